This design comes from an exercise in tuning for a short achievable clock period and few clock cycles on the open sky130 flow, not from production work. Where RTL was checked, it was by simulation tests only, not by an equivalence proof against the original. The runs stand in the order in which they began. Some may have run side by side, so a run need not build on the results above it, and the first need not be the original design. Not every run is shown, and edits may drop behaviour that the tests do not exercise. Function not checked in run 4: the RTL went through the layout flow alone. Power is estimated from default activity; no workload was simulated.

[config.mk]
export PLATFORM = sky130hd
export DESIGN_NAME = pipelineProcessor
export DESIGN_NICKNAME = pipelineProcessor
export VERILOG_FILES = /design/flow/design.v
export SDC_FILE = /design/flow/constraint.sdc
export NUM_CORES = 4
export LEC_CHECK = 0
export CAP_MARGIN = 20
export CORE_MARGIN = 2
export CORE_UTILIZATION = 40
export PLACE_DENSITY = 0.6
export SLEW_MARGIN = 20
[constraint.sdc]
create_clock -name core_clock -period 9.0 [get_ports {clk}]
set_input_delay 1.8000 -clock core_clock [delete_from_list [all_inputs] [get_ports {clk}]]
set_output_delay 1.8000 -clock core_clock [all_outputs]
set_load 0.01 [all_outputs]
[design.v]
module pc_counter(
		input clk,
		input reset,
		input [31:0] next_addr,
		output reg [31:0] current,
		input hazardStall);
	always @(posedge clk) begin
		if (reset == 1)
			current <= 32'h00003000;
		else if (hazardStall == 0)
			current <= next_addr;
	end
endmodule
module alu( output reg[31:0] aluresult, output zero,
            input[3:0] operation, input[31:0] data_a, input [31:0] data_b );
  assign zero = (aluresult == 32'b0);
  always @(*) begin
    case (operation)
      4'b0000: begin  
        aluresult = data_a & data_b;
      end
      4'b0001: begin  
        aluresult = data_a | data_b;
      end
      4'b0010: begin  
        aluresult = data_a + data_b;
      end
      4'b0110: begin  
        aluresult = data_a - data_b;
      end
      4'b0111: begin  
        if  
          ((data_a[31] == 1) && (data_b [31] == 0))
          begin
          aluresult = 1;
        end
       else if  
          ((data_b[31] == 1) && (data_a [31] == 0))
          begin
          aluresult = 0;
        end
        else  
        begin
          aluresult =  data_a < data_b ? 1 : 0;
      end
      end
      4'b1100: begin  
        aluresult = ~( data_a  | data_b );
      end
      default: begin
        aluresult = data_a + data_b;
      end
    endcase
  end
endmodule
module mux32_2_1(
	input s,
	input [31:0] in0,
	input [31:0] in1,
	output reg [31:0] out
	);
	always @(*)
		if (s==1) begin
			out = in1;
		end
		else begin
			out = in0;
		end
endmodule
module InstructionFetch(
    input clk,
		input reset,
		output [31:0] inst_addr,
		input [31:0] aluAddresult,
		output [31:0] instr_add_4,
		input pcSrc,
		input hazardStall,  
		input jump,
		input [31:0] jumpMux1
		);
	wire [31:0] next_addr;
	pc_counter pc_counter(
	    .clk (clk),
			.reset    (reset   ), 	 
			.next_addr    (next_addr), 	 
			.current  (inst_addr),	 
			.hazardStall(hazardStall));
	wire [31:0] mux2mux;
	mux32_2_1 mux32_2_1_b (
			.s    (pcSrc   ),  
			.in0  (instr_add_4 ),   
			.in1  (aluAddresult ),  
			.out  (mux2mux ));  
	alu aluPLus4 (
			.aluresult  (instr_add_4),  
			.zero       (      ), 		
			.operation  (4'b0010 ), 	 
			.data_a     (inst_addr), 	 
			.data_b     (32'd4    ));		 
  mux32_2_1 mux32_2_1_j (
			.s    (jump   ),  
			.in0  (mux2mux ),   
			.in1  (jumpMux1),  
			.out  (next_addr ));  
endmodule
module IFIDPipeReg(
		input reset,
		input[31:0] instr_add_4,
		output reg [31:0] IFIDinstr_add_4,
		input[31:0] instr,
		output reg [31:0] IFIDinstr,
		input ifFlush,  
		input stall,
		input clk);  
	always @(posedge clk)
	begin
		if (reset == 1) begin
			IFIDinstr <= 32'h0000;
		end
		else if (stall == 1) begin
			IFIDinstr <= IFIDinstr;
		end
		else if (ifFlush == 1) begin
			IFIDinstr <= 32'h0000;
		end
		else begin
			IFIDinstr_add_4 <= instr_add_4;
			IFIDinstr <= instr;
		end
	end
endmodule
module controlunit ( output reg regdest, output reg jump, output reg branch, output reg memread,
                     output reg memtoreg, output reg memwrite, output reg alusrc, output reg regwrite,
                     output reg[1:0] aluop, input [5:0] opcode );
  always @(*) begin
    {regdest, alusrc, memtoreg, regwrite, memread, memwrite, branch, jump, aluop}=10'b0000000000;
    case (opcode)
      6'b000000: begin  
        regdest = 1;
        regwrite = 1;
        aluop = 2'b10;
      end
      6'b100011: begin  
        alusrc = 1;
        memtoreg = 1;
        regwrite = 1;
        memread = 1;
      end
      6'b101011: begin  
        alusrc = 1;
	   memwrite = 1;
      end
      6'b000100: begin  
        branch = 1;
        aluop = 2'b01;
      end
      6'b001000: begin  
        regwrite = 1;
	alusrc = 1;
      end
      6'b001001: begin  
        regwrite = 1;
	   alusrc = 1;
      end
      6'b000010: begin  
        jump = 1;
      end
    endcase
  end
endmodule
module sign_extend(
	input [15:0] extendMe,
	output reg [31:0] extended);
	always @(*)
		begin if
				(extendMe[15] == 0)
			extended =  {16'b0000000000000000, extendMe};
		else
			extended =  {16'b1111111111111111, extendMe};
		end
endmodule
module shiftleft2(
	input [29:0] shiftMe,
	output reg [31:0] shifted);
	always @(*) begin
		shifted = {shiftMe[29:0], 2'b00};
	end
endmodule
module combineSLPC4(
	input [3:0] aluPlus4,
	input [25:0] instr,
	output reg [31:0] out
	);
	always @(*) begin
		out = {aluPlus4, instr, 2'b00};
	end
endmodule
module reg_file(
input [4:0] readReg1, readReg2, writeReg,
input [31:0] writeData,
input regWrite, clk,
output reg [31:0] readData1, readData2
);
reg [31:0] regFile [31:0];
always @(*) begin
	if (readReg1 == 0)
		readData1 = 0;
	else if (regWrite && writeReg == readReg1)
		readData1 = writeData;
	else
		readData1 = regFile[readReg1];
	if (readReg2 == 0)
		readData2 = 0;
	else if (regWrite && writeReg == readReg2)
		readData2 = writeData;
	else
		readData2 = regFile[readReg2];
end
always @(posedge clk) begin
	if (regWrite && writeReg != 0)
		regFile[writeReg] <= writeData;
end
endmodule
module comparator(
		input [31:0] readData1,
		input [31:0] readData2,
		output reg IFFlush,
		input [5:0] IFIDinstr,
		output reg PCSrc,
		output reg jump,
		output zero
		);
	alu alu (
			.aluresult  (  ),
			.zero       (zero      ),
			.operation  (4'b0110 ),
			.data_a     (readData1    ),
			.data_b     (readData2    ));
	always @(*) begin
    case (IFIDinstr)
      6'b000010: begin
		IFFlush = 1;
		PCSrc = 0;
		jump = 1;
      end
      6'b000100: begin  
		IFFlush = zero;
		PCSrc = zero;
		jump = 0;
      end
      default: begin
        IFFlush = 0;
		PCSrc = 0;
		jump = 0;
      end
    endcase
  end
endmodule
module andGate(input in0, input in1, output reg out);
	always @(*) begin
		if ((in0 == 1 ) && (in1 == 1))
				out = 1;
		else
			out = 0;
		end
endmodule
module InstructionDecode(
		input [31:0] IFIDinstr,
		input [31:0] IFIDinstr_add_4,
		output [31:0] aluAddresult,
		input [4:0] writeReg,
		input [31:0] writeData,
		input regWrite,
		input clk,
		input stall,
		output [31:0] readData1,
		output [31:0] data_out,
		output ifflush,
		output pcSrc,
		output [31:0] signExtended,
		output jump,
		output [31:0] aluAddB
		);
	wire [31:0] branchOffset;
	sign_extend sign_extend (
			.extendMe  (IFIDinstr[15:0]),  
			.extended  (signExtended));  
	shiftleft2 shiftleft2 (
			.shiftMe  (signExtended[29:0]),   
			.shifted  (branchOffset ));		 
	alu aluAdd (
			.aluresult  (aluAddresult ),  
			.zero       (      ),  
			.operation  (4'b0010),  
			.data_a     (IFIDinstr_add_4  ),   
			.data_b     (branchOffset    ));  
	combineSLPC4 combineSLPC4 (
		.aluPlus4  (IFIDinstr_add_4[31:28]),  
		.instr  (IFIDinstr[25:0] ),  
		.out  (aluAddB ));	 
	reg_file reg_file (
			.readReg1   (IFIDinstr[25:21]),  
			.readReg2   (IFIDinstr[20:16]),  
			.writeReg   (writeReg  ),    
			.writeData  (writeData ),    
			.regWrite   (regWrite  ),    
			.clk        (clk       ),    
			.readData1  (readData1 ),    
			.readData2  (data_out ));   
	wire ifflushInternal, pcSrcAnd, jumpInternal, zero;
	comparator c1(
			.readData1 (readData1),
			.readData2 (data_out),
			.IFFlush (ifflushInternal),
			.IFIDinstr (IFIDinstr[31:26]),
			.PCSrc (pcSrcAnd),
			.jump (jumpInternal),
			.zero (zero));
	wire go = ~stall;
	andGate andGate (
		.in0  (ifflushInternal ),
		.in1  (go ),
		.out  (ifflush ));
	andGate andGate2 (
		.in0  (pcSrcAnd ),
		.in1  (go ),
		.out  (pcSrc ));
	andGate andGate3 (
		.in0  (jumpInternal ),
		.in1  (go ),
		.out  (jump ));
endmodule
module IDEXPipeReg(
	input reset,
	input bubble,
	input regdestID,
	input mem_readID,
	input memtoregID,
	input MemWriteSafe,
	input alusrcID,
	input RegWriteHazardSafe,
	input [1:0] aluopID,
	output reg regdest,
	output reg mem_readEX,
	output reg memtoregEX,
	output reg MemWriteSafeEX,
	output reg alusrc,
	output reg RegWriteHazardSafeEX,
	output reg [1:0] aluop,
	input  [31:0] readData1ID,
	input  [31:0] readData2ID,
	output reg [31:0] readData1EX,
	output reg  [31:0] readData2EX,
	input [31:0] extendedID,
	output reg [31:0] extendedEX,
	input [31:0] IFIDinstr,
	output reg [31:0] IDEXinstr,
	input clk);
	always @(posedge clk)
	begin
		if (reset == 1 || bubble == 1) begin
			mem_readEX <= 0;
			MemWriteSafeEX <= 0;
			RegWriteHazardSafeEX <= 0;
		end
		else begin
			mem_readEX <= mem_readID;
			MemWriteSafeEX <= MemWriteSafe;
			RegWriteHazardSafeEX <= RegWriteHazardSafe;
		end
		regdest <= regdestID;
		memtoregEX <= memtoregID;
		alusrc <= alusrcID;
		aluop <= aluopID;
		readData1EX <= readData1ID;
		readData2EX <= readData2ID;
		extendedEX <= extendedID;
		IDEXinstr <= IFIDinstr;
	end
endmodule
module alu_control(input[1:0] aluop, input[5:0] funct, output reg[3:0] operation );
  always @(*) begin
    if (aluop == 2'b00)
      operation = 4'b0010;       
    else if (aluop == 2'b01)
      operation = 4'b0110;       
    else if (aluop == 2'b10 && funct == 6'b100000)
      operation = 4'b0010;       
    else if (aluop[1] == 1 && funct == 6'b100010)
      operation = 4'b0110;        
    else if (aluop == 2'b10 && funct == 6'b100100)
      operation = 4'b0000;       
    else if (aluop == 2'b10 && funct== 6'b100101)
      operation = 4'b0001;       
    else if (aluop == 2'b10 && funct == 6'b101010)
      operation = 4'b0111;       
    else
      operation = 4'b0010;       
  end
endmodule
module mux4_4_1(
		input [31:0] IDEX,
		input [31:0] EXMEM,
		input [31:0] MEMWB,
		input [1:0] s,
		output reg [31:0] aluInput);
	always @(*)
	    case (s)
     2'b10 : begin 
        aluInput = EXMEM;
      end
     2'b01 : begin 
        aluInput = MEMWB;
      end
     default : begin 
        aluInput = IDEX;
      end
	    endcase
endmodule
module mux4_2_1(
		input [4:0] in0,
		input [4:0] in1,
		input s,
		output reg [4:0] out);
	always @(*)
		if (s==1) begin
			out = in1;
	 end
	 else begin
			out = in0;
	 end
endmodule
module execute(
		input [1:0] alu_op,
		output [31:0] data_addrEXMEM,
		input [31:0] IDEXreadData1,
		input [31:0] IDEXreadData2,
		input [31:0] EXMEMresult,
		input [31:0] MEMWBresult,
		input [31:0] IDEXsignExtended,
		input [31:0] IDEXinstr,
		input alu_src,
		input [1:0] fwdA,
		input [1:0] fwdB,
		input regdest,
		output [4:0] writeReg,
		output [31:0] fwdBMux
		);
	wire [3:0] operation;
	alu_control alu_control (
			.aluop      (alu_op),   
			.funct      (IDEXinstr[5:0]     ),  
			.operation  (operation ));  
	wire [31:0] readData1;
	wire [31:0] readData2;
	mux4_4_1 fwdmuxa (
			.IDEX      (IDEXreadData1     ),
			.EXMEM     (EXMEMresult       ),
			.MEMWB     (MEMWBresult       ),
			.s         (fwdA        ),
			.aluInput  (readData1 ));
	mux4_4_1 fwdmuxb (
			.IDEX      (IDEXreadData2     ),
			.EXMEM     (EXMEMresult       ),
			.MEMWB     (MEMWBresult       ),
			.s         (fwdB        ),
			.aluInput  (fwdBMux ));
	mux32_2_1 mux32_2_1 (
			.s    (alu_src   ),
			.in0  (fwdBMux ),
			.in1  (IDEXsignExtended ),
			.out  (readData2 ));
	alu aluMain (
			.aluresult  (data_addrEXMEM),
			.zero       (      ),
			.operation  (operation ),
			.data_a     (readData1    ),
			.data_b     (readData2    ));
	mux4_2_1 mux4_2_1 (
			.in0  (IDEXinstr[20:16]),
			.in1  (IDEXinstr[15:11]),
			.s    (regdest),
			.out  (writeReg));
endmodule
module EXMEMPipeReg(
		input reset,
		input [4:0] writeRegEX,
		input [31:0] data_addrEX,
		input [31:0] writeDataEX,
		input mem_readEX, memwrite,
		input RegWriteEx, memtoregEX,
		output reg [4:0] writeRegMEM,
		output reg [31:0] data_addr,
		output reg [31:0] writeData,
		output reg mem_read, mem_write,
		output reg RegWriteMem, memtoregMEM,
		input clk);
	always @(posedge clk) begin
		if (reset == 1) begin
			mem_read <= 0;
			mem_write <= 0;
			RegWriteMem <= 0;
		end
		else begin
			mem_read <= mem_readEX;
			mem_write <= memwrite;
			RegWriteMem <= RegWriteEx;
		end
		writeRegMEM <= writeRegEX;
		data_addr <= data_addrEX;
		writeData <= writeDataEX;
		memtoregMEM <= memtoregEX;
	end
endmodule
module MEMWBPipeReg(
	input reset,
	input [31:0] read_data,
	input [31:0] data_addr,
	input [4:0] writeRegMem,
	input regWriteMem,
	input memtoregMem,
	output reg [31:0] read_dataIF,
	output reg [31:0] data_addrIF,
	output reg [4:0] writeRegMemIF,
	output reg regWrite,
	output reg memtoreg,
	input clk);
	always @(posedge clk) begin
		if (reset == 1)
			regWrite <= 0;
		else
			regWrite <= regWriteMem;
		data_addrIF <= data_addr;
		memtoreg <= memtoregMem;
		writeRegMemIF <= writeRegMem;
		read_dataIF <= read_data;
	end
endmodule
module HazardDetector(
		input [4:0] IDEXinstrRt2016,
		input [4:0] IFIDinstrRs2521,
		input [4:0] IFIDinstrRt2016,
		input IDEXMemRead,
		input IDbranch,
		input IDEXRegWrite,
		input [4:0] IDEXWriteReg,
		input EXMEMRegWrite,
		input [4:0] EXMEMWriteReg,
		output reg stall,
		input RegWrite,
		input MemWrite,
		output reg RegWriteSafe,
		output reg MemWriteSafe);
	reg loadUse, branchWait;
	always @(*) begin
		loadUse = (IDEXMemRead == 1) &&
			((IDEXinstrRt2016 == IFIDinstrRs2521) || (IDEXinstrRt2016 == IFIDinstrRt2016));
		branchWait = (IDbranch == 1) && (
			((IDEXRegWrite == 1) && (IDEXWriteReg != 0) &&
			 ((IDEXWriteReg == IFIDinstrRs2521) || (IDEXWriteReg == IFIDinstrRt2016))) ||
			((EXMEMRegWrite == 1) && (EXMEMWriteReg != 0) &&
			 ((EXMEMWriteReg == IFIDinstrRs2521) || (EXMEMWriteReg == IFIDinstrRt2016))));
		stall = loadUse || branchWait;
		if (stall) begin
			RegWriteSafe = 0;
			MemWriteSafe = 0;
		end
		else begin
			RegWriteSafe = RegWrite;
			MemWriteSafe = MemWrite;
		end
	end
endmodule
module ForwardingUnit(
		input [4:0] IDEXinstrRt2016,
		input [4:0] IDEXinstrRs2521,
		input EXMEMRegWrite,
		input [4:0] EXMEMRegRd1511,
		input MEMWBRegWrite,
		input [4:0] MEMWBRegRd1511,
		output reg [1:0] fwdA,
		output reg [1:0] fwdB
		);
	always @(*)
	begin
		fwdA = 2'b00;
		fwdB = 2'b00;
		if ((EXMEMRegWrite == 1) && (EXMEMRegRd1511 != 0)) begin
			if (EXMEMRegRd1511 == IDEXinstrRs2521) begin
				fwdA = 2'b10;
			end
			if (EXMEMRegRd1511 == IDEXinstrRt2016) begin
				fwdB = 2'b10;
			end
		end
		if ((EXMEMRegWrite == 0) || (EXMEMRegRd1511 == 0 || EXMEMRegRd1511 != IDEXinstrRs2521)) begin
			if ((MEMWBRegWrite == 1) && (MEMWBRegRd1511 != 0)) begin
				if (MEMWBRegRd1511 == IDEXinstrRs2521) begin
					fwdA = 2'b01;
				end
			end
		end
		if ((EXMEMRegWrite == 0) || (EXMEMRegRd1511 == 0 || EXMEMRegRd1511 != IDEXinstrRt2016)) begin
			if ((MEMWBRegWrite == 1) && (MEMWBRegRd1511 != 0)) begin
				if (MEMWBRegRd1511 == IDEXinstrRt2016) begin
					fwdB = 2'b01;
				end
			end
		end
	end
endmodule
module pipelineProcessor(
	input clk,
	input reset,
	output [31:0]  inst_addr,
	input  [31:0]  instr,
	output [31:0]  data_addr,
	output  [31:0]  data_out,
	output        mem_read,
	output          mem_write,
	input  [31:0]  data_in
	);
	wire [31:0] instr_add_4;
	wire [31:0] aluAddresult;
	wire [31:0] IFIDinstr;
	wire [31:0] jumpMux1;
	wire pcSrc, jump, stall, ifFlush;
	InstructionFetch InstructionFetch (
	  .clk   (clk),
		.reset         (reset        ),
		.inst_addr     (inst_addr    ),
		.aluAddresult  (aluAddresult ),
		.instr_add_4   (instr_add_4  ),
		.pcSrc         (pcSrc        ),
		.hazardStall	(stall ),
		.jump         (jump),
		.jumpMux1     (jumpMux1));
	wire [31:0] IFIDinstr_add_4;
	IFIDPipeReg IFIDPipeReg (
		.reset            (reset           ),
		.instr_add_4      (instr_add_4     ),
		.IFIDinstr_add_4  (IFIDinstr_add_4 ),
		.instr            (instr           ),
		.IFIDinstr        (IFIDinstr       ),
		.ifFlush          (ifFlush         ),
		.stall            (stall           ),
		.clk              (clk             ));
	wire [1:0] aluopID;
	wire regdestID, jumpID, branchID, mem_readID, memtoregID, MemWriteHazard;
	wire alusrcID, RegWriteHazard;
	controlunit controlunit (
		.regdest   (regdestID  ),
		.jump      (jumpID     ),
		.branch    (branchID   ),
		.memread   (mem_readID  ),
		.memtoreg  (memtoregID ),
		.memwrite  (MemWriteHazard ),
		.alusrc    (alusrcID   ),
		.regwrite  (RegWriteHazard ),
		.aluop     (aluopID    ),
		.opcode    (IFIDinstr[31:26]   ));
	wire [31:0] readData1ID;
	wire [31:0] readData2ID;
	wire [31:0] signExtended;
	wire [4:0] writeReg;
	wire [31:0] writeData;
	wire regWrite;
	InstructionDecode InstructionDecode (
		.IFIDinstr        (IFIDinstr       ),
		.IFIDinstr_add_4  (IFIDinstr_add_4 ),
		.aluAddresult     (aluAddresult    ),
		.writeReg         (writeReg        ),
		.writeData        (writeData       ),
		.regWrite         (regWrite        ),
		.clk              (clk             ),
		.stall            (stall           ),
		.readData1        (readData1ID       ),
		.data_out         (readData2ID        ),
		.ifflush          (ifFlush         ),
		.pcSrc            (pcSrc           ),
		.signExtended     (signExtended    ),
		.jump 			  (jump)			,
		.aluAddB		  (jumpMux1));
	wire [31:0] extendedEX;
	wire [31:0] IDEXreadData1, IDEXreadData2, IDEXinstr2;
	wire [1:0] alu_op;
	wire regdest, mem_readEX, memtoregEX, mem_writeEX, alusrc, RegWriteEx;
	wire RegWriteSafe, MemWriteSafe;
	IDEXPipeReg IDEXPipeReg (
		.reset                 (reset                ),
		.bubble                (stall                ),
		.regdestID             (regdestID            ),
		.mem_readID            (mem_readID           ),
		.memtoregID            (memtoregID           ),
		.MemWriteSafe          (MemWriteSafe         ),
		.alusrcID              (alusrcID             ),
		.RegWriteHazardSafe    (RegWriteSafe  		 ),
		.aluopID               (aluopID              ),
		.regdest               (regdest              ),
		.mem_readEX            (mem_readEX           ),
		.memtoregEX            (memtoregEX           ),
		.MemWriteSafeEX        (mem_writeEX       ),
		.alusrc                (alusrc               ),
		.RegWriteHazardSafeEX  (RegWriteEx		 ),
		.aluop                 (alu_op                ),
		.readData1ID           (readData1ID          ),
		.readData2ID           (readData2ID          ),
		.readData1EX           (IDEXreadData1          ),
		.readData2EX           (IDEXreadData2          ),
		.extendedID            (signExtended           ),
		.extendedEX            (extendedEX           ),
		.IFIDinstr			   (IFIDinstr			  ),
		.IDEXinstr				(IDEXinstr2			  ),
		.clk                   (clk                  ));
	wire [31:0] data_addrEX;
	wire [1:0] fwdA, fwdB;
	wire [4:0] writeRegEX;
	wire [31:0] writeDataEX;
	execute execute (
		.alu_op            (alu_op           ),
		.data_addrEXMEM    (data_addrEX   ),
		.IDEXreadData1     (IDEXreadData1    ),
		.IDEXreadData2     (IDEXreadData2    ),
		.EXMEMresult       (data_addr      ),
		.MEMWBresult       (writeData      ),
		.IDEXsignExtended  (extendedEX  ),
		.IDEXinstr         (IDEXinstr2        ),
		.alu_src           (alusrc          ),
		.fwdA              (fwdA             ),
		.fwdB              (fwdB             ),
		.regdest           (regdest          ),
		.writeReg          (writeRegEX       ),
		.fwdBMux		   (writeDataEX		));
	wire [4:0] writeRegMEM;
	wire RegWriteMem, memtoregMEM;
	EXMEMPipeReg EXMEMPipeReg (
		.reset        (reset       ),
		.writeRegEX   (writeRegEX  ),
		.data_addrEX  (data_addrEX ),
		.writeDataEX  (writeDataEX ),
		.mem_readEX   (mem_readEX  ),
		.memwrite     (mem_writeEX    ),
		.RegWriteEx   (RegWriteEx  ),
		.memtoregEX   (memtoregEX  ),
		.writeRegMEM  (writeRegMEM ),
		.data_addr    (data_addr   ),
		.writeData    (data_out   ),
		.mem_read     (mem_read    ),
		.mem_write    (mem_write   ),
		.RegWriteMem  (RegWriteMem ),
		.memtoregMEM  (memtoregMEM ),
		.clk          (clk         ));
	wire [31:0] read_dataIF, data_addrIF;
	wire memtoreg;
	MEMWBPipeReg MEMWBPipeReg (
		.reset          (reset         ),
		.read_data      (data_in     ),
		.data_addr      (data_addr     ),
		.writeRegMem    (writeRegMEM   ),
		.regWriteMem    (RegWriteMem  ),
		.memtoregMem    (memtoregMEM   ),
		.read_dataIF    (read_dataIF   ),
		.data_addrIF    (data_addrIF   ),
		.writeRegMemIF  (writeReg ),
		.regWrite       (regWrite      ),
		.memtoreg       (memtoreg      ),
		.clk            (clk           ));
	mux32_2_1 mux32_2_1data (
		.s    (memtoreg   ),
		.in0  (data_addrIF ),
		.in1  (read_dataIF ),
		.out  (writeData ));
	HazardDetector HazardDetector (
		.IDEXinstrRt2016  (IDEXinstr2[20:16] ),
		.IFIDinstrRs2521  (IFIDinstr[25:21] ),
		.IFIDinstrRt2016  (IFIDinstr[20:16] ),
		.IDEXMemRead      (mem_readEX     ),
		.IDbranch         (branchID        ),
		.IDEXRegWrite     (RegWriteEx      ),
		.IDEXWriteReg     (writeRegEX      ),
		.EXMEMRegWrite    (RegWriteMem     ),
		.EXMEMWriteReg    (writeRegMEM     ),
		.stall            (stall           ),
		.RegWrite         (RegWriteHazard        ),
		.MemWrite         (MemWriteHazard        ),
		.RegWriteSafe     (RegWriteSafe    ),
		.MemWriteSafe     (MemWriteSafe    ));
	ForwardingUnit ForwardingUnit (
		.IDEXinstrRt2016  (IDEXinstr2[20:16] ),
		.IDEXinstrRs2521  (IDEXinstr2[25:21] ),
		.EXMEMRegWrite    (RegWriteMem   ),
		.EXMEMRegRd1511   (writeRegMEM  ),
		.MEMWBRegWrite    (regWrite   ),
		.MEMWBRegRd1511   (writeReg  ),
		.fwdA             (fwdA            ),
		.fwdB             (fwdB            ));
endmodule
[run.sh]
#!/bin/bash
# synth_recipe.tcl (not shown) runs the flow's synth.tcl, then flattens the netlist and writes it again
# the make line also repeats each setting of config.mk as NAME=value (left out here)
make -C /OpenROAD-flow-scripts/flow DESIGN_CONFIG=/design/flow/config.mk WORK_HOME=/design/flow/orfs CLKGATE_MAP_FILE= SYNTH_SCRIPT=/design/flow/synth_recipe.tcl finish
==> impl_metrics.py, run 1 <==
metrics = {
    "routing": {
        "first_iter_violations": 5016,
        "viasPerCell": 6.258,
        "wire_per_inst_um": 29.77,
        "wl_mm": 209.1,
        "firstDrtPassIters": 6,
        "drt_drc_violations_left": 0,
        "ant_nets": 0,
        "num_vias": 43960,
    },
    "sta": {
        "period_minus_slack_ps": 7601,
        "fin_crit_sh_pct": 84.46,
        "fmax_ghz": 0.1316,
        "fin_skew_ps": 36.56,
        "rsz0062_at_grt": "no",
        "setup_viol": 0,
        "hold_violations": 0,
        "slew_viol_final": 0,
        "hold_ws_ps": 327.5,
        "slew-limit-headroom_pct": 23.95,
        "tns_ps": 0,
        "tightest_slew_ps": 1136,
    },
    "clock_tree": {
        "cts_hold_buf": 0,
        "clock_path_buffers": 3,
        "clock-sinks": 1372,
        "clock_latency_ps": 820,
        "ctsResizeCount": 0,
        "clk_pin_slew_worst_paths_ps": 60,
        "cts-htree-levels": 4,
        "cts_tree": "yes",
        "root_buffer": "clkbuf_16",
        "cts_post_setup_buffers_inserted": 0,
        "cts-buffers-inserted": 150,
    },
    "logic_synthesis": {
        "synth_edf_count": 1056,
        "ys_seq_elements": 1372,
        "ys.flop_type": "edfxtp_1",
        "seq_area_frac_synth_pct": 55.98,
        "yosys_warnings": 19,
        "synthDistinctLibCells": 91,
        "synth.avg_cell_area_um2": 14.95,
        "syn-cell-area_um2": 67950,
        "syn_inst": 4544,
        "async_reset_ff_share_pct": 0,
    },
    "global_routing": {
        "grt_usage_pct": 23.96,
        "overflow": 0,
        "antenna_found_initial": 11,
        "grt_pass1_vias": 43150,
        "grt_pass1_wl_mm": 303.1,
        "grt_start_max_net_pins": 71,
    },
    "status": {
        "status": "complete, no violations",
    },
    "critical_path": {
        "slowest_stage": "mux2i_1",
        "crit_chain": "buf_4 -> mux4_2 -> mux4_2 -> mux2i_1 -> nand2_1 -> o21ai_0 -> or2_2 -> ha_1 -> o21a_1 -> a21boi_2 -> o2111ai_1 -> a2111oi_0 -> o211ai_1 -> and3_1 -> o2111ai_1 -> nor4b_4 -> and2_1 -> buf_4 -> nor2_1 -> a22oi_1 -> a211oi_1",
        "worstPathMaxFanout": 27,
        "reg2reg_slack_ps": 1400,
        "critPathArrivalTime_ps": 8300,
        "critPathBufInv": 2,
        "start_kind": "register",
        "path_delay_family": "compound AO/OA/AOI/OAI gates",
        "cp_slowest_stage_delay_ps": 810,
        "setup.worst_path.end_class": "register",
        "crit_type": "register to register",
        "required_ps": 9700,
    },
    "floorplan": {
        "die_h_um": 416.2,
        "fp-row-count": 151,
        "pin_count": 164,
        "dieArea_um2": 173200,
        "initial_utilization_pct": 40.18,
        "core_um2": 169100,
        "die_w_um": 416.2,
    },
    "layout": {
        "fin_util_pct": 45.91,
        "final_cells": 7024,
        "area_growth_syn_to_layout_pct": 14.25,
        "drive_gt1_share_pct": 23.49,
        "nNetsFinal": 4912,
    },
    "place": {
        "dp.cells": 6747,
        "port_buffers": 163,
        "hpwl_mm": 130.5,
        "gp_congestion": 0.9124,
    },
    "power": {
        "worst_ir_drop_vdd_mv": 0.2041,
        "power_density_nw_per_um2": 246.2,
        "p_leak_uw": 0.02595,
    },
    "run": {
        "maxCapViolations": 0,
    },
    "min_path": {
        "holdCritPathClass": "register to register",
    },
}
[placed cells by master (no fill, tap or decap), types with 69 or more instances in the layout]
master,n
a21oi_1,182
a22oi_1,102
buf_4,86
clkbuf_16,155
clkdlybuf4s50_1,162
dfxtp_1,304
edfxtp_1,1056
ha_1,160
inv_1,198
mux2i_1,78
mux4_2,637
nand2_1,205
nor2_1,232
o21ai_0,197
xnor2_1,69
[metrics by stage]
| stage | worst slack (ps) | total power [uW] | instance area [um2] |
|---|---|---|---|
| floorplan | 758.0 | 11000 | 68060 |
| global placement | 1496 | 12760 | 72530 |
| detailed placement | 1445 | 12800 | 72550 |
| CTS | 1423 | 19150 | 77620 |
| global route | 890.1 | 19840 | 77620 |
| finish | 1399 | 19110 | 77630 |
[synth_stat cells, types with 13 or more instances]
cell type	count	area (um2)
edfxtp_1	1056	31710
mux4_2	637	14350
dfxtp_1	316	6326
nor2_1	265	994.7
clkbuf_1	222	833.3
nand2_1	205	769.5
inv_1	198	743.2
o21ai_0	197	986.0
a21oi_1	182	910.9
ha_1	162	2027
a22oi_1	102	765.7
mux2i_1	78	780.8
xnor2_1	69	604.3
buf_1	60	225.2
nand3_1	59	295.3
xor2_1	54	473.0
a211oi_1	53	397.9
nor3_1	45	225.2
a21o_1	37	277.8
or2_2	37	231.5
mux2_2	34	382.9
o22ai_1	33	206.5
o21bai_1	29	217.7
or3_1	28	175.2
a221oi_1	24	210.2
nand4_1	24	150.1
a31oi_1	23	143.9
and3_1	23	143.9
buf_2	21	105.1
nand2b_1	20	125.1
nor2b_1	18	112.6
o211ai_1	15	112.6
nor4_1	13	81.33
o221a_2	13	146.4
o221ai_1	13	113.9
[power breakdown]
part,internal (uW),switching (uW)
Sequential,7900,345
Combinational,1590,2900
Clock,3720,2660
[path summary, 6_finish.rpt]
path                                              from                                 endpoint  depth (start not counted)
worst max register to register                register  InstructionFetch.pc_counter.current[16]                         21
worst min register to register  IDEXPipeReg.memtoregEX                 EXMEMPipeReg.memtoregMEM                          0
worst max-delay path                          register  InstructionFetch.pc_counter.current[16]                         21
worst min-delay path            IDEXPipeReg.memtoregEX                 EXMEMPipeReg.memtoregMEM                          0
[cell type report]
class	instances	area (um2)
Sequential cell	1372	38070
Fill cell	14550	91470
Antenna cell	3	7.507
Clock inverter	81	953.4
Multi-Input combinational cell	2690	28310
Inverter	199	747.0
Tap cell	2218	2775
Timing Repair Buffer	268	2644
Clock buffer	193	4121
[sequential cells by signal (all words and copies together), names as in the netlist, 2 cells and up, named ones only]
name,count
EXMEMPipeReg.data_addr,32
EXMEMPipeReg.writeData,32
EXMEMPipeReg.writeRegMEM,5
IDEXPipeReg.IDEXinstr,26
IDEXPipeReg.aluop,2
IDEXPipeReg.readData1EX,32
IDEXPipeReg.readData2EX,32
IFIDPipeReg.IFIDinstr,32
IFIDPipeReg.IFIDinstr_add_4,32
InstructionDecode.reg_file.regFile,1024
InstructionFetch.pc_counter.current,32
MEMWBPipeReg.data_addrIF,32
MEMWBPipeReg.read_dataIF,32
MEMWBPipeReg.writeRegMemIF,5
[cell families after synthesis]
logic type / Yosys count / synth area share, %
flops: 1372 / 55.98
compound gates: 823 / 7.916
simple gates: 795 / 5.557
mux: 750 / 22.84
buf+inv: 513 / 2.976
fa+ha+maj: 165 / 3.071
xor+xnor: 125 / 1.652
other cells: 1 / 0.005519
[layer usage]
metal  up-vias  part of all wire (%)  GRT usage (%)
met2      2184                    48          38.90
met3       364                   8.6          3.806
met5         -                 0.017              0
met1     23010                    40          33.24
li1      18400                     -              -
met4         6                   2.9          7.260
Testbench counts, summed over its fixed seeds: cycles 82,488.
==> run 2, diff against run 1 <==
==> design.v (replaced) <==
module pipelineProcessor(
	input clk,
	input reset,
	output [31:0]  inst_addr,
	input  [31:0]  instr,
	output [31:0]  data_addr,
	output  [31:0]  data_out,
	output        mem_read,
	output          mem_write,
	input  [31:0]  data_in
	);
	reg [31:2] pc;
	reg        ifid_v;
	reg [31:0] ifid_ir;
	reg [31:2] ifid_pc4;
	reg        idex_we, idex_mr, idex_mw, idex_br;
	reg [4:0]  idex_rd;
	reg [31:0] idex_a, idex_b, idex_sd;
	reg        idex_fa_em, idex_fa_mw, idex_fb_em, idex_fb_mw, idex_fs_em, idex_fs_mw;
	reg        idex_sub, idex_and, idex_or, idex_slt;
	reg [31:2] idex_tgt;
	reg        exmem_we, exmem_mr, exmem_mw;
	reg [4:0]  exmem_rd;
	reg [31:0] exmem_res, exmem_sd;
	reg        memwb_we;
	reg [4:0]  memwb_rd;
	reg [31:0] memwb_res;
	reg [31:0] rf [1:31];
	wire [31:2] pc4 = pc + 30'd1;
	wire if_j = (instr[31:26] == 6'b000010);
	wire [31:2] if_jt = {pc4[31:28], instr[25:0]};
	wire [5:0] op = ifid_ir[31:26];
	wire [4:0] rs = ifid_ir[25:21];
	wire [4:0] rt = ifid_ir[20:16];
	wire [4:0] rdf = ifid_ir[15:11];
	wire [15:0] imm = ifid_ir[15:0];
	wire d_rtype = (op == 6'b000000);
	wire d_addi  = (op == 6'b001000) | (op == 6'b001001);
	wire d_lw    = (op == 6'b100011);
	wire d_sw    = (op == 6'b101011);
	wire d_beq   = (op == 6'b000100) & (imm != 16'd0);
	wire d_same  = (rs == rt);
	wire d_bsame = d_beq & d_same;     
	wire d_bex   = d_beq & ~d_same;    
	wire use_rs = d_rtype | d_addi | d_lw | d_sw | d_bex;
	wire use_rt = d_rtype | d_sw | d_bex;
	wire d_we   = d_rtype | d_addi | d_lw;
	wire [4:0] d_rd = d_rtype ? rdf : rt;
	wire wb_hit_s = memwb_we & (memwb_rd == rs);
	wire wb_hit_t = memwb_we & (memwb_rd == rt);
	wire [31:0] rf_s = (rs == 5'd0) ? 32'd0 : (wb_hit_s ? memwb_res : rf[rs]);
	wire [31:0] rf_t = (rt == 5'd0) ? 32'd0 : (wb_hit_t ? memwb_res : rf[rt]);
	wire [31:0] sext = {{16{imm[15]}}, imm};
	wire [31:2] d_tgt = ifid_pc4 + {{14{imm[15]}}, imm};
	wire em_s = idex_we & (idex_rd == rs);
	wire em_t = idex_we & (idex_rd == rt);
	wire mw_s = exmem_we & (exmem_rd == rs);
	wire mw_t = exmem_we & (exmem_rd == rt);
	wire stall = ifid_v & idex_mr & ((use_rs & em_s) | (use_rt & em_t));
	wire [31:0] ex_a  = idex_fa_em ? exmem_res : (idex_fa_mw ? memwb_res : idex_a);
	wire [31:0] ex_b  = idex_fb_em ? exmem_res : (idex_fb_mw ? memwb_res : idex_b);
	wire [31:0] ex_sd = idex_fs_em ? exmem_res : (idex_fs_mw ? memwb_res : idex_sd);
	wire [31:0] ex_sum = ex_a + (ex_b ^ {32{idex_sub}}) + {31'd0, idex_sub};
	wire ex_lt = (ex_a[31] ^ ex_b[31]) ? ex_a[31] : ex_sum[31];
	wire [31:0] ex_res = idex_slt ? {31'd0, ex_lt} :
	                     idex_and ? (ex_a & ex_b) :
	                     idex_or  ? (ex_a | ex_b) : ex_sum;
	wire ex_taken = idex_br & (ex_a == ex_b);
	wire id_taken = ifid_v & d_bsame;
	always @(posedge clk) begin
		if (reset)
			pc <= 30'h00000C00;
		else if (ex_taken)
			pc <= idex_tgt;
		else if (id_taken)
			pc <= d_tgt;
		else if (stall)
			pc <= pc;
		else if (if_j)
			pc <= if_jt;
		else
			pc <= pc4;
	end
	always @(posedge clk) begin
		if (reset | ex_taken | id_taken)
			ifid_v <= 1'b0;
		else if (!stall)
			ifid_v <= ~if_j;
		if (!stall) begin
			ifid_ir  <= instr;
			ifid_pc4 <= pc4;
		end
	end
	wire id_go = ifid_v & ~stall & ~ex_taken;
	always @(posedge clk) begin
		if (reset) begin
			idex_we <= 1'b0;
			idex_mr <= 1'b0;
			idex_mw <= 1'b0;
			idex_br <= 1'b0;
		end
		else begin
			idex_we <= id_go & d_we & (d_rd != 5'd0);
			idex_mr <= id_go & d_lw;
			idex_mw <= id_go & d_sw;
			idex_br <= id_go & d_bex;
		end
		idex_rd  <= d_rd;
		idex_a   <= rf_s;
		idex_b   <= (d_addi | d_lw | d_sw) ? sext : rf_t;
		idex_sd  <= rf_t;
		idex_fa_em <= em_s;
		idex_fa_mw <= mw_s & ~em_s;
		idex_fb_em <= em_t & ~(d_addi | d_lw | d_sw);
		idex_fb_mw <= mw_t & ~em_t & ~(d_addi | d_lw | d_sw);
		idex_fs_em <= em_t;
		idex_fs_mw <= mw_t & ~em_t;
		idex_sub <= d_bex | (d_rtype & ifid_ir[1]) | (d_rtype & ifid_ir[3]);
		idex_slt <= d_rtype & ifid_ir[3];
		idex_and <= d_rtype & ~ifid_ir[3] & ifid_ir[2] & ~ifid_ir[0];
		idex_or  <= d_rtype & ~ifid_ir[3] & ifid_ir[2] & ifid_ir[0];
		idex_tgt <= d_tgt;
	end
	always @(posedge clk) begin
		if (reset) begin
			exmem_we <= 1'b0;
			exmem_mr <= 1'b0;
			exmem_mw <= 1'b0;
		end
		else begin
			exmem_we <= idex_we;
			exmem_mr <= idex_mr;
			exmem_mw <= idex_mw;
		end
		exmem_rd  <= idex_rd;
		exmem_res <= ex_res;
		exmem_sd  <= ex_sd;
	end
	assign data_addr = exmem_res;
	assign data_out  = exmem_sd;
	assign mem_read  = exmem_mr;
	assign mem_write = exmem_mw;
	always @(posedge clk) begin
		if (reset)
			memwb_we <= 1'b0;
		else
			memwb_we <= exmem_we;
		memwb_rd  <= exmem_rd;
		memwb_res <= exmem_mr ? data_in : exmem_res;
	end
	always @(posedge clk) begin
		if (memwb_we)
			rf[memwb_rd] <= memwb_res;
	end
	assign inst_addr = {pc, 2'b00};
endmodule
--- a/config.mk
+++ b/config.mk
@@ -5,8 +5,11 @@
 export SDC_FILE = /design/flow/constraint.sdc
 export NUM_CORES = 4
 export LEC_CHECK = 0
+export ABC_CLOCK_PERIOD_IN_PS = 3000
 export CAP_MARGIN = 20
 export CORE_MARGIN = 2
 export CORE_UTILIZATION = 40
 export PLACE_DENSITY = 0.6
+export SETUP_SLACK_MARGIN = 5
 export SLEW_MARGIN = 20
+export TNS_END_PERCENT = 100
==> impl_metrics.py, run 2 <==
metrics = {
    "status": {
        "status": "complete, no violations",
    },
    "logic_synthesis": {
        "synth.avg_cell_area_um2": 14.86,
        "synthTopCellsByArea": "edfxtp_1 49%, mux4_2 17%, dfxtp_1 9.0%",
        "ys_seq_elements": 1345,
        "synth_xor_area_share_pct": 1.994,
        "synth_edf_count": 1054,
        "syn-cell-area_um2": 64940,
        "synth_most_common_cell": "edfxtp_1",
        "yosys-mux-area-fraction_pct": 23.15,
        "synthDistinctLibCells": 79,
        "seq_area_frac_synth_pct": 57.71,
        "ys.flop_type": "edfxtp_1",
        "yosys.area.top_type_share_pct": 48.74,
        "syn_inst": 4369,
        "synth-compound-area-share_pct": 7.297,
        "yosys_warnings": 1,
        "synth_top_family_by_area": "multiplexers",
        "async_reset_ff_share_pct": 0,
        "synthAdderAreaFrac_pct": 2.412,
        "synth_common_cells": "1054 x edfxtp_1, 493 x mux4_2, 291 x dfxtp_1",
        "synthSimpleGateAreaFrac_pct": 4.954,
        "yosysTopAreaCell": "edfxtp_1",
    },
    "global_routing": {
        "grt_pass1_wl_mm": 293.1,
        "grt_start_max_net_pins": 113,
        "grt_usage_pct": 24.65,
        "overflow": 0,
        "antenna_found_initial": 2,
        "grt_pass1_vias": 41380,
    },
    "clock_tree": {
        "clock_path_buffers": 3,
        "cts-htree-levels": 4,
        "cts_hold_buf": 0,
        "cts_tree": "yes",
        "root_buffer": "clkbuf_16",
        "clock-sinks": 1345,
        "cts-buffers-inserted": 141,
        "clk_pin_slew_worst_paths_ps": 60,
        "clock_latency_ps": 790,
    },
    "layout": {
        "mostFrequentLayoutCells": "1054 x edfxtp_1, 493 x mux4_2, 270 x mux2i_1, 265 x dfxtp_1",
        "final_common_cell": "edfxtp_1",
        "antenna_cells": 0,
        "drive_gt1_share_pct": 24.05,
        "largest_register_ffs": 992,
        "nNetsFinal": 4726,
        "regMostFlops": "rf",
        "area_growth_syn_to_layout_pct": 15.40,
    },
    "routing": {
        "wire_per_inst_um": 30.29,
        "viasPerCell": 6.159,
        "first_iter_violations": 4668,
        "firstDrtPassIters": 5,
        "wl_mm": 206.2,
        "drt_drc_violations_left": 0,
        "num_vias": 41940,
        "ant_nets": 0,
    },
    "min_path": {
        "holdPathEnd": "exmem_rd[2]",
        "worstHoldStart": "idex_rd[2]",
        "holdCritPathClass": "register to register",
        "hold_depth": 0,
    },
    "critical_path": {
        "setup.worst_path.end_class": "register",
        "required_ps": 9700,
        "crit_type": "register to register",
        "critPathArrivalTime_ps": 4670,
        "start_kind": "register",
        "r2r_end": "exmem_res[28]",
        "reg2reg_depth": 16,
        "worstPathMaxFanout": 6,
        "reg2reg_slack_ps": 5020,
        "r2r_start": "exmem_res[0]",
    },
    "power": {
        "power_density_nw_per_um2": 219.2,
        "p_leak_uw": 0.02551,
        "p_total_uw": 16430,
        "worst_ir_drop_vdd_mv": 0.2224,
    },
    "floorplan": {
        "initial_utilization_pct": 40.35,
        "fp-row-count": 147,
        "die_w_um": 406.9,
        "dieArea_um2": 165600,
        "pin_count": 164,
        "core_um2": 160900,
        "die_h_um": 406.9,
    },
    "place": {
        "gp_congestion": 0.8816,
        "port_buffers": 161,
        "hpwl_mm": 119.0,
    },
    "sta": {
        "fin_skew_ps": 25.94,
        "hold_violations": 0,
        "tightest_slew_ps": 1081,
        "fmax_ghz": 0.2514,
        "fin_crit_sh_pct": 44.19,
        "slew-limit-headroom_pct": 27.97,
        "slew_viol_final": 0,
        "setup_viol": 0,
        "period_minus_slack_ps": 3978,
        "tns_ps": 0,
        "rsz0062_at_grt": "yes",
    },
    "run": {
        "maxCapViolations": 0,
    },
}
## run 2: changes by cell type in the layout (fill, tap and decap cells not counted), sizes merged, moves of 31 or more
cell	previous run	this run
a211oi	55	92
a21oi	184	263
a22oi	102	1
buf	106	173
ha	162	122
inv	206	108
mux2	35	97
mux2i	78	281
mux4	637	493
o21ai	203	145
o22ai	33	2
or2	38	6
## run 2: how the worst max path moves through the flow
stage                              from            end  slack [ps]  cells past startpoint
after global placement       idex_fb_em          pc[5]        3840                     10
after detailed placement     idex_fb_em          pc[8]        3760                     10
after CTS                  memwb_res[4]  exmem_res[21]        4960                     18
final                      exmem_res[0]  exmem_res[28]        5020                     16
after floorplan              idex_fa_em  exmem_res[28]        4910                     18
after global routing      memwb_res[31]         pc[20]        4880                     13
## run 2: logic make-up after synthesis
family,after synthesis
AO/OA/AOI/OAI,748
buffers and inverters,416
other,1
flip-flops,1345
adder cells (fa/ha/maj),124
XOR/XNOR,147
AND/OR/NAND/NOR,717
multiplexers,871
## run 2: critical path, stage by stage (launching register included)
cell	delay [ps]
dfxtp_1	590
nand2b_1	260
o21ai_4	80
buf_4	140
a21oi_2	160
fa_2	230
nor2b_2	50
o311a_4	320
a211oi_2	260
o211a_1	270
nor4_4	80
o31a_1	350
a21bo_2	260
a221oi_2	290
xor2_1	100
mux2_4	280
a211oi_2	160
## run 2: where the power goes
part           switching, uW  internal [uW]  total [uW]
sequential               518           7620        8140
combinational           1540           1030        2570
clock                   2500           3210        5710
## run 2: layer usage
layer | global-route usage, % | share of wire (%) | up-vias
li1 | - | - | 17620
met1 | 34.68 | 41 | 21730
met2 | 38.52 | 46 | 2220
met3 | 4.035 | 9.0 | 376
met4 | 9.123 | 3.9 | 0
met5 | 0 | 0 | -
## run 2: timing repair
item / 4_1_cts / 5_1_grt
gates resized for setup: 81 / 51
gates cloned: 3 / 1
setup endpoints to repair: 96 / 55
endpoints found under the hold margin: 0 / 0
setup buffers: 31 / 28
pin swaps: 16 / 25
## run 2: through the flow
stage	hold WS, ps	setup WS [ps]	utilization (%)	instance area, um2	instances
4_1_cts	393.4	4962	46.27	74460	6780
2_1_floorplan	373.0	4906	-	64980	4370
3_5_place_dp	385.3	3760	43.06	69300	6490
5_1_grt	399.6	4880	46.56	74930	6809
3_3_place_gp	387.1	3837	43.06	69290	6490
6_report	391.1	5022	46.56	74930	6809
## run 2: cell type report
| cell class | instances | area (um2) |
|---|---|---|
| repair buffers | 337 | 3378 |
| well taps | 2160 | 2703 |
| flip-flops and latches | 1345 | 37550 |
| multi-input cells | 2609 | 26450 |
| inverters | 102 | 385.4 |
| fillers | 13870 | 86000 |
| clock buffers | 198 | 3970 |
| clock inverters | 58 | 495.5 |
Testbench counts for the RTL of run 2, summed over its fixed seeds: cycles 64,940.
==> run 3, diff against run 2 <==
==> config.mk (replaced) <==
export PLATFORM = sky130hd
export DESIGN_NAME = pipelineProcessor
export DESIGN_NICKNAME = pipelineProcessor
export VERILOG_FILES = /design/flow/design.v
export SDC_FILE = /design/flow/constraint.sdc
export NUM_CORES = 4
export LEC_CHECK = 0
export CAP_MARGIN = 20
export CORE_MARGIN = 2
export CORE_UTILIZATION = 40
export PLACE_DENSITY = 0.6
export SLEW_MARGIN = 20
==> impl_metrics.py, run 3 <==
metrics = {
    "sta": {
        "tns_ps": 0,
        "hold_violations": 0,
        "slew_viol_final": 0,
        "fin_crit_sh_pct": 54.32,
        "period_minus_slack_ps": 4889,
        "fin_skew_ps": 25.12,
        "slew-limit-headroom_pct": 25.00,
        "setup_viol": 0,
        "rsz0062_at_grt": "no",
        "tightest_slew_ps": 1118,
        "fmax_ghz": 0.2046,
    },
    "logic_synthesis": {
        "yosys_warnings": 1,
        "syn_inst": 4369,
        "async_reset_ff_share_pct": 0,
        "synth.avg_cell_area_um2": 14.86,
        "synthTopCellsByArea": "edfxtp_1 49%, mux4_2 17%, dfxtp_1 9.0%",
        "seq_area_frac_synth_pct": 57.71,
        "syn-cell-area_um2": 64940,
        "synth_common_cells": "1054 x edfxtp_1, 493 x mux4_2, 291 x dfxtp_1",
        "synthDistinctLibCells": 79,
        "yosysTopAreaCell": "edfxtp_1",
        "synth_edf_count": 1054,
        "yosys.area.top_type_share_pct": 48.74,
        "synth_most_common_cell": "edfxtp_1",
        "ys.flop_type": "edfxtp_1",
        "ys_seq_elements": 1345,
    },
    "routing": {
        "drt_drc_violations_left": 0,
        "wl_mm": 201.4,
        "firstDrtPassIters": 5,
        "wl_met2_mm": 95.78,
        "wire_per_inst_um": 29.86,
        "ant_nets": 0,
        "viasPerCell": 6.115,
        "wl_met3_mm": 16.59,
        "first_iter_violations": 4966,
        "drt-met1-wl_mm": 82.11,
        "num_vias": 41250,
        "top_layer": "met4",
    },
    "floorplan": {
        "dieArea_um2": 165600,
        "pin_count": 164,
        "die_w_um": 406.9,
        "die_h_um": 406.9,
        "initial_utilization_pct": 40.35,
        "fp-row-count": 147,
        "core_um2": 160900,
    },
    "status": {
        "status": "complete, no violations",
    },
    "power": {
        "pwr-share-seq_pct": 48.6,
        "pwr-share-comb_pct": 15.3,
        "p_leak_uw": 0.02512,
        "p_sw_uw": 4469,
        "sw_frac_of_total_pct": 26.97,
        "clock_power_share_pct": 36.1,
        "worst_ir_drop_vdd_mv": 0.2032,
        "p_total_uw": 16570,
        "power_density_nw_per_um2": 223.9,
        "internal-power_uw": 12100,
    },
    "place": {
        "place_area_um2": 69280,
        "port_buffers": 161,
        "dp.cells": 6489,
        "hpwl_mm": 118.0,
        "gp_congestion": 0.8950,
    },
    "layout": {
        "largest_register_ffs": 992,
        "post-route-cell-area_um2": 74010,
        "nNetsFinal": 4662,
        "final_common_cell": "edfxtp_1",
        "nFillCells": 13910,
        "drive_gt1_share_pct": 21.65,
        "final_cells": 6746,
        "antenna_cells": 0,
        "fin_util_pct": 45.99,
        "area_growth_syn_to_layout_pct": 13.97,
        "mostFrequentLayoutCells": "1054 x edfxtp_1, 493 x mux4_2, 279 x mux2i_1, 270 x dfxtp_1, 263 x a21oi_1",
        "regMostFlops": "rf",
    },
    "critical_path": {
        "cp_slowest_stage_delay_ps": 930,
        "start_kind": "register",
        "worstPathMaxFanout": 33,
        "critPathBufInv": 1,
        "critPathArrivalTime_ps": 5580,
        "crit_chain": "buf_4 -> mux2i_1 -> nor2_1 -> a21oi_1 -> ha_1 -> nor4_1 -> nand4_1 -> nor4_1 -> or3_1 -> o211ai_1 -> a21oi_1",
        "r2r_start": "idex_fb_mw",
        "slowest_stage": "nor4_1",
        "required_ps": 9690,
        "reg2reg_slack_ps": 4110,
        "setup.worst_path.end_class": "register",
        "reg2reg_depth": 11,
        "path_delay_family": "simple AND/OR/NAND/NOR gates",
        "crit_type": "register to register",
        "r2r_end": "pc[7]",
    },
    "min_path": {
        "worstHoldStart": "idex_rd[4]",
        "hold_depth": 0,
        "holdPathEnd": "exmem_rd[4]",
        "holdCritPathClass": "register to register",
    },
    "clock_tree": {
        "clock-sinks": 1345,
        "ctsResizeCount": 0,
        "cts_hold_buf": 0,
        "cts-buffers-inserted": 140,
        "cts-htree-levels": 4,
        "clock_path_buffers": 3,
        "cts_tree": "yes",
        "root_buffer": "clkbuf_16",
        "cts_post_setup_buffers_inserted": 0,
        "clk_pin_slew_worst_paths_ps": 60,
        "clock_latency_ps": 770,
    },
    "global_routing": {
        "grt_start_max_net_pins": 132,
        "overflow": 0,
        "grt_pass1_wl_mm": 288.5,
        "grt_usage_pct": 24.18,
        "grt_pass1_vias": 41030,
        "antenna_found_initial": 3,
    },
    "run": {
        "maxCapViolations": 0,
    },
}
==> run 3: power by group through the flow <==
| stage | Sequential, uW | Combinational (uW) | Clock (uW) |
|---|---|---|---|
| after global placement | 8180 | 2510 | 0 |
| after detailed placement | 8180 | 2530 | 0 |
| after CTS | 8050 | 2540 | 6060 |
| final | 8050 | 2540 | 5980 |
| after floorplan | 8300 | 1180 | 0 |
| after global routing | 8090 | 2740 | 6310 |
==> run 3: per-stage QoR <==
| step | hold slack (ps) | worst slack (ps) |
|---|---|---|
| after floorplan | 373.0 | 4459 |
| after global placement | 392.8 | 4227 |
| after detailed placement | 391.1 | 4108 |
| after CTS | 382.1 | 4079 |
| after global routing | 402.7 | 3775 |
| final | 383.8 | 4111 |
==> run 3: routing by layer <==
| layer | track usage, % | vias to the layer above |
|---|---|---|
| li1 | - | 17500 |
| met1 | 33.19 | 21480 |
| met2 | 38.84 | 1956 |
| met3 | 4.035 | 311 |
| met4 | 8.551 | 0 |
| met5 | 0 | - |
==> run 3: how the worst max path moves through the flow <==
stage | to | cells after the start | from | slack [ps]
after floorplan | exmem_res[28] | 19 | idex_fb_mw | 4460
after global placement | exmem_res[30] | 16 | memwb_res[0] | 4230
after detailed placement | exmem_res[28] | 16 | memwb_res[2] | 4110
after CTS | exmem_res[28] | 16 | memwb_res[2] | 4080
after global routing | exmem_res[26] | 16 | idex_fb_mw | 3770
final | pc[7] | 11 | idex_fb_mw | 4110
==> run 3: area by class of cell <==
cell class | count | area (um2) | share of cell area (%)
Clock buffer | 203 | 4074 | 5.504
Inverter | 102 | 382.9 | 0.5173
Multi-Input combinational cell | 2609 | 26130 | 35.31
Timing Repair Buffer | 274 | 2567 | 3.469
Clock inverter | 53 | 635.6 | 0.8588
Tap cell | 2160 | 2703 | 3.652
Sequential cell | 1345 | 37510 | 50.69
==> run 3: cell families after synthesis <==
family / count (synthesis) / synth area share [%]
DFF: 1345 / 57.71
muxes: 871 / 23.15
AOI/OAI and AO/OA: 748 / 7.297
and+or+nand+nor: 717 / 4.954
buffers and inverters: 416 / 2.476
xor gates and xnor gates: 147 / 1.994
adders and majority gates: 124 / 2.412
other: 1 / 0.005775
==> run 4, diff against run 3 <==
==> design.v (replaced) <==
module ks_add #(parameter W = 32) (
	input  [W-1:0] a,
	input  [W-1:0] b,
	input          cin,
	output [W-1:0] s,
	output         cout);
	reg [W:0] g, p, gn, pn;
	integer l, i;
	always @(*) begin
		g = {a & b, cin};
		p = {a ^ b, 1'b0};
		for (l = 0; (1 << l) <= W; l = l + 1) begin
			for (i = 0; i <= W; i = i + 1) begin
				if (i >= (1 << l)) begin
					gn[i] = g[i] | (p[i] & g[i - (1 << l)]);
					pn[i] = p[i] & p[i - (1 << l)];
				end
				else begin
					gn[i] = g[i];
					pn[i] = p[i];
				end
			end
			g = gn;
			p = pn;
		end
	end
	assign s = a ^ b ^ g[W-1:0];
	assign cout = g[W];
endmodule
module pipelineProcessor(
	input clk,
	input reset,
	output [31:0]  inst_addr,
	input  [31:0]  instr,
	output [31:0]  data_addr,
	output  [31:0]  data_out,
	output        mem_read,
	output          mem_write,
	input  [31:0]  data_in
	);
	reg [31:2] pc;
	reg        ifid_v;
	reg [31:0] ifid_ir;
	reg [31:2] ifid_pc4;
	reg        idex_we, idex_mr, idex_mw, idex_br;
	reg [4:0]  idex_rd;
	reg [31:0] idex_a, idex_b, idex_bx, idex_sd;
	reg        idex_fa_em, idex_fb_em, idex_fs_em;
	reg        idex_sub, idex_and, idex_or, idex_slt;
	reg [31:2] idex_tgt;
	reg        exmem_we, exmem_mr, exmem_mw;
	reg [4:0]  exmem_rd;
	reg [31:0] exmem_res, exmem_sd;
	reg        memwb_we;
	reg [4:0]  memwb_rd;
	reg [31:0] memwb_res;
	reg        ifid_imm, ifid_lw, ifid_sw, ifid_bex, ifid_bsame;
	reg        ifid_use_rs, ifid_use_rt, ifid_we, ifid_sub, ifid_slt, ifid_and, ifid_or;
	reg [4:0]  ifid_rd;
	reg [31:0] ifid_rs_oh, ifid_rt_oh;
	wire [31:2] pc4;
	ks_add #(30) pc_inc (.a(pc), .b(30'd0), .cin(1'b1), .s(pc4), .cout());
	wire if_j = (instr[31:26] == 6'b000010);
	wire [31:2] if_jt = {pc4[31:28], instr[25:0]};
	wire [5:0] f_op = instr[31:26];
	wire f_rtype = (f_op == 6'b000000);
	wire f_addi  = (f_op == 6'b001000) | (f_op == 6'b001001);
	wire f_lw    = (f_op == 6'b100011);
	wire f_sw    = (f_op == 6'b101011);
	wire f_beq   = (f_op == 6'b000100) & (instr[15:0] != 16'd0);
	wire f_same  = (instr[25:21] == instr[20:16]);
	wire f_bex   = f_beq & ~f_same;    
	wire f_short = (instr[15:3] == 13'h0000) | (instr[15:3] == 13'h1fff);
	wire if_bs   = f_beq & f_same & f_short;
	wire [16*30-1:0] if_bts;
	genvar gk;
	generate
		for (gk = 0; gk < 16; gk = gk + 1) begin : bts
			wire [29:0] off = {{26{gk[3]}}, gk[3:0]} + 30'd1;
			ks_add #(30) add (.a(pc), .b(off), .cin(1'b0), .s(if_bts[gk*30 +: 30]), .cout());
		end
	endgenerate
	wire [31:2] if_bt = if_bts[instr[3:0]*30 +: 30];
	wire [4:0] f_rd = f_rtype ? instr[15:11] : instr[20:16];
	wire [31:0] f_rs_oh = 32'd1 << instr[25:21];
	wire [31:0] f_rt_oh = 32'd1 << instr[20:16];
	wire [4:0] rs = ifid_ir[25:21];
	wire [4:0] rt = ifid_ir[20:16];
	wire [15:0] imm = ifid_ir[15:0];
	wire [32*32-1:0] rfq;
	assign rfq[31:0] = 32'd0;
	genvar gi;
	generate
		for (gi = 1; gi < 32; gi = gi + 1) begin : regs
			reg [31:0] q;
			always @(posedge clk)
				if (memwb_we && memwb_rd == gi)
					q <= memwb_res;
			assign rfq[gi*32 +: 32] = q;
		end
	endgenerate
	reg [31:0] rd_s, rd_t;
	integer ri;
	always @(*) begin
		rd_s = 32'd0;
		rd_t = 32'd0;
		for (ri = 1; ri < 32; ri = ri + 1) begin
			rd_s = rd_s | ({32{ifid_rs_oh[ri]}} & rfq[ri*32 +: 32]);
			rd_t = rd_t | ({32{ifid_rt_oh[ri]}} & rfq[ri*32 +: 32]);
		end
	end
	wire wb_hit_s = memwb_we & (memwb_rd == rs);
	wire wb_hit_t = memwb_we & (memwb_rd == rt);
	wire [31:0] rf_s = wb_hit_s ? memwb_res : rd_s;
	wire [31:0] rf_t = wb_hit_t ? memwb_res : rd_t;
	wire [31:0] sext = {{16{imm[15]}}, imm};
	wire [31:2] d_tgt;
	ks_add #(30) id_badd (.a(ifid_pc4), .b({{14{imm[15]}}, imm}), .cin(1'b0), .s(d_tgt), .cout());
	wire em_s = idex_we & (idex_rd == rs);
	wire em_t = idex_we & (idex_rd == rt);
	wire mw_s = exmem_we & (exmem_rd == rs);
	wire mw_t = exmem_we & (exmem_rd == rt);
	wire [31:0] mem_val = exmem_mr ? data_in : exmem_res;
	wire stall = ifid_v & idex_mr & ((ifid_use_rs & em_s) | (ifid_use_rt & em_t));
	wire [31:0] ex_a  = idex_fa_em ? exmem_res : idex_a;
	wire [31:0] ex_b  = idex_fb_em ? exmem_res : idex_b;
	wire [31:0] ex_sd = idex_fs_em ? exmem_res : idex_sd;
	wire [31:0] ex_fbx = exmem_res ^ {32{idex_sub}};
	wire [31:0] sum00, sum01, sum10, sum11;
	wire        c00, c01, c10, c11;
	ks_add #(32) ex_add00 (.a(idex_a),    .b(idex_bx), .cin(idex_sub), .s(sum00), .cout(c00));
	ks_add #(32) ex_add01 (.a(idex_a),    .b(ex_fbx),  .cin(idex_sub), .s(sum01), .cout(c01));
	ks_add #(32) ex_add10 (.a(exmem_res), .b(idex_bx), .cin(idex_sub), .s(sum10), .cout(c10));
	ks_add #(32) ex_add11 (.a(exmem_res), .b(ex_fbx),  .cin(idex_sub), .s(sum11), .cout(c11));
	wire [31:0] ex_sum  = idex_fa_em ? (idex_fb_em ? sum11 : sum10) : (idex_fb_em ? sum01 : sum00);
	wire        ex_cout = idex_fa_em ? (idex_fb_em ? c11 : c10) : (idex_fb_em ? c01 : c00);
	wire ex_lt = ~ex_cout ^ ex_a[31] ^ ex_b[31];
	wire [31:0] ex_res = idex_slt ? {31'd0, ex_lt} :
	                     idex_and ? (ex_a & ex_b) :
	                     idex_or  ? (ex_a | ex_b) : ex_sum;
	wire ex_taken = idex_br & (idex_fa_em ? (exmem_res == idex_b) :
	                           idex_fb_em ? (idex_a == exmem_res) : (idex_a == idex_b));
	wire id_taken = ifid_v & ifid_bsame;
	always @(posedge clk) begin
		if (reset)
			pc <= 30'h00000C00;
		else if (ex_taken)
			pc <= idex_tgt;
		else if (id_taken)
			pc <= d_tgt;
		else if (stall)
			pc <= pc;
		else if (if_j)
			pc <= if_jt;
		else if (if_bs)
			pc <= if_bt;
		else
			pc <= pc4;
	end
	always @(posedge clk) begin
		if (reset | ex_taken | id_taken)
			ifid_v <= 1'b0;
		else if (!stall)
			ifid_v <= ~(if_j | if_bs);
		if (!stall) begin
			ifid_ir  <= instr;
			ifid_pc4 <= pc4;
			ifid_imm   <= f_addi | f_lw | f_sw;
			ifid_lw    <= f_lw;
			ifid_sw    <= f_sw;
			ifid_bex   <= f_bex;
			ifid_bsame <= f_beq & f_same & ~f_short;
			ifid_use_rs <= f_rtype | f_addi | f_lw | f_sw | f_bex;
			ifid_use_rt <= f_rtype | f_sw | f_bex;
			ifid_we    <= (f_rtype | f_addi | f_lw) & (f_rd != 5'd0);
			ifid_rd    <= f_rd;
			ifid_sub   <= f_rtype & (instr[1] | instr[3]);
			ifid_slt   <= f_rtype & instr[3];
			ifid_and   <= f_rtype & ~instr[3] & instr[2] & ~instr[0];
			ifid_or    <= f_rtype & ~instr[3] & instr[2] & instr[0];
			ifid_rs_oh <= f_rs_oh;
			ifid_rt_oh <= f_rt_oh;
		end
	end
	wire id_go = ifid_v & ~stall & ~ex_taken;
	wire [31:0] d_b = ifid_imm ? sext : (mw_t ? mem_val : rf_t);
	always @(posedge clk) begin
		if (reset) begin
			idex_we <= 1'b0;
			idex_mr <= 1'b0;
			idex_mw <= 1'b0;
			idex_br <= 1'b0;
		end
		else begin
			idex_we <= id_go & ifid_we;
			idex_mr <= id_go & ifid_lw;
			idex_mw <= id_go & ifid_sw;
			idex_br <= id_go & ifid_bex;
		end
		idex_rd  <= ifid_rd;
		idex_a   <= mw_s ? mem_val : rf_s;
		idex_b   <= d_b;
		idex_bx  <= d_b ^ {32{ifid_sub}};
		idex_sd  <= mw_t ? mem_val : rf_t;
		idex_fa_em <= em_s;
		idex_fb_em <= em_t & ~ifid_imm;
		idex_fs_em <= em_t;
		idex_sub <= ifid_sub;
		idex_slt <= ifid_slt;
		idex_and <= ifid_and;
		idex_or  <= ifid_or;
		idex_tgt <= d_tgt;
	end
	always @(posedge clk) begin
		if (reset) begin
			exmem_we <= 1'b0;
			exmem_mr <= 1'b0;
			exmem_mw <= 1'b0;
		end
		else begin
			exmem_we <= idex_we;
			exmem_mr <= idex_mr;
			exmem_mw <= idex_mw;
		end
		exmem_rd  <= idex_rd;
		exmem_res <= ex_res;
		exmem_sd  <= ex_sd;
	end
	assign data_addr = exmem_res;
	assign data_out  = exmem_sd;
	assign mem_read  = exmem_mr;
	assign mem_write = exmem_mw;
	always @(posedge clk) begin
		if (reset)
			memwb_we <= 1'b0;
		else
			memwb_we <= exmem_we;
		memwb_rd  <= exmem_rd;
		memwb_res <= mem_val;
	end
	assign inst_addr = {pc, 2'b00};
endmodule
==> flow/run.sh (new file) <==
#!/bin/bash
# Standard layout, with the timing repair aiming further below the clock
# period and free to resize cells to any footprint.
set -o pipefail
export SETUP_SLACK_MARGIN=5.5
bash standard.sh MATCH_CELL_FOOTPRINT=0 finish > standard.log 2>&1
==> standard.sh (new file) <==
#!/bin/bash
# synth_recipe.tcl (not shown) runs the flow's synth.tcl, then flattens the netlist and writes it again
# the make line also repeats each setting of config.mk as NAME=value (left out here)
make -C /OpenROAD-flow-scripts/flow DESIGN_CONFIG=/design/flow/config.mk WORK_HOME=/design/flow/orfs CLKGATE_MAP_FILE= SYNTH_SCRIPT=/design/flow/synth_recipe.tcl "${@:-finish}"
--- a/config.mk
+++ b/config.mk
@@ -5,8 +5,10 @@
 export SDC_FILE = /design/flow/constraint.sdc
 export NUM_CORES = 4
 export LEC_CHECK = 0
+export ABC_CLOCK_PERIOD_IN_PS = 3000
 export CAP_MARGIN = 20
 export CORE_MARGIN = 2
 export CORE_UTILIZATION = 40
 export PLACE_DENSITY = 0.6
 export SLEW_MARGIN = 20
+export TNS_END_PERCENT = 100
removed: run.sh
==> impl_metrics.py, run 4 <==
metrics = {
    "routing": {
        "viasPerCell": 7.229,
        "drt_drc_violations_left": 0,
        "wire_per_inst_um": 37.94,
        "num_vias": 64350,
        "firstDrtPassIters": 10,
        "ant_nets": 0,
        "wl_mm": 337.7,
        "first_iter_violations": 14250,
    },
    "layout": {
        "regMostFlops": "regs.q",
        "final_common_cell": "edfxtp_1",
        "nNetsFinal": 6654,
        "area_growth_syn_to_layout_pct": 19.41,
        "mostFrequentLayoutCells": "1127 x edfxtp_1, 390 x a22oi_1, 323 x buf_4, 291 x nor2_1, 287 x nand2_1",
        "post-route-cell-area_um2": 85910,
        "drive_gt1_share_pct": 16.54,
        "nFillCells": 15800,
        "largest_register_ffs": 992,
    },
    "sta": {
        "fin_crit_sh_pct": 42.81,
        "setup_viol": 0,
        "fmax_ghz": 0.2596,
        "period_minus_slack_ps": 3853,
        "tightest_slew_ps": 1326,
        "slew-limit-headroom_pct": 11.60,
        "rsz0062_at_grt": "yes",
        "tns_ps": 0,
        "slew_viol_final": 0,
        "fin_skew_ps": 42.12,
        "hold_violations": 0,
        "fin_ws_ps": 5147,
    },
    "global_routing": {
        "grt_pass1_wl_mm": 459.2,
        "grt_pass1_vias": 59930,
        "grt_usage_pct": 35.10,
        "grt_start_max_net_pins": 70,
        "antenna_found_initial": 12,
        "overflow": 0,
    },
    "min_path": {
        "holdCritPathClass": "register to register",
        "holdPathEnd": "idex_and",
        "worstHoldStart": "ifid_and",
        "hold_depth": 0,
    },
    "critical_path": {
        "path_delay_family": "compound AO/OA/AOI/OAI gates",
        "cpMostUsedCell": "ha_4",
        "r2r_end": "exmem_res[0]",
        "slowest_stage": "dfxtp_4",
        "reg2reg_depth": 16,
        "start_kind": "register",
        "crit_chain": "clkinvlp_4 -> buf_12 -> ha_4 -> inv_2 -> ha_4 -> o21a_1 -> o211ai_1 -> a211o_1 -> a2111oi_4 -> buf_4 -> o31a_1 -> a41o_1 -> nand2_1 -> a311o_1 -> o2111ai_1 -> or3b_1",
        "critPathArrivalTime_ps": 4560,
        "required_ps": 9700,
        "worstPathMaxFanout": 14,
        "critPathBufInv": 4,
        "cp_slowest_stage_delay_ps": 390,
        "setup.worst_path.end_class": "register",
        "crit_type": "register to register",
        "r2r_start": "idex_sub",
        "reg2reg_slack_ps": 5150,
    },
    "clock_tree": {
        "cts-buffers-inserted": 155,
        "clock-sinks": 1442,
        "root_buffer": "clkbuf_16",
        "clock_path_buffers": 3,
        "cts_tree": "yes",
        "clk_pin_slew_worst_paths_ps": 70,
        "cts-htree-levels": 4,
        "clock_latency_ps": 830,
    },
    "status": {
        "status": "complete, no violations",
    },
    "place": {
        "gp_congestion": 0.9602,
        "port_buffers": 161,
        "hpwl_mm": 189.8,
        "place_area_um2": 76920,
        "pre_cts_ws_ps": 3006,
    },
    "power": {
        "p_total_uw": 21710,
        "power_density_nw_per_um2": 252.7,
        "worst_ir_drop_vdd_mv": 0.1847,
        "p_leak_uw": 0.03086,
    },
    "logic_synthesis": {
        "async_reset_ff_share_pct": 0,
        "ys.flop_type": "edfxtp_1",
        "yosys_warnings": 3,
        "seq_area_frac_synth_pct": 55.80,
        "synthDistinctLibCells": 99,
        "synth_top_family_by_area": "compound AO/OA/AOI/OAI gates",
        "syn_inst": 6137,
        "synth.avg_cell_area_um2": 11.72,
        "synth_common_cells": "1127 x edfxtp_1, 395 x a22oi_1, 343 x clkbuf_1",
        "synth_edf_count": 1127,
        "syn-cell-area_um2": 71950,
        "synth_xor_area_share_pct": 4.675,
        "synthSimpleGateAreaFrac_pct": 9.462,
        "yosys-mux-area-fraction_pct": 3.127,
        "yosysTopAreaCell": "edfxtp_1",
        "synthAdderAreaFrac_pct": 3.075,
        "synthTopCellsByArea": "edfxtp_1 47%, dfxtp_1 8.8%, a22oi_1 4.1%",
        "yosys.area.top_type_share_pct": 47.04,
        "ys_seq_elements": 1442,
        "synth-compound-area-share_pct": 20.76,
        "synth_most_common_cell": "edfxtp_1",
    },
    "floorplan": {
        "fp-row-count": 155,
        "die_w_um": 428.1,
        "pin_count": 164,
        "die_h_um": 428.1,
        "dieArea_um2": 183300,
        "core_um2": 178600,
        "initial_utilization_pct": 40.28,
    },
    "run": {
        "maxCapViolations": 0,
    },
}
[run 4: changes by cell type after synthesis, sizes merged, moves of 68 or more]
cell and change:
a22o +258, xnor2 +136, nand2 +96, a22oi +394
mux4 -477, xor2 +101, nand4 +167, mux2i -162
edfxtp +73, nor3 +68, nand3 +112, o21ai +117
a221oi +255, clkbuf +130
[run 4: layout make-up]
type	count	area [um2]	area share [%]
well taps	2355	2947	3.430
diodes	6	15.01	0.01748
flip-flops and latches	1442	40360	46.97
repair inverters	1	7.507	0.008738
repair buffers	547	5380	6.262
inverters	140	578.1	0.6728
multi-input cells	4126	31600	36.78
clock inverters	82	789.5	0.9190
clock buffers	202	4240	4.936
[run 4: worst max path at each step]
stage,from,end,depth (start not counted)
2_1_floorplan,idex_sub,exmem_res[0],19
4_1_cts,idex_sub,exmem_res[0],16
3_3_place_gp,instr[3],pc[25],12
5_1_grt,idex_sub,exmem_res[0],16
6_report,idex_sub,exmem_res[0],16
3_5_place_dp,instr[3],pc[25],12
[run 4: cells by family (layout without fill, tap and decap cells)]
group,after synthesis,in the layout
AOI/OAI and AO/OA,1994,1994
and+or+nand+nor,1371,1374
muxes,197,197
other,1,8
DFF,1442,1442
xor gates and xnor gates,384,384
adders and majority gates,175,175
buffers and inverters,573,972
[run 4: power breakdown]
part | leakage, uW | total, uW | internal (uW) | switching, uW
registers | 0.0132 | 9140 | 8220 | 919
clock network | 0.00244 | 6450 | 3610 | 2840
logic | 0.0152 | 6130 | 2500 | 3620
total | 0.0309 | 21700 | 14300 | 7380
[run 4: what timing repair did]
| item | in CTS | in global routing |
|---|---|---|
| endpoints found under the setup margin | 165 | 79 |
| cloned | 14 | 3 |
| pin swaps | 68 | 64 |
| setup buffers | 138 | 55 |
| resized for setup | 414 | 185 |
| hold buffers | 0 | 0 |
[run 4: stage by stage]
step                      instances  hold slack, ps  utilization [%]
after global routing           8896           344.1            48.09
after floorplan                6138           323.3                -
after detailed placement       8401           329.6            43.06
final                          8901           337.4            48.10
after CTS                      8837           339.6            47.40
after global placement         8401           325.1            43.06
[run 4: layer usage]
| layer | share of wire (%) | vias up | track usage (%) |
|---|---|---|---|
| met4 | 7.3 | 8 | 20.17 |
| li1 | - | 25140 | - |
| met5 | 0.015 | - | 0.1561 |
| met3 | 16 | 1553 | 13.40 |
| met2 | 40 | 6382 | 49.20 |
| met1 | 36 | 31270 | 46.07 |
==> run 5, diff against run 4 <==
--- a/design.v
+++ b/design.v
@@ -54,6 +54,7 @@
 	reg        memwb_we;
 	reg [4:0]  memwb_rd;
 	reg [31:0] memwb_res;
+	reg [31:1] memwb_wen;    
 	reg        ifid_imm, ifid_lw, ifid_sw, ifid_bex, ifid_bsame;
 	reg        ifid_use_rs, ifid_use_rt, ifid_we, ifid_sub, ifid_slt, ifid_and, ifid_or;
 	reg [4:0]  ifid_rd;
@@ -94,7 +95,7 @@
 		for (gi = 1; gi < 32; gi = gi + 1) begin : regs
 			reg [31:0] q;
 			always @(posedge clk)
-				if (memwb_we && memwb_rd == gi)
+				if (memwb_wen[gi])
 					q <= memwb_res;
 			assign rfq[gi*32 +: 32] = q;
 		end
@@ -230,12 +231,17 @@
 	assign data_out  = exmem_sd;
 	assign mem_read  = exmem_mr;
 	assign mem_write = exmem_mw;
+	wire [31:0] wen_oh = 32'd1 << exmem_rd;
 	always @(posedge clk) begin
 		if (reset)
 			memwb_we <= 1'b0;
 		else
 			memwb_we <= exmem_we;
 		memwb_rd  <= exmem_rd;
+		if (reset)
+			memwb_wen <= 31'd0;
+		else
+			memwb_wen <= exmem_we ? wen_oh[31:1] : 31'd0;
 		memwb_res <= mem_val;
 	end
 	assign inst_addr = {pc, 2'b00};
==> impl_metrics.py, run 5 <==
metrics = {
    "status": {
        "status": "complete, no violations",
    },
    "floorplan": {
        "dieArea_um2": 184400,
        "die_w_um": 429.4,
        "fp-row-count": 156,
        "core_um2": 180400,
        "initial_utilization_pct": 40.13,
        "pin_count": 164,
        "die_h_um": 429.4,
    },
    "clock_tree": {
        "cts-buffers-inserted": 154,
        "clk_pin_slew_worst_paths_ps": 60,
        "cts-htree-levels": 4,
        "cts_hold_buf": 0,
        "cts_tree": "yes",
        "clock_latency_ps": 810,
        "clock_path_buffers": 3,
        "clock-sinks": 1473,
        "root_buffer": "clkbuf_16",
    },
    "global_routing": {
        "antenna_found_initial": 12,
        "grt_pass1_vias": 60370,
        "grt_pass1_wl_mm": 463.2,
        "grt_usage_pct": 35.43,
        "overflow": 0,
        "grt_start_max_net_pins": 65,
    },
    "layout": {
        "nNetsFinal": 6642,
        "area_growth_syn_to_layout_pct": 18.81,
        "largest_register_ffs": 992,
        "drive_gt1_share_pct": 16.77,
        "final_common_cell": "edfxtp_1",
        "mostFrequentLayoutCells": "1127 x edfxtp_1, 398 x a22oi_1, 317 x buf_4, 309 x nor2_1, 276 x nand2_1",
        "final-seq-area_um2": 41020,
        "multi_input_area_um2": 31340,
        "regMostFlops": "regs.q",
        "nFillCells": 16220,
        "final_cells": 8911,
    },
    "critical_path": {
        "crit_start": "idex_sub",
        "crit_type": "register to register",
        "critPathArrivalTime_ps": 4470,
        "r2r_end": "exmem_res[27]",
        "cp-endpoint": "exmem_res[27]",
        "reg2reg_depth": 18,
        "required_ps": 9670,
        "start_kind": "register",
        "setup.worst_path.end_class": "register",
        "worstPathMaxFanout": 10,
        "reg2reg_slack_ps": 5200,
        "r2r_start": "idex_sub",
    },
    "logic_synthesis": {
        "synthTopCellsByArea": "edfxtp_1 47%, dfxtp_1 9.6%, a22oi_1 4.1%",
        "yosysTopAreaCell": "edfxtp_1",
        "syn-cell-area_um2": 72380,
        "ys_seq_elements": 1473,
        "ys.flop_type": "edfxtp_1",
        "yosys_warnings": 3,
        "synth_edf_count": 1127,
        "synth_common_cells": "1127 x edfxtp_1, 400 x a22oi_1, 346 x dfxtp_1",
        "synthDistinctLibCells": 99,
        "synth_most_common_cell": "edfxtp_1",
        "async_reset_ff_share_pct": 0,
        "synth.avg_cell_area_um2": 11.81,
        "yosys.area.top_type_share_pct": 46.75,
        "seq_area_frac_synth_pct": 56.32,
        "syn_inst": 6130,
    },
    "power": {
        "power_density_nw_per_um2": 253.2,
        "worst_ir_drop_vdd_mv": 0.1631,
        "p_leak_uw": 0.03057,
    },
    "min_path": {
        "holdCritPathClass": "register to register",
        "worstHoldStart": "ifid_and",
    },
    "run": {
        "maxCapViolations": 0,
    },
    "routing": {
        "drt_drc_violations_left": 0,
        "firstDrtPassIters": 13,
        "num_vias": 65100,
        "viasPerCell": 7.306,
        "ant_nets": 0,
        "wl_mm": 344.2,
        "wire_per_inst_um": 38.63,
        "first_iter_violations": 14100,
    },
    "sta": {
        "slew-limit-headroom_pct": 19.61,
        "rsz0062_at_grt": "yes",
        "slew_viol_final": 0,
        "tns_ps": 0,
        "fmax_ghz": 0.2629,
        "fin_skew_ps": 42.80,
        "fin_crit_sh_pct": 42.27,
        "period_minus_slack_ps": 3804,
        "hold_violations": 0,
        "setup_viol": 0,
        "tightest_slew_ps": 1206,
    },
    "place": {
        "gp_congestion": 0.9977,
        "dp.cells": 8388,
        "port_buffers": 161,
        "hpwl_mm": 186.4,
    },
}
[run 5: power by group]
group	leakage, uW	total [uW]	internal, uW	switching [uW]
clock network	0.00241	6420	3610	2820
registers	0.0134	9370	8370	1000
logic	0.0147	5980	2400	3580
[run 5: final cells by class]
cell class | instances | share of cell area, %
clock inverter | 81 | 0.8176
tap | 2370 | 3.448
sequential | 1473 | 47.70
inverter | 117 | 0.5427
antenna | 12 | 0.03492
clock buffer | 203 | 4.961
timing repair buffer | 534 | 6.049
timing repair inverter | 1 | 0.008729
multi-input combinational | 4120 | 36.44
[run 5: worst min path at each step]
stage	to	slack, ps	cells past startpoint
2_1_floorplan	idex_and	320	0
3_3_place_gp	idex_and	330	0
3_5_place_dp	idex_and	330	0
4_1_cts	idex_and	340	0
5_1_grt	idex_rd[1]	350	0
6_report	idex_and	340	0
[run 5: worst max-delay path, cell delays in order (launching register included)]
cell	delay, ps
dfxtp_4	360
buf_12	110
clkinvlp_4	90
buf_12	160
ha_4	270
inv_2	40
ha_4	220
a21o_1	170
or4_1	400
o211ai_1	290
buf_4	200
nor4_4	50
buf_4	160
a311oi_4	360
nor2_2	100
a21oi_2	170
xnor2_1	130
mux2i_1	100
a2111oi_2	290
[run 5: cell families (layout without fill, tap and decap cells)]
| logic type | count (synthesis) | after routing | synth area share [%] |
|---|---|---|---|
| AOI/OAI and AO/OA | 1978 | 1978 | 20.33 |
| buffers and inverters | 545 | 936 | 3.118 |
| DFF | 1473 | 1473 | 56.32 |
| and+or+nand+nor | 1374 | 1381 | 9.443 |
| adders and majority gates | 175 | 175 | 3.056 |
| muxes | 194 | 194 | 3.008 |
| xor gates and xnor gates | 390 | 390 | 4.719 |
| other | 1 | 14 | 0.005181 |
[run 5: per-stage QoR]
stage | instance area [um2] | worst slack, ps | utilization [%] | power [uW] | hold slack (ps)
2_1_floorplan | 72750 | 4720 | - | 12400 | 323.3
3_3_place_gp | 76660 | 2998 | 42.51 | 14350 | 325.8
3_5_place_dp | 76670 | 2880 | 42.51 | 14420 | 326.9
4_1_cts | 84440 | 5351 | 46.82 | 21270 | 339.6
5_1_grt | 85970 | 5121 | 47.67 | 22430 | 345.0
6_report | 86000 | 5196 | 47.68 | 21780 | 338.6
[run 5: layer usage]
metal  up-vias  global-route usage (%)  wire (um)
met4        10                   21.76      27870
met3      1731                   14.28      57970
met5         -                  0.4944         69
met2      6628                   49.01     136500
li1      25090                       -          -
met1     31640                   45.99     121800
[run 5: repair_timing]
item                                    4_1_cts  5_1_grt
resized for setup                           431      206
buffers inserted                            134       69
endpoints found under the hold margin         0        0
endpoints found under the setup margin      145       70
pin swaps                                    61       86
gates cloned                                 12       12
Testbench counts for the RTL of run 5, summed over its fixed seeds: cycles 63,284.
==> run 6, diff against run 5 <==
--- a/design.v
+++ b/design.v
@@ -126,15 +126,18 @@
 	wire [31:0] ex_a  = idex_fa_em ? exmem_res : idex_a;
 	wire [31:0] ex_b  = idex_fb_em ? exmem_res : idex_b;
 	wire [31:0] ex_sd = idex_fs_em ? exmem_res : idex_sd;
-	wire [31:0] ex_fbx = exmem_res ^ {32{idex_sub}};
-	wire [31:0] sum00, sum01, sum10, sum11;
-	wire        c00, c01, c10, c11;
-	ks_add #(32) ex_add00 (.a(idex_a),    .b(idex_bx), .cin(idex_sub), .s(sum00), .cout(c00));
-	ks_add #(32) ex_add01 (.a(idex_a),    .b(ex_fbx),  .cin(idex_sub), .s(sum01), .cout(c01));
-	ks_add #(32) ex_add10 (.a(exmem_res), .b(idex_bx), .cin(idex_sub), .s(sum10), .cout(c10));
-	ks_add #(32) ex_add11 (.a(exmem_res), .b(ex_fbx),  .cin(idex_sub), .s(sum11), .cout(c11));
-	wire [31:0] ex_sum  = idex_fa_em ? (idex_fb_em ? sum11 : sum10) : (idex_fb_em ? sum01 : sum00);
-	wire        ex_cout = idex_fa_em ? (idex_fb_em ? c11 : c10) : (idex_fb_em ? c01 : c00);
+	wire [31:0] sum00, sum01a, sum01s, sum10, sum11;
+	wire        c00, c01a, c01s, c10, c11;
+	ks_add #(32) ex_add00  (.a(idex_a),    .b(idex_bx),    .cin(idex_sub), .s(sum00),  .cout(c00));
+	ks_add #(32) ex_add01a (.a(idex_a),    .b(exmem_res),  .cin(1'b0),     .s(sum01a), .cout(c01a));
+	ks_add #(32) ex_add01s (.a(idex_a),    .b(~exmem_res), .cin(1'b1),     .s(sum01s), .cout(c01s));
+	ks_add #(32) ex_add10  (.a(exmem_res), .b(idex_bx),    .cin(idex_sub), .s(sum10),  .cout(c10));
+	assign sum11 = idex_sub ? 32'd0 : {exmem_res[30:0], 1'b0};
+	assign c11   = idex_sub | exmem_res[31];
+	wire [31:0] ex_sum  = idex_fa_em ? (idex_fb_em ? sum11 : sum10) :
+	                      (idex_fb_em ? (idex_sub ? sum01s : sum01a) : sum00);
+	wire        ex_cout = idex_fa_em ? (idex_fb_em ? c11 : c10) :
+	                      (idex_fb_em ? (idex_sub ? c01s : c01a) : c00);
 	wire ex_lt = ~ex_cout ^ ex_a[31] ^ ex_b[31];
 	wire [31:0] ex_res = idex_slt ? {31'd0, ex_lt} :
 	                     idex_and ? (ex_a & ex_b) :
==> impl_metrics.py, run 6 <==
metrics = {
    "power": {
        "p_total_uw": 21060,
        "worst_ir_drop_vdd_mv": 0.1622,
        "p_leak_uw": 0.03051,
        "pwr-share-comb_pct": 24.2,
        "clock_power_share_pct": 31.3,
        "power_density_nw_per_um2": 248.1,
        "internal-power_uw": 14070,
        "pwr-share-seq_pct": 44.5,
        "p_sw_uw": 6993,
        "sw_frac_of_total_pct": 33.21,
    },
    "sta": {
        "fin_ws_ps": 5341,
        "period_minus_slack_ps": 3659,
        "hold_violations": 0,
        "rsz0062_at_grt": "yes",
        "slew_viol_final": 0,
        "tns_ps": 0,
        "slew-limit-headroom_pct": 7.468,
        "fmax_ghz": 0.2733,
        "fin_skew_ps": 34.59,
        "fin_crit_sh_pct": 40.66,
        "tightest_slew_ps": 1349,
        "setup_viol": 0,
    },
    "logic_synthesis": {
        "synthDistinctLibCells": 101,
        "syn_inst": 6183,
        "seq_area_frac_synth_pct": 56.82,
        "yosys.area.top_type_share_pct": 47.17,
        "synth_common_cells": "1127 x edfxtp_1, 382 x a22oi_1, 358 x nor2_1",
        "async_reset_ff_share_pct": 0,
        "synth_edf_count": 1127,
        "yosysTopAreaCell": "edfxtp_1",
        "syn-cell-area_um2": 71750,
        "synth_most_common_cell": "edfxtp_1",
        "yosys_warnings": 3,
        "ys_seq_elements": 1473,
        "synthTopCellsByArea": "edfxtp_1 47%, dfxtp_1 9.7%, a22oi_1 4.0%",
        "synth.avg_cell_area_um2": 11.60,
        "ys.flop_type": "edfxtp_1",
    },
    "critical_path": {
        "reg2reg_slack_ps": 5340,
        "critPathBufInv": 1,
        "r2r_start": "ifid_rs_oh[26]",
        "path_delay_family": "simple AND/OR/NAND/NOR gates",
        "worstPathMaxFanout": 21,
        "setup.worst_path.end_class": "register",
        "reg2reg_depth": 8,
        "r2r_end": "idex_a[11]",
        "crit_start": "ifid_rs_oh[26]",
        "critPathArrivalTime_ps": 4300,
        "crit_type": "register to register",
        "required_ps": 9640,
        "cp-endpoint": "idex_a[11]",
        "slowest_stage": "nor3_1",
        "cp_slowest_stage_delay_ps": 1000,
        "start_kind": "register",
        "crit_chain": "buf_4 -> a22o_1 -> a221oi_1 -> nand4_1 -> nor3_1 -> nand2_1 -> o211ai_1 -> o21ai_0",
        "cp.depth": 8,
    },
    "floorplan": {
        "dieArea_um2": 182800,
        "fp-row-count": 155,
        "die_h_um": 427.5,
        "core_um2": 178400,
        "initial_utilization_pct": 40.21,
        "die_w_um": 427.5,
        "pin_count": 164,
    },
    "layout": {
        "nNetsFinal": 6646,
        "fin_util_pct": 47.58,
        "area_growth_syn_to_layout_pct": 18.33,
        "mostFrequentLayoutCells": "1127 x edfxtp_1, 382 x a22oi_1, 342 x nor2_1, 293 x nand2_1, 278 x buf_4",
        "regMostFlops": "regs.q",
        "final_cells": 8898,
        "drive_gt1_share_pct": 15.75,
        "final_common_cell": "edfxtp_1",
        "largest_register_ffs": 992,
    },
    "clock_tree": {
        "cts_hold_buf": 0,
        "cts-htree-levels": 4,
        "clk_pin_slew_worst_paths_ps": 60,
        "clock_path_buffers": 3,
        "cts_tree": "yes",
        "cts-buffers-inserted": 154,
        "root_buffer": "clkbuf_16",
        "clock_latency_ps": 820,
        "clock-sinks": 1473,
    },
    "global_routing": {
        "grt_usage_pct": 35.78,
        "antenna_found_initial": 15,
        "grt_start_max_net_pins": 70,
        "grt_pass1_wl_mm": 460.5,
        "overflow": 0,
        "grt_pass1_vias": 60050,
    },
    "routing": {
        "wl_mm": 339.2,
        "first_iter_violations": 13550,
        "drt_drc_violations_left": 0,
        "num_vias": 64040,
        "ant_nets": 0,
        "wire_per_inst_um": 38.12,
        "firstDrtPassIters": 17,
        "viasPerCell": 7.197,
    },
    "place": {
        "pre_cts_ws_ps": 3209,
        "port_buffers": 161,
        "hpwl_mm": 190.6,
        "dp.cells": 8441,
        "gp_congestion": 0.9902,
    },
    "min_path": {
        "holdCritPathClass": "register to register",
    },
    "run": {
        "maxCapViolations": 0,
    },
    "status": {
        "status": "complete, no violations",
    },
}
-- run 6: cell types whose count changed after synthesis, sizes merged, moves of 14 or more --
| cell | before | now |
|---|---|---|
| xor2 | 166 | 129 |
| nor2 | 322 | 361 |
| a22oi | 400 | 382 |
| nand3 | 157 | 187 |
| o21ai | 255 | 269 |
| mux2i | 123 | 94 |
| inv | 113 | 143 |
| xnor2 | 224 | 187 |
| clkbuf | 327 | 350 |
| a21oi | 209 | 284 |
-- run 6: area by class of cell --
class,instances,area [um2]
diodes,10,25.02
clock buffers,215,4317
clock inverters,71,809.5
fillers,16050,93530
inverters,145,564.3
multi-input cells,4130,30310
flip-flops and latches,1473,40990
well taps,2355,2947
repair buffers,497,4918
repair inverters,2,12.51
-- run 6: worst min-delay path by stage --
stage | endpoint | startpoint | slack (ps) | cells past startpoint
floorplan | idex_and | ifid_and | 320 | 0
global placement | idex_and | ifid_and | 330 | 0
detailed placement | idex_rd[2] | ifid_rd[2] | 330 | 0
CTS | idex_rd[2] | ifid_rd[2] | 340 | 0
global route | idex_rd[2] | ifid_rd[2] | 350 | 0
finish | idex_rd[2] | ifid_rd[2] | 340 | 0
-- run 6: kinds of logic (layout without fill, tap and decap cells) --
kind of cell,after synthesis,in the layout,synth area share [%]
flops,1473,1473,56.82
mux,151,151,2.227
simple gates,1438,1440,9.820
other cells,1,12,0.005227
buf+inv,584,930,3.153
compound gates,2043,2044,20.98
fa+ha+maj,177,177,3.129
xor+xnor,316,316,3.858
-- run 6: metrics by stage --
| step | instance area [um2] | hold WS [ps] |
|---|---|---|
| 4_1_cts | 83580 | 341.0 |
| 2_1_floorplan | 71970 | 323.3 |
| 3_3_place_gp | 76180 | 325.6 |
| 6_report | 84890 | 339.8 |
| 5_1_grt | 84870 | 345.2 |
| 3_5_place_dp | 76180 | 326.9 |
-- run 6: routing by layer --
| layer | vias up | track usage (%) | share of wire [%] |
|---|---|---|---|
| met5 | - | 0.3125 | 0.060 |
| met4 | 19 | 23.01 | 8.3 |
| met3 | 1636 | 14.71 | 16 |
| met2 | 6323 | 49.49 | 40 |
| met1 | 30990 | 45.90 | 35 |
| li1 | 25070 | - | - |
-- run 6: what timing repair did --
action / 4_1_cts / 5_1_grt
setup endpoints to repair: 255 / 149
cloned: 16 / 1
pin swaps: 54 / 92
resized for setup: 470 / 202
buffers inserted: 95 / 48
-- run 6: power groups by stage --
| stage | clock, uW | sequential [uW] | combinational (uW) |
|---|---|---|---|
| global route | 6850 | 9430 | 5420 |
| detailed placement | 0 | 9520 | 4380 |
| global placement | 0 | 9500 | 4350 |
| floorplan | 0 | 9040 | 2910 |
| finish | 6590 | 9370 | 5100 |
| CTS | 6590 | 9340 | 4760 |
Testbench counts for the RTL of run 6, summed over its fixed seeds: cycles 63,284.
==> run 7, diff against run 6 <==
--- a/design.v
+++ b/design.v
@@ -54,7 +54,6 @@
 	reg        memwb_we;
 	reg [4:0]  memwb_rd;
 	reg [31:0] memwb_res;
-	reg [31:1] memwb_wen;    
 	reg        ifid_imm, ifid_lw, ifid_sw, ifid_bex, ifid_bsame;
 	reg        ifid_use_rs, ifid_use_rt, ifid_we, ifid_sub, ifid_slt, ifid_and, ifid_or;
 	reg [4:0]  ifid_rd;
@@ -71,17 +70,6 @@
 	wire f_beq   = (f_op == 6'b000100) & (instr[15:0] != 16'd0);
 	wire f_same  = (instr[25:21] == instr[20:16]);
 	wire f_bex   = f_beq & ~f_same;    
-	wire f_short = (instr[15:3] == 13'h0000) | (instr[15:3] == 13'h1fff);
-	wire if_bs   = f_beq & f_same & f_short;
-	wire [16*30-1:0] if_bts;
-	genvar gk;
-	generate
-		for (gk = 0; gk < 16; gk = gk + 1) begin : bts
-			wire [29:0] off = {{26{gk[3]}}, gk[3:0]} + 30'd1;
-			ks_add #(30) add (.a(pc), .b(off), .cin(1'b0), .s(if_bts[gk*30 +: 30]), .cout());
-		end
-	endgenerate
-	wire [31:2] if_bt = if_bts[instr[3:0]*30 +: 30];
 	wire [4:0] f_rd = f_rtype ? instr[15:11] : instr[20:16];
 	wire [31:0] f_rs_oh = 32'd1 << instr[25:21];
 	wire [31:0] f_rt_oh = 32'd1 << instr[20:16];
@@ -95,7 +83,7 @@
 		for (gi = 1; gi < 32; gi = gi + 1) begin : regs
 			reg [31:0] q;
 			always @(posedge clk)
-				if (memwb_wen[gi])
+				if (memwb_we && memwb_rd == gi)
 					q <= memwb_res;
 			assign rfq[gi*32 +: 32] = q;
 		end
@@ -126,18 +114,15 @@
 	wire [31:0] ex_a  = idex_fa_em ? exmem_res : idex_a;
 	wire [31:0] ex_b  = idex_fb_em ? exmem_res : idex_b;
 	wire [31:0] ex_sd = idex_fs_em ? exmem_res : idex_sd;
-	wire [31:0] sum00, sum01a, sum01s, sum10, sum11;
-	wire        c00, c01a, c01s, c10, c11;
-	ks_add #(32) ex_add00  (.a(idex_a),    .b(idex_bx),    .cin(idex_sub), .s(sum00),  .cout(c00));
-	ks_add #(32) ex_add01a (.a(idex_a),    .b(exmem_res),  .cin(1'b0),     .s(sum01a), .cout(c01a));
-	ks_add #(32) ex_add01s (.a(idex_a),    .b(~exmem_res), .cin(1'b1),     .s(sum01s), .cout(c01s));
-	ks_add #(32) ex_add10  (.a(exmem_res), .b(idex_bx),    .cin(idex_sub), .s(sum10),  .cout(c10));
-	assign sum11 = idex_sub ? 32'd0 : {exmem_res[30:0], 1'b0};
-	assign c11   = idex_sub | exmem_res[31];
-	wire [31:0] ex_sum  = idex_fa_em ? (idex_fb_em ? sum11 : sum10) :
-	                      (idex_fb_em ? (idex_sub ? sum01s : sum01a) : sum00);
-	wire        ex_cout = idex_fa_em ? (idex_fb_em ? c11 : c10) :
-	                      (idex_fb_em ? (idex_sub ? c01s : c01a) : c00);
+	wire [31:0] ex_fbx = exmem_res ^ {32{idex_sub}};
+	wire [31:0] sum00, sum01, sum10, sum11;
+	wire        c00, c01, c10, c11;
+	ks_add #(32) ex_add00 (.a(idex_a),    .b(idex_bx), .cin(idex_sub), .s(sum00), .cout(c00));
+	ks_add #(32) ex_add01 (.a(idex_a),    .b(ex_fbx),  .cin(idex_sub), .s(sum01), .cout(c01));
+	ks_add #(32) ex_add10 (.a(exmem_res), .b(idex_bx), .cin(idex_sub), .s(sum10), .cout(c10));
+	ks_add #(32) ex_add11 (.a(exmem_res), .b(ex_fbx),  .cin(idex_sub), .s(sum11), .cout(c11));
+	wire [31:0] ex_sum  = idex_fa_em ? (idex_fb_em ? sum11 : sum10) : (idex_fb_em ? sum01 : sum00);
+	wire        ex_cout = idex_fa_em ? (idex_fb_em ? c11 : c10) : (idex_fb_em ? c01 : c00);
 	wire ex_lt = ~ex_cout ^ ex_a[31] ^ ex_b[31];
 	wire [31:0] ex_res = idex_slt ? {31'd0, ex_lt} :
 	                     idex_and ? (ex_a & ex_b) :
@@ -156,8 +141,6 @@
 			pc <= pc;
 		else if (if_j)
 			pc <= if_jt;
-		else if (if_bs)
-			pc <= if_bt;
 		else
 			pc <= pc4;
 	end
@@ -165,7 +148,7 @@
 		if (reset | ex_taken | id_taken)
 			ifid_v <= 1'b0;
 		else if (!stall)
-			ifid_v <= ~(if_j | if_bs);
+			ifid_v <= ~if_j;
 		if (!stall) begin
 			ifid_ir  <= instr;
 			ifid_pc4 <= pc4;
@@ -173,7 +156,7 @@
 			ifid_lw    <= f_lw;
 			ifid_sw    <= f_sw;
 			ifid_bex   <= f_bex;
-			ifid_bsame <= f_beq & f_same & ~f_short;
+			ifid_bsame <= f_beq & f_same;
 			ifid_use_rs <= f_rtype | f_addi | f_lw | f_sw | f_bex;
 			ifid_use_rt <= f_rtype | f_sw | f_bex;
 			ifid_we    <= (f_rtype | f_addi | f_lw) & (f_rd != 5'd0);
@@ -234,17 +217,12 @@
 	assign data_out  = exmem_sd;
 	assign mem_read  = exmem_mr;
 	assign mem_write = exmem_mw;
-	wire [31:0] wen_oh = 32'd1 << exmem_rd;
 	always @(posedge clk) begin
 		if (reset)
 			memwb_we <= 1'b0;
 		else
 			memwb_we <= exmem_we;
 		memwb_rd  <= exmem_rd;
-		if (reset)
-			memwb_wen <= 31'd0;
-		else
-			memwb_wen <= exmem_we ? wen_oh[31:1] : 31'd0;
 		memwb_res <= mem_val;
 	end
 	assign inst_addr = {pc, 2'b00};
==> impl_metrics.py, run 7 <==
metrics = {
    "sta": {
        "tns_ps": 0,
        "fin_crit_sh_pct": 39.47,
        "fmax_ghz": 0.2815,
        "setup_viol": 0,
        "fin_ws_ps": 5448,
        "hold_violations": 0,
        "fin_skew_ps": 38.87,
        "period_minus_slack_ps": 3552,
        "slew_viol_final": 0,
        "rsz0062_at_grt": "yes",
        "slew-limit-headroom_pct": 16.26,
        "tightest_slew_ps": 1251,
    },
    "logic_synthesis": {
        "yosysTopAreaCell": "edfxtp_1",
        "synthTopCellsByArea": "edfxtp_1 50%, dfxtp_1 9.4%, a22oi_1 4.3%",
        "ys_seq_elements": 1442,
        "synth.avg_cell_area_um2": 12.44,
        "syn-cell-area_um2": 67190,
        "yosys.area.top_type_share_pct": 50.37,
        "seq_area_frac_synth_pct": 59.75,
        "yosys_warnings": 3,
        "synth_most_common_cell": "edfxtp_1",
        "synthDistinctLibCells": 87,
        "synth_common_cells": "1127 x edfxtp_1, 386 x a22oi_1, 315 x dfxtp_1",
        "ys.flop_type": "edfxtp_1",
        "synth_edf_count": 1127,
        "syn_inst": 5403,
        "async_reset_ff_share_pct": 0,
    },
    "routing": {
        "drt_drc_violations_left": 0,
        "firstDrtPassIters": 15,
        "viasPerCell": 7.257,
        "ant_nets": 0,
        "first_iter_violations": 12150,
        "wl_mm": 311.6,
        "wire_per_inst_um": 39.16,
        "num_vias": 57750,
    },
    "global_routing": {
        "grt_start_max_net_pins": 84,
        "antenna_found_initial": 12,
        "grt_pass1_vias": 53840,
        "grt_usage_pct": 35.23,
        "grt_pass1_wl_mm": 420.9,
        "overflow": 0,
    },
    "critical_path": {
        "crit_type": "register to register",
        "required_ps": 9660,
        "critPathArrivalTime_ps": 4210,
        "worstPathMaxFanout": 16,
        "reg2reg_slack_ps": 5450,
        "r2r_start": "ifid_ir[17]",
        "r2r_end": "idex_bx[7]",
        "setup.worst_path.end_class": "register",
        "start_kind": "register",
        "reg2reg_depth": 7,
    },
    "place": {
        "hpwl_mm": 174.7,
        "gp_congestion": 0.9711,
        "port_buffers": 161,
        "place_area_um2": 72010,
        "pre_cts_ws_ps": 3502,
    },
    "floorplan": {
        "dieArea_um2": 171300,
        "fp-row-count": 150,
        "initial_utilization_pct": 40.23,
        "pin_count": 164,
        "core_um2": 167000,
        "die_w_um": 413.9,
        "die_h_um": 413.9,
    },
    "layout": {
        "fin_util_pct": 47.24,
        "regMostFlops": "regs.q",
        "largest_register_ffs": 992,
        "nFillCells": 14740,
        "drive_gt1_share_pct": 13.27,
        "area_growth_syn_to_layout_pct": 17.43,
        "mostFrequentLayoutCells": "1127 x edfxtp_1, 386 x a22oi_1, 268 x a221oi_1, 264 x nor2_1, 259 x a22o_1",
        "final_common_cell": "edfxtp_1",
        "nNetsFinal": 5837,
        "post-route-cell-area_um2": 78900,
    },
    "min_path": {
        "holdCritPathClass": "register to register",
        "hold_depth": 0,
        "worstHoldStart": "ifid_rd[0]",
        "holdPathEnd": "idex_rd[0]",
    },
    "power": {
        "p_total_uw": 21230,
        "internal-power_uw": 14160,
        "pwr-share-seq_pct": 43.5,
        "p_sw_uw": 7071,
        "worst_ir_drop_vdd_mv": 0.2089,
        "clock_power_share_pct": 31.1,
        "p_leak_uw": 0.02807,
        "power_density_nw_per_um2": 269.1,
        "sw_frac_of_total_pct": 33.31,
        "pwr-share-comb_pct": 25.4,
    },
    "run": {
        "maxCapViolations": 0,
    },
    "status": {
        "status": "complete, no violations",
    },
    "clock_tree": {
        "cts-buffers-inserted": 156,
        "clock_path_buffers": 3,
        "cts-htree-levels": 4,
        "clock-sinks": 1442,
        "cts_tree": "yes",
        "clk_pin_slew_worst_paths_ps": 60,
        "clock_latency_ps": 810,
        "root_buffer": "clkbuf_16",
        "cts_hold_buf": 0,
    },
}
[run 7: what timing repair did]
| item | 4_1_cts | 5_1_grt |
|---|---|---|
| buffers inserted | 56 | 14 |
| gates cloned | 3 | 2 |
| resized for setup | 198 | 100 |
| pin swaps | 9 | 14 |
| setup endpoints to repair | 167 | 81 |
[run 7: critical path: stages (launching register included)]
cell	delay (ps)
edfxtp_1	460
xor2_1	220
nor4_4	570
nand3_2	740
o211ai_1	440
o21ai_0	380
mux2_2	450
xor2_1	140
[run 7: how the worst max path moves through the flow]
stage / from / end / slack [ps] / cells past startpoint
2_1_floorplan: idex_sub / exmem_res[31] / 5030 / 14
3_3_place_gp: idex_sub / exmem_res[29] / 3490 / 12
3_5_place_dp: idex_sub / exmem_res[29] / 3500 / 12
4_1_cts: idex_sub / exmem_res[29] / 5390 / 16
5_1_grt: idex_sub / exmem_res[31] / 5310 / 17
6_report: ifid_ir[17] / idex_bx[7] / 5450 / 7
[run 7: stage by stage]
| step | hold WS [ps] | std cells |
|---|---|---|
| after floorplan | 323.3 | 5404 |
| after global placement | 325.8 | 7581 |
| after detailed placement | 326.9 | 7581 |
| after CTS | 333.8 | 7929 |
| after global routing | 350.0 | 7948 |
| final | 339.8 | 7958 |
[run 7: per-layer routing]
layer,GRT usage (%),part of all wire (%),vias to the layer above
met5,0.1696,0.023,-
met4,21.31,8.0,10
met3,15.16,17,1549
met2,48.74,40,5933
met1,45.28,35,28060
li1,-,-,22200
[run 7: final cells by class]
class / count / area [um2] / share of cell area [%]
Clock buffer: 221 / 4458 / 5.650
Inverter: 103 / 394.1 / 0.4995
Antenna cell: 12 / 30.03 / 0.03806
Tap cell: 2204 / 2758 / 3.495
Timing Repair inverter: 1 / 7.507 / 0.009515
Clock inverter: 68 / 753.2 / 0.9546
Sequential cell: 1442 / 40310 / 51.09
Multi-Input combinational cell: 3525 / 26570 / 33.68
Timing Repair Buffer: 382 / 3616 / 4.583
[run 7: logic make-up after synthesis]
logic type / after synthesis / share of synthesized area, %
AOI/OAI and AO/OA: 1736 / 19.49
xor gates and xnor gates: 324 / 4.246
adders and majority gates: 160 / 3.013
buffers and inverters: 440 / 2.493
DFF: 1442 / 59.75
muxes: 170 / 2.817
other: 1 / 0.005581
and+or+nand+nor: 1130 / 8.188
[run 7: power by group through the flow]
stage	clock, uW	combinational [uW]	sequential [uW]
after CTS	6590	5030	9190
after detailed placement	0	4660	9460
after global routing	6860	5710	9290
final	6600	5400	9230
after floorplan	0	3170	8920
after global placement	0	4660	9430
Testbench counts for the RTL of run 7, summed over its fixed seeds: cycles 64,940.
==> run 8, diff against run 7 <==
==> design.v: back to that of run 6 <==
==> flow/run.sh (replaced) <==
#!/bin/bash
# Standard layout, with the timing repair aiming further below the clock
# period and free to resize cells to any footprint.
set -o pipefail
export SETUP_SLACK_MARGIN=6.2
bash standard.sh MATCH_CELL_FOOTPRINT=0 finish > standard.log 2>&1
==> impl_metrics.py, run 8 <==
metrics = {
    "status": {
        "status": "complete, no violations",
    },
    "layout": {
        "final_cells": 9271,
        "nNetsFinal": 7014,
        "largest_register_ffs": 992,
        "regMostFlops": "regs.q",
        "post-route-cell-area_um2": 91920,
        "final_common_cell": "edfxtp_1",
        "drive_gt1_share_pct": 27.37,
        "area_growth_syn_to_layout_pct": 28.12,
        "mostFrequentLayoutCells": "1127 x edfxtp_1, 492 x buf_4, 382 x a22oi_1, 329 x nor2_1, 287 x nand2_1",
    },
    "floorplan": {
        "core_um2": 178400,
        "initial_utilization_pct": 40.21,
        "die_h_um": 427.5,
        "dieArea_um2": 182800,
        "pin_count": 164,
        "die_w_um": 427.5,
        "fp-row-count": 155,
    },
    "logic_synthesis": {
        "syn-cell-area_um2": 71750,
        "yosysTopAreaCell": "edfxtp_1",
        "yosys.area.top_type_share_pct": 47.17,
        "synthTopCellsByArea": "edfxtp_1 47%, dfxtp_1 9.7%, a22oi_1 4.0%",
        "synthDistinctLibCells": 101,
        "async_reset_ff_share_pct": 0,
        "seq_area_frac_synth_pct": 56.82,
        "yosys_warnings": 3,
        "synth_edf_count": 1127,
        "ys_seq_elements": 1473,
        "ys.flop_type": "edfxtp_1",
        "synth.avg_cell_area_um2": 11.60,
        "synth_common_cells": "1127 x edfxtp_1, 382 x a22oi_1, 358 x nor2_1",
        "synth_most_common_cell": "edfxtp_1",
        "syn_inst": 6183,
    },
    "sta": {
        "tightest_slew_ps": 1234,
        "fin_skew_ps": 28.02,
        "slew-limit-headroom_pct": 17.71,
        "slew_viol_final": 0,
        "fmax_ghz": 0.2772,
        "rsz0062_at_grt": "yes",
        "hold_ws_ps": 343.4,
        "tns_ps": 0,
        "hold_violations": 0,
        "period_minus_slack_ps": 3608,
        "fin_crit_sh_pct": 40.08,
        "setup_viol": 0,
    },
    "critical_path": {
        "setup.worst_path.end_class": "register",
        "worstPathMaxFanout": 4,
        "start_kind": "input pin",
        "critPathArrivalTime_ps": 4280,
        "crit_type": "input pin to register",
        "required_ps": 9670,
    },
    "power": {
        "power_density_nw_per_um2": 244.9,
        "sw_frac_of_total_pct": 33.74,
        "p_sw_uw": 7596,
        "internal-power_uw": 14920,
        "worst_ir_drop_vdd_mv": 0.1491,
        "pwr-share-seq_pct": 41.2,
        "pwr-share-comb_pct": 29.3,
        "p_leak_uw": 0.03276,
        "clock_power_share_pct": 29.5,
    },
    "clock_tree": {
        "clock-sinks": 1473,
        "cts_hold_buf": 0,
        "cts-buffers-inserted": 154,
        "clock_path_buffers": 3,
        "clk_pin_slew_worst_paths_ps": 60,
        "cts_tree": "yes",
        "root_buffer": "clkbuf_16",
        "cts-htree-levels": 4,
        "clock_latency_ps": 820,
    },
    "global_routing": {
        "grt_pass1_wl_mm": 476.5,
        "antenna_found_initial": 15,
        "grt_start_max_net_pins": 64,
        "overflow": 0,
        "grt_pass1_vias": 61610,
        "grt_usage_pct": 37.10,
    },
    "routing": {
        "drt_drc_violations_left": 0,
        "firstDrtPassIters": 13,
        "wl_mm": 362.9,
        "ant_nets": 0,
        "num_vias": 67630,
        "viasPerCell": 7.294,
        "wire_per_inst_um": 39.15,
        "first_iter_violations": 14610,
    },
    "place": {
        "dp.cells": 8451,
        "place_area_um2": 76470,
        "hpwl_mm": 192.9,
        "gp_congestion": 0.9752,
        "port_buffers": 161,
    },
    "min_path": {
        "holdCritPathClass": "register to register",
    },
    "run": {
        "maxCapViolations": 0,
    },
}
-- run 8: cell count changes in the layout (fill, tap and decap cells not counted), moves of 56 or more --
cell	previous run	this run
a21oi_1	148	226
buf_12	7	89
buf_4	201	492
buf_6	8	160
clkdlybuf4s50_1	89	33
dfxtp_2	24	85
dlymetal6s2s_1	72	7
nand2_1	227	287
nor2_1	264	329
-- run 8: per-stage QoR --
stage	worst slack, ps	total power (uW)	util, %
finish	5392	22510	51.52
global route	5404	23100	51.50
CTS	5541	21670	49.12
detailed placement	3213	14010	42.86
global placement	3248	13970	42.86
floorplan	4997	12070	-
-- run 8: worst max-delay path, cell delays in order --
cell and delay, ps:
clkbuf_4 150, nand4_1 160, nor4_4 260, a41oi_2 100
buf_4 200, nor3_4 230, buf_12 160, nor2_2 90
buf_4 160, a221oi_1 630, a21oi_2 140, nand3_1 110
a31oi_1 80
-- run 8: repair_timing --
| action | in CTS | in global routing |
|---|---|---|
| gates cloned | 26 | 24 |
| pin swaps | 200 | 251 |
| setup buffers | 295 | 174 |
| endpoints found under the setup margin | 441 | 312 |
| resized for setup | 1237 | 526 |
-- run 8: per-layer routing --
metal / wire (um) / vias to the layer above / GRT usage [%]
met5: 565 / - / 0.5208
met4: 32100 / 23 / 23.54
met3: 64310 / 1991 / 15.58
met2: 142400 / 7240 / 51.10
met1: 123600 / 32560 / 47.66
li1: - / 25810 / -
-- run 8: worst paths after layout --
path	endpoint	cells past startpoint	start	slack [ps]
max	pc[24]	13	instr[8]	5390
min reg2reg	idex_rd[0]	0	ifid_rd[0]	340
min	idex_rd[0]	0	ifid_rd[0]	340
max reg2reg	pc[30]	14	ifid_ir[0]	5570
-- run 8: power by group through the flow --
stage | combinational [uW] | sequential, uW | clock, uW
4_1_cts | 5810 | 9230 | 6630
5_1_grt | 6890 | 9320 | 6890
3_5_place_dp | 4530 | 9480 | 0
2_1_floorplan | 3000 | 9070 | 0
6_report | 6590 | 9270 | 6650
3_3_place_gp | 4510 | 9450 | 0
-- run 8: cell type report --
cell class	count	area, um2
well taps	2355	2947
inverters	145	595.6
multi-input cells	4132	32850
fillers	15350	86500
flip-flops and latches	1473	41090
repair inverters	5	38.79
diodes	17	42.54
repair buffers	860	9179
clock inverters	89	890.9
clock buffers	195	4289
-- run 8: logic make-up after synthesis --
group	synth area share (%)
other	0.005227
DFF	56.82
adders and majority gates	3.129
buffers and inverters	3.153
AOI/OAI and AO/OA	20.98
muxes	2.227
and+or+nand+nor	9.820
xor gates and xnor gates	3.858
Testbench counts for the RTL of run 8, summed over its fixed seeds: cycles 63,284.
==> run 9, diff against run 8 <==
==> flow/run.sh (replaced) <==
#!/bin/bash
# Standard layout, with the timing repair aiming further below the clock period.
set -o pipefail
export SETUP_SLACK_MARGIN=5.5
bash standard.sh > standard.log 2>&1
==> impl_metrics.py, run 9 <==
metrics = {
    "status": {
        "status": "complete, no violations",
    },
    "logic_synthesis": {
        "ys.flop_type": "edfxtp_1",
        "synth-compound-area-share_pct": 20.98,
        "synth.avg_cell_area_um2": 11.60,
        "synth_edf_count": 1127,
        "yosys.area.top_type_share_pct": 47.17,
        "syn_inst": 6183,
        "yosys-mux-area-fraction_pct": 2.227,
        "seq_area_frac_synth_pct": 56.82,
        "synth_common_cells": "1127 x edfxtp_1, 382 x a22oi_1, 358 x nor2_1",
        "async_reset_ff_share_pct": 0,
        "synth_top_family_by_area": "compound AO/OA/AOI/OAI gates",
        "yosysTopAreaCell": "edfxtp_1",
        "synth_most_common_cell": "edfxtp_1",
        "ys_seq_elements": 1473,
        "yosys_warnings": 3,
        "synth_xor_area_share_pct": 3.858,
        "synthDistinctLibCells": 101,
        "synthAdderAreaFrac_pct": 3.129,
        "synthTopCellsByArea": "edfxtp_1 47%, dfxtp_1 9.7%, a22oi_1 4.0%",
        "syn-cell-area_um2": 71750,
        "synthSimpleGateAreaFrac_pct": 9.820,
    },
    "clock_tree": {
        "cts-buffers-inserted": 152,
        "cts_hold_buf": 0,
        "clk_pin_slew_worst_paths_ps": 70,
        "cts_tree": "yes",
        "clock_path_buffers": 3,
        "clock-sinks": 1473,
        "root_buffer": "clkbuf_16",
        "cts-htree-levels": 4,
        "clock_latency_ps": 810,
    },
    "sta": {
        "period_minus_slack_ps": 3610,
        "fin_skew_ps": 43.47,
        "slew_viol_final": 0,
        "rsz0062_at_grt": "yes",
        "tns_ps": 0,
        "fin_crit_sh_pct": 40.11,
        "tightest_slew_ps": 1198,
        "setup_viol": 0,
        "fmax_ghz": 0.2770,
        "hold_ws_ps": 341.7,
        "hold_violations": 0,
        "slew-limit-headroom_pct": 17.85,
    },
    "layout": {
        "drive_gt1_share_pct": 15.60,
        "largest_register_ffs": 992,
        "nNetsFinal": 6632,
        "mostFrequentLayoutCells": "1127 x edfxtp_1, 381 x a22oi_1, 345 x nor2_1, 295 x nand2_1, 276 x a221oi_1",
        "final_common_cell": "edfxtp_1",
        "final_cells": 8878,
        "regMostFlops": "regs.q",
        "nFillCells": 16040,
        "area_growth_syn_to_layout_pct": 17.93,
    },
    "floorplan": {
        "core_um2": 178400,
        "fp-row-count": 155,
        "dieArea_um2": 182800,
        "pin_count": 164,
        "initial_utilization_pct": 40.21,
        "die_h_um": 427.5,
        "die_w_um": 427.5,
    },
    "routing": {
        "wl_mm": 339.1,
        "num_vias": 64250,
        "first_iter_violations": 14650,
        "firstDrtPassIters": 12,
        "ant_nets": 0,
        "wire_per_inst_um": 38.20,
        "viasPerCell": 7.237,
        "drt_drc_violations_left": 0,
    },
    "critical_path": {
        "cp_slowest_stage_delay_ps": 410,
        "worstPathMaxFanout": 15,
        "slowest_stage": "or3_4",
        "cpMostUsedCell": "buf_12",
        "required_ps": 9650,
        "setup.worst_path.end_class": "register",
        "critPathArrivalTime_ps": 4260,
        "start_kind": "input pin",
        "reg2reg_slack_ps": 5440,
        "crit_chain": "buf_8 -> buf_12 -> buf_12 -> inv_12 -> nor4_4 -> a41oi_2 -> or3_4 -> buf_12 -> nor2_4 -> a31oi_4 -> buf_12 -> or2_4 -> nand2_4 -> buf_12 -> a21oi_4 -> nand3_1 -> a31oi_1",
        "crit_type": "input pin to register",
    },
    "power": {
        "p_leak_uw": 0.02973,
        "power_density_nw_per_um2": 249.1,
        "worst_ir_drop_vdd_mv": 0.1441,
    },
    "place": {
        "port_buffers": 161,
        "gp_congestion": 0.9814,
        "hpwl_mm": 191.0,
        "dp.cells": 8436,
    },
    "run": {
        "maxCapViolations": 0,
    },
    "global_routing": {
        "grt_usage_pct": 35.71,
        "grt_pass1_vias": 59700,
        "overflow": 0,
        "grt_start_max_net_pins": 72,
        "antenna_found_initial": 19,
        "grt_pass1_wl_mm": 459.6,
    },
    "min_path": {
        "holdCritPathClass": "register to register",
    },
}
-- run 9: changes by cell type in the layout (fill, tap and decap cells not counted), sizes merged, moves of 14 or more --
cell           change
clkinv            -15
dlygate4sd2       +73
clkdlybuf4s50     +18
clkbuf            -23
clkinvlp          -14
buf              -435
-- run 9: cells by family after synthesis --
kind of cell / count (synthesis)
compound gates: 2043
flops: 1473
simple gates: 1438
buf+inv: 584
xor+xnor: 316
fa+ha+maj: 177
mux: 151
other cells: 1
-- run 9: repair_timing --
action                                  CTS  global route
gates cloned                             14             2
gates resized for setup                 463           226
buffers inserted                         94            44
pin swaps                                51            88
endpoints found under the setup margin  222           141
-- run 9: worst paths after layout --
kind / endpoint / from / cells past startpoint
worst max-delay path: pc[24] / instr[3] / 17
worst min-delay path: idex_and / ifid_and / 0
worst max register to register: exmem_res[0] / exmem_res[12] / 14
worst min register to register: idex_and / ifid_and / 0
-- run 9: report_power, final --
group	internal, uW	switching [uW]	total [uW]
clock	3800	2780	6580
sequential	8360	1020	9380
combinational	1950	3170	5110
total	14100	6970	21100
-- run 9: area by class of cell --
type | instances | area [um2] | area share (%)
flip-flops and latches | 1473 | 41010 | 48.47
repair inverters | 1 | 5.005 | 0.005915
diodes | 9 | 22.52 | 0.02662
inverters | 145 | 578.1 | 0.6832
clock buffers | 212 | 4403 | 5.204
clock inverters | 67 | 715.7 | 0.8459
repair buffers | 485 | 4534 | 5.359
well taps | 2355 | 2947 | 3.483
multi-input cells | 4131 | 30390 | 35.92
-- run 9: critical path, delay by kind of cell --
family	cells	cell delay [ps]
AOI/OAI and AO/OA	4	320
buffers and inverters	7	770
and+or+nand+nor	6	1360
-- run 9: stage by stage --
stage          instance area [um2]  utilization, %  total power (uW)  setup slack (ps)
4_1_cts                      83320           46.70             20650              5435
5_1_grt                      84590           47.41             21700              5320
2_1_floorplan                71980               -             11950              4991
3_3_place_gp                 76140           42.67             13870              3288
3_5_place_dp                 76150           42.68             13900              3293
6_report                     84610           47.42             21070              5390
-- run 9: layer usage --
metal | wire length [um] | GRT usage (%)
met1 | 118800 | 46.67
met4 | 27380 | 22.17
met5 | 272 | 0.5208
met2 | 135300 | 49.08
met3 | 57440 | 14.20

[re-timing with driven ports]
The flow's constraints put no driver on any port. The routed layouts listed below were extracted and timed again, unchanged, in two steps. Step 1 assumes that a clkbuf_16 drives the clock port and a buf_2 every other input. Step 2, shift: input delay + t, output delay - t, t = (earliest + latest rising clock arrival at the registers) / 2. This alone moves slack from input paths to output paths. a / b / c = no drivers / after step 1 / after step 2; a / b = the first two.
run | t (ns) | setup WS [ns] | latest minus earliest clock arrival (ns) | slew at the worst register clock pin (ns)
run 1 | 0.885 | 1.399 / 1.399 / 1.399 | 0.041 / 0.041 | 0.07 / 0.07
run 2 | 0.859 | 5.022 / 5.022 / 4.934 | 0.036 / 0.035 | 0.07 / 0.07
run 3 | 0.836 | 4.111 / 4.111 / 4.111 | 0.029 / 0.028 | 0.06 / 0.06
run 4 | 0.889 | 5.147 / 5.147 / 4.559 | 0.047 / 0.047 | 0.07 / 0.07
run 5 | 0.877 | 5.196 / 5.196 / 4.575 | 0.046 / 0.047 | 0.07 / 0.07
run 6 | 0.898 | 5.341 / 5.298 / 4.400 | 0.038 / 0.038 | 0.07 / 0.07
run 7 | 0.885 | 5.448 / 5.448 / 4.731 | 0.042 / 0.042 | 0.07 / 0.07
run 8 | 0.886 | 5.392 / 5.250 / 4.364 | 0.031 / 0.030 | 0.07 / 0.07
run 9 | 0.871 | 5.390 / 5.327 / 4.457 | 0.043 / 0.043 | 0.07 / 0.07
After both steps every run listed still meets setup and hold. The setup slack of run 8, which loses most, moves by -0.142 ns with the drivers and by -1.028 ns with both steps.
